Context: an optimization exercise on an open-source flow, tuned for small area, a short achievable clock period and few clock cycles. The choices shown serve that exercise and are no tape-out recipe.
At most, simulation tests tie the RTL to the original design; equivalence was not proved.
Order is by start time. A run may have started before the one above it ended, and the first run may already hold edits.
Not every run is shown, and edits may drop behaviour that the tests do not exercise.
Function not checked in runs 5, 6 and 8: the RTL went through the layout flow alone.
Power and IR drop assume default switching activity.

`design/flow/run.sh`:
```
#!/bin/bash
# synth_recipe.tcl (not shown) runs the flow's synth.tcl, then flattens the netlist and writes it again
# the make line also repeats each setting of config.mk as NAME=value (left out here)
make -C /OpenROAD-flow-scripts/flow DESIGN_CONFIG=/design/flow/config.mk WORK_HOME=/design/flow/orfs CLKGATE_MAP_FILE= SYNTH_SCRIPT=/design/flow/synth_recipe.tcl finish
```
`design/flow/config.mk`:
```
export PLATFORM = sky130hd
export DESIGN_NAME = multicycle
export DESIGN_NICKNAME = multicycle
export VERILOG_FILES = /design/flow/design.v
export SDC_FILE = /design/flow/constraint.sdc
export NUM_CORES = 4
export LEC_CHECK = 0
export CAP_MARGIN = 20
export CORE_MARGIN = 2
export CORE_UTILIZATION = 40
export PLACE_DENSITY = 0.6
export SLEW_MARGIN = 20
```
`design/flow/constraint.sdc`:
```
create_clock -name core_clock -period 20.0 [get_ports {clk}]
set_input_delay 4.0000 -clock core_clock [delete_from_list [all_inputs] [get_ports {clk}]]
set_output_delay 4.0000 -clock core_clock [all_outputs]
set_load 0.01 [all_outputs]
```
`design/flow/design.v`:
```
`timescale 1ns/1ps
module alu
#(	parameter[3:0] 	LAND = 4'b0000,
			LOR  = 4'b0001,
			ADD  = 4'b0010,
			SUB  = 4'b0110,
			LESS = 4'b0111,
			LSHR = 4'b1000,
			LSHL = 4'b1001,
			ASHR = 4'b1010,
			LXOR = 4'b1101
)
(
input [31:0] op1,
input [31:0] op2,
input [3:0] alu_op,
output reg zero,
output reg [31:0] result
);
always @(op1, op2, alu_op)
begin
case(alu_op)
LAND:result = op1 & op2;
LOR: result = op1 | op2;
ADD: result = op1 + op2;
SUB: result = op1 - op2;
LESS: result = $signed(op1) < $signed(op2);
LSHR: result = op1 >> op2[4:0];
LSHL: result = op1 << op2[4:0];
ASHR: result = $unsigned($signed(op1) >>> op2[4:0]);
LXOR: result = op1 ^ op2;
default: result=0;
endcase
zero = ~|result ;
end
endmodule
`timescale 1ns/1ps
module regfile(
input clk,
input [4:0] readReg1, readReg2, writeReg,
input [31:0] writeData,
input  write,
output reg [31:0] readData1, readData2
);
integer i;
reg [31:0] Registers [0:31];
always @(posedge clk)
begin
	if (write) 
	begin
		Registers[writeReg] <= writeData;
	end
end
always @(negedge clk)
begin
	readData1 <= Registers[readReg1];
	readData2 <= Registers[readReg2];
end
endmodule
`timescale 1ns/1ps
module datapath
#(	parameter [31:0] INITIAL_PC = 32'h00400000
)
(
input clk, rst,
input [31:0] instr, dReadData,
input PCSrc, ALUSrc, RegWrite, MemToReg,
input [3:0] ALUCtrl,
input loadPC,
output reg [31:0] PC,
output zero,
output [31:0] dAddress, dWriteData, WriteBackData
);
wire [31:0] readData1, readData2, writeData, result, branchOffset;
reg [31:0] op2, dataMemMuxOut, immGenOut;
always @(posedge clk)
begin
if (rst) PC <= INITIAL_PC;
else if(loadPC)
	begin:PC_mux
		case(PCSrc)
		1'b0: PC <= PC + 32'h00000004;
		1'b1: PC <= PC + branchOffset;
		default: PC<=32'bx;  
		endcase
	end
end
regfile regfile1 (.readData1(readData1), .readData2(readData2), .clk(clk),
		  .readReg1(instr[19:15]), .readReg2(instr[24:20]), .writeReg(instr[11:7]),
		  .writeData(dataMemMuxOut), .write(RegWrite));
always @( * )
begin : opcode_case
	case(instr[6:0])
	7'b0010011: immGenOut = { {20{instr[31]}}, instr[31:20]};  
	7'b0000011: immGenOut = { {20{instr[31]}}, instr[31:20]};  
	7'b0100011: immGenOut = { {20{instr[31]}}, instr[31:25], instr[11:7]};  
	7'b1100011: immGenOut = { {20{instr[31]}}, instr[31], instr[7], instr[30:25], instr[11:8]};  
	default: immGenOut = 32'bx;  
	endcase
end
assign branchOffset = immGenOut << 1;
always @( * ) 
begin:ALU_mux
	case(ALUSrc)
		1'b0: op2 = readData2;
		1'b1: op2 = immGenOut;
		default: op2 = 32'bx;
	endcase
end
alu alu1 (.result(result), .zero(zero), .op1(readData1), .op2(op2), .alu_op(ALUCtrl));
assign dAddress = result;
always @( * ) 
begin:DataMemory_mux
	case(MemToReg)
		1'b0: dataMemMuxOut = result;
		1'b1: dataMemMuxOut = dReadData;
		default: dataMemMuxOut = 32'bx;
	endcase
end
assign WriteBackData = dataMemMuxOut;
assign dWriteData = readData2;
endmodule
`timescale 1ns/1ps
module multicycle
#(	parameter [31:0] INITIAL_PC = 32'h00400000
)
(
input clk, rst, 
input [31:0] instr, dReadData,
output reg MemRead, MemWrite,
output [31:0] PC, dAddress, dWriteData
);
localparam[3:0]	LAND = 4'b0000,
		LOR  = 4'b0001,
		ADD  = 4'b0010,
		SUB  = 4'b0110,
		LESS = 4'b0111,
		LSHR = 4'b1000,
		LSHL = 4'b1001,
		ASHR = 4'b1010,
		LXOR = 4'b1101;
wire zero;
reg ALUSrc, RegWrite, MemToReg, PCSrc, loadPC;
reg [3:0] ALUCtrl;
datapath #(INITIAL_PC) datapath1(.PC(PC), .zero(zero), .dAddress(dAddress), .dWriteData(dWriteData), .WriteBackData(),
			       .clk(clk), .rst(rst), .instr(instr), .dReadData(dReadData), .PCSrc(PCSrc),
			       .ALUSrc(ALUSrc), .RegWrite(RegWrite), .MemToReg(MemToReg), .ALUCtrl(ALUCtrl), .loadPC(loadPC));
reg [2:0] state, next_state;
parameter [2:0] IF  = 3'b001,
		ID  = 3'b010,
		EX  = 3'b011,
		MEM = 3'b100,
		WB  = 3'b101;
always @ ( posedge clk )
begin:STATE_MEMORY
	if(rst) 
		state <= IF;
	else 
		state <= next_state;
end
always @ ( state )
begin:NEXT_STATE_LOGIC
	case(state)
	IF: next_state = ID; 
	ID: next_state = EX;
	EX: next_state = MEM;
	MEM: next_state = WB;
	WB: next_state = IF;
	default: next_state=3'bxxx; 
	endcase
end
always @( instr )
begin : ALUCtrl_block
	casex( { instr[31:25] , instr[14:12] , instr[6:0] } )
	17'bxxxxxxx_xxx_0000011: ALUCtrl = ADD; 	 
	17'bxxxxxxx_xxx_0100011: ALUCtrl = ADD; 	 
	17'bxxxxxxx_xxx_1100011: ALUCtrl = SUB; 	 
	17'bxxxxxxx_000_0010011: ALUCtrl = ADD; 	 
	17'bxxxxxxx_010_0010011: ALUCtrl = LESS;	 
	17'bxxxxxxx_100_0010011: ALUCtrl = LXOR; 	 
	17'bxxxxxxx_110_0010011: ALUCtrl = LOR;		 
	17'bxxxxxxx_111_0010011: ALUCtrl = LAND;	 
	17'bxxxxxxx_001_0010011: ALUCtrl = LSHL;	 
	17'b0000000_101_0010011: ALUCtrl = LSHR;	 
	17'b0100000_101_0010011: ALUCtrl = ASHR; 	 
	17'b0000000_000_0110011: ALUCtrl = ADD; 	 
	17'b0100000_000_0110011: ALUCtrl = SUB; 	 
	17'bxxxxxxx_001_0110011: ALUCtrl = LSHL; 	 
	17'bxxxxxxx_010_0110011: ALUCtrl = LESS;	 
	17'bxxxxxxx_100_0110011: ALUCtrl = LXOR;	 
	17'b0000000_101_0110011: ALUCtrl = LSHR;	 
	17'b0100000_101_0110011: ALUCtrl = ASHR; 	 
	17'bxxxxxxx_110_0110011: ALUCtrl = LOR; 	 
	17'bxxxxxxx_111_0110011: ALUCtrl = LAND;	 
	default: ALUCtrl = 4'bx;
	endcase
end
always @( instr )
begin : ALUSrc_block
	case(instr[6:0])  
	7'b0000011: ALUSrc = 1'b1; 	 
	7'b0100011: ALUSrc = 1'b1; 	 
	7'b0010011: ALUSrc = 1'b1; 	 
	default: ALUSrc = 1'b0;
	endcase
end
always @( * )
begin
	if ( state == MEM ) begin
		case(instr[6:0])  
		7'b0000011: begin MemRead = 1'b1; MemWrite = 1'b0; end  
		7'b0100011: begin MemRead = 1'b0; MemWrite = 1'b1; end  
		default:
			begin
				MemRead = 1'b0;  
				MemWrite = 1'b0;  
			end
		endcase
	end else begin
		MemRead = 1'b0;  
		MemWrite = 1'b0;  
	end
end
always @( instr, state )
begin : RegWrite_block
	if( state == WB )begin
		if( instr[6:0] == 7'b1100011 || instr[6:0] == 7'b0100011 ) RegWrite = 1'b0;
		else RegWrite = 1'b1;
		end
	else RegWrite = 1'b0;
end
always @( instr )
begin : MemToReg_block
	if( instr[6:0] == 7'b0000011 ) MemToReg = 1'b1;  
	else MemToReg = 1'b0;
end
always @( state )
begin : loadPC_block
	if( state == WB ) loadPC = 1'b1;  
	else loadPC = 1'b0;
end
always @( instr, zero )
begin : PCSrc_block
	if( (instr[6:0] == 7'b1100011)   && zero) PCSrc = 1'b1;
	else PCSrc = 1'b0;
end
endmodule
```
==> reports/metrics.cfg, run 1 <==
[floorplanning]
rows=145
core_area_sq_um=156000
die_area_sq_um=160000
start_util_pct=40.2
die_h_microns=400
die_w_microns=400
ioPinCount=164

[worst_setup_path]
crit_required_ns=16.00
cpMaxStageDelayCell=clkdlybuf4s50_1
arrival_ns=15.76
r2r_setup_slack_ns=2.73
endpoint_kind=primary output
critPathKind=reg -> out
slowest_delay_ns=0.63
crit_path_start_kind=flop
critPathMaxFanout=6
cpMostUsedCell=a21oi_1
path_cells=o21ai_1, nand2_2, ha_1, a21oi_1, o2111ai_1, a41oi_1, o211ai_1, buf_4, a21o_1, a211oi_1, o21bai_1, a21oi_1, o21bai_1, a21oi_1, nor2_1, nor2_1, xor2_1, o2111ai_2, clkdlybuf4s50_1

[logic_synthesis]
synth_fa_ha_area_share_pct=2.49
yosysSeqAreaShare_pct=52.0
synth.largest_area_cell=edfxtp_1
synth_ff_type=edfxtp_1
yosys.area.top_type_share_pct=48.9
synth-simple-area-share_pct=6.89
synth_compound_area_share_pct=9.78
synth_common_cells=edfxtp_1 (1024), mux4_2 (642), nor2_1 (256), a21oi_1 (205), nand2_1 (204)
synth-edff-count=1024
synth_most_common_cell=edfxtp_1
async_reset_ff_share_pct=0
ys_warn_count=4
ys_seq_elements=1122
synthCells=4327
synth_area_leaders=edfxtp_1 (49%), mux4_2 (23%), dfxtp_1 (3.1%)
synth_area_per_cell_sq_um=14.5
syn_area_sq_um=62900
synth.distinct_cells=103
synth_top_family_by_area=multiplexers
synthXorXnorAreaFrac_pct=0.627
synth_mux_area_share_pct=25.3

[cells_and_area]
syn2layout_area_growth_pct=13.9
fin_cells=6642
finalInstanceArea_sq_um=71600
multi_input_area_sq_um=28800
drive_above_1_share_pct=25.7
nFillCells=13600
ff_latch_area_sq_um=32700
layout.nets=4669

[placement]
pre_cts_slack_ns=0.306
place_inst=6357
portBuffers=162
gp_congestion=1.03
dp_hpwl_mm=151
placed_cell_area_sq_um=67300

[route]
drc=0
viasPerCell=6.70
drt-total-wl_mm=236
vias=44500
drt-initial-drc-count=5956
ant_nets=0
wl_per_cell_microns=35.5
dr.pass1.iters=6

[sta]
rsz0062_at_grt=no
finalSetupViolCount=0
slew_headroom_pct=28.4
fin_worst_skew_ns=0.0639
drv_slew=0
hold_violations=0
worstMarginPinSlew_ns=1.07
fin_setup_tns_ns=0
setup_ws_ns=0.240

[global_routing]
grt_pass1_wl_mm=332
grt_overflow_total=0
grt_pass1_vias=43300
grt_start_max_net_pins=89
antenna_found_initial=21
track_usage_pct=29.0

[hold_path]
hold_class=reg -> reg

[clock_network]
clockBufferDepth=3
hold_buffers=0
cts_buffers=114
cts_root_buf=clkbuf_16
path_clk_slew_ns=0.06
clkSinkCount=1122
htreeDepth=3
cts_tree=built
worstSkewPairLatency_ns=0.76

[status]
status=timing/DRC/antenna clean

[power]
leakage_nw=23.5
ir_drop_mv=0.0716
power_density_nw_per_um2=96.2
power_mw=6.88

[job]
maxCapViolCount=0

==> placed cells by master, fill, tap and decap left out, types with 16 or more instances in the layout <==
cell             count
inv_1              184
ha_1               122
nand3_1            112
o211ai_1            58
clkinv_1            19
a21oi_1            196
nor2_1             220
nand2_1            203
mux4_2             642
and3_1              19
o22ai_1             16
nor4_1              19
nor2b_1             19
nor3_1              91
xnor2_1             33
bufinv_16           17
edfxtp_1          1024
a21o_1              47
o31ai_1             29
nor2_4              33
dfxtp_1             98
a211oi_1            68
a31oi_1             50
mux2_2              95
clkdlybuf4s50_1    151
a2111oi_0           17
buf_4              134
clkbuf_1            19
and2_1              17
mux2i_1             31
o21ai_0            175
clkbuf_16          119
clkinv_2            20
nand4_1             22
nand2b_1            23
or3_1               31
==> critical path, delay by kind of cell, from the launching register on <==
kind | cells | cell delay, ns
buffers and inverters | 2 | 0.86
adder cells (fa/ha/maj) | 1 | 0.33
flip-flops | 1 | 0.31
AO/OA/AOI/OAI | 12 | 3.06
XOR/XNOR | 1 | 0.10
AND/OR/NAND/NOR | 3 | 0.34
==> per-layer routing <==
layer  GRT usage (%)  vias up  share of wire, %
li1                -    18100                 -
met1            38.9    23200                39
met2            47.1     2606                48
met3            3.87      490               8.4
met4            13.5       12               5.2
met5               0        -             0.037
==> cell families after synthesis <==
logic type	Yosys count
AO/OA/AOI/OAI	914
XOR/XNOR	45
adder cells (fa/ha/maj)	124
buffers and inverters	456
flip-flops	1122
multiplexers	771
other	1
AND/OR/NAND/NOR	894
==> where the power goes <==
part	leakage [nW]	switching, mW	internal, mW
clock network	2.28	0.981	1.33
logic	11.2	1.14	0.516
registers	10.0	0.0392	2.87
total	23.5	2.16	4.72
==> final timing paths <==
path	from	to	depth (start not counted)
worst max-delay path	datapath1.regfile1.readData2[1]	dAddress[31]	19
worst min-delay path	state[1]	state[2]	2
worst max register to register	datapath1.regfile1.readData2[0]	datapath1.PC[27]	18
worst min register to register	state[1]	state[2]	2
==> per-stage QoR <==
stage	util [%]	hold slack (ns)
final	45.8	0.542
after global routing	45.8	0.576
after CTS	45.8	0.539
after detailed placement	43.1	0.532
after global placement	43.1	0.497
after floorplan	-	0.487
==> layout make-up <==
type	instances	share of cell area, %
flip-flops and latches	1122	45.7
multi-input cells	2749	40.2
clock buffers	138	4.26
repair buffers	303	3.91
well taps	2058	3.60
clock inverters	142	1.67
inverters	125	0.656
diodes	5	0.0175
==> registers in the layout (all words and copies together) (netlist names) <==
register and flops:
datapath1.regfile1.readData2 32, datapath1.PC 31, datapath1.regfile1.Registers 1024, datapath1.regfile1.readData1 32
state 3
==> what timing repair did <==
action | 4_1_cts | 5_1_grt
setup buffers | 1 | 0
endpoints found under the hold margin | 0 | 0
pin swaps | 1 | 0
resized for setup | 2 | 3
setup endpoints to repair | 3 | 3
Testbench counts, summed over its fixed seeds: cycles 67,622.
==> run 2: changes to the inputs <==
==> design/flow/design.v (replaced) <==
`timescale 1ns/1ps
module alu (
input  [31:0] a,
input  [31:0] b,
input         sub,       
input         sel_add,   
input         sel_slt,
input         sel_xor,
input         sel_or,
input         sel_and,
input         sel_sh,    
input         sh_left,
input         sh_arith,
output [31:0] result,
output        eq         
);
wire [31:0] bx  = sub ? ~b : b;
wire [31:0] sum = a + bx + {31'b0, sub};
wire        lt  = (a[31] ^ b[31]) ? a[31] : sum[31];
wire [31:0] x   = a ^ b;
reg  [31:0] ain, sr, shout;
integer i;
always @(*) begin
	for (i = 0; i < 32; i = i + 1) ain[i] = sh_left ? a[31-i] : a[i];
	sr = $unsigned($signed({sh_arith & a[31], ain}) >>> b[4:0]);
	for (i = 0; i < 32; i = i + 1) shout[i] = sh_left ? sr[31-i] : sr[i];
end
assign result = ({32{sel_add}} & sum)
              | ({32{sel_slt}} & {31'b0, lt})
              | ({32{sel_xor}} & x)
              | ({32{sel_or}}  & (a | b))
              | ({32{sel_and}} & (a & b))
              | ({32{sel_sh}}  & shout);
assign eq = ~|x;
endmodule
`timescale 1ns/1ps
module regfile(
input clk,
input [4:0] readReg1, readReg2, writeReg,
input [31:0] writeData,
input  write,
output [31:0] readData1, readData2
);
reg [31:0] Registers [0:31];
always @(posedge clk)
	if (write) Registers[writeReg] <= writeData;
assign readData1 = Registers[readReg1];
assign readData2 = Registers[readReg2];
endmodule
`timescale 1ns/1ps
module datapath
#(	parameter [31:0] INITIAL_PC = 32'h00400000
)
(
input clk, rst,
input [31:0] instr, dReadData,
output reg [31:0] PC,
output reg MemRead, MemWrite,
output reg [31:0] dAddress, dWriteData
);
reg        iv;           
reg [31:0] ir;
reg        dv;           
reg [31:0] ea, eb;
reg [13:0] eimm;
reg [4:0]  erd;
reg        ewe, eld, est, ebr, euimm;
reg        esub, esel_add, esel_slt, esel_xor, esel_or, esel_and, esel_sh, esh_left, esh_arith;
reg        efa, efb;
reg [4:0]  m1rd, m2rd;
reg        m1we, m1ld, m2we, m2ld;
reg [31:0] m2res;
wire [6:0] op  = ir[6:0];
wire [2:0] f3  = ir[14:12];
wire [4:0] rs1 = ir[19:15];
wire [4:0] rs2 = ir[24:20];
wire [4:0] rd  = ir[11:7];
wire isR  = (op == 7'b0110011);
wire isI  = (op == 7'b0010011);
wire isLW = (op == 7'b0000011);
wire isSW = (op == 7'b0100011);
wire isBR = (op == 7'b1100011);
wire isA  = isR | isI;
wire d_we  = isA | isLW;
wire d_rs2 = isR | isSW | isBR;
wire [12:0] immb = {ir[31], ir[7], ir[30:25], ir[11:8], 1'b0};
wire [13:0] d_imm = isBR ? ({immb[12], immb} - 14'd12)
                  : isSW ? {{2{ir[31]}}, ir[31:25], ir[11:7]}
                  :        {{2{ir[31]}}, ir[31:20]};
wire [31:0] wdata = m2ld ? dReadData : m2res;
wire [31:0] rd1, rd2;
regfile regfile1 (.clk(clk), .readReg1(rs1), .readReg2(rs2), .writeReg(m2rd),
		  .writeData(wdata), .write(m2we), .readData1(rd1), .readData2(rd2));
wire [31:0] d_a = (m1we && m1rd == rs1) ? dAddress : (m2we && m2rd == rs1) ? wdata : rd1;
wire [31:0] d_b = (m1we && m1rd == rs2) ? dAddress : (m2we && m2rd == rs2) ? wdata : rd2;
wire hz = dv & ((eld  & (erd  == rs1 || (d_rs2 && erd  == rs2)))
              | (m1ld & (m1rd == rs1 || (d_rs2 && m1rd == rs2))));
wire [31:0] a   = efa ? dAddress : ea;
wire [31:0] b   = efb ? dAddress : eb;
wire [31:0] op2 = euimm ? {{18{eimm[13]}}, eimm} : b;
wire [31:0] result;
wire        eq;
alu alu1 (.a(a), .b(op2), .sub(esub), .sel_add(esel_add), .sel_slt(esel_slt),
	  .sel_xor(esel_xor), .sel_or(esel_or), .sel_and(esel_and), .sel_sh(esel_sh),
	  .sh_left(esh_left), .sh_arith(esh_arith), .result(result), .eq(eq));
wire taken    = ebr & eq;
wire redirect = taken | hz;
wire d_go     = dv & ~redirect;
wire [31:0] pc_off = taken ? {{18{eimm[13]}}, eimm} : hz ? 32'hfffffff8 : 32'd4;
always @(posedge clk) begin
	if (rst) PC <= INITIAL_PC;
	else     PC <= PC + pc_off;
	iv <= ~rst & ~redirect;
	dv <= ~rst & iv & ~redirect;
	ir <= instr;
	ewe  <= ~rst & d_go & d_we;
	eld  <= ~rst & d_go & isLW;
	est  <= ~rst & d_go & isSW;
	ebr  <= ~rst & d_go & isBR;
	euimm <= isI | isLW | isSW;
	esub     <= isR & ((f3 == 3'b000 & ir[30]) | f3 == 3'b010) | isI & f3 == 3'b010;
	esel_add <= isA & f3 == 3'b000 | isLW | isSW;
	esel_slt <= isA & f3 == 3'b010;
	esel_xor <= isA & f3 == 3'b100;
	esel_or  <= isA & f3 == 3'b110;
	esel_and <= isA & f3 == 3'b111;
	esel_sh  <= isA & f3[1:0] == 2'b01;
	esh_left <= ~f3[2];
	esh_arith <= ir[30];
	eimm <= d_imm;
	erd  <= rd;
	efa  <= ewe && erd == rs1;
	efb  <= ewe && erd == rs2;
	ea   <= d_a;
	eb   <= d_b;
	dAddress   <= result;
	dWriteData <= b;
	MemRead    <= ~rst & eld;
	MemWrite   <= ~rst & est;
	m1we <= ~rst & ewe;
	m1ld <= ~rst & eld;
	m1rd <= erd;
	m2we  <= ~rst & m1we;
	m2ld  <= m1ld;
	m2rd  <= m1rd;
	m2res <= dAddress;
end
endmodule
`timescale 1ns/1ps
module multicycle
#(	parameter [31:0] INITIAL_PC = 32'h00400000
)
(
input clk, rst,
input [31:0] instr, dReadData,
output MemRead, MemWrite,
output [31:0] PC, dAddress, dWriteData
);
datapath #(INITIAL_PC) datapath1 (.clk(clk), .rst(rst), .instr(instr), .dReadData(dReadData),
	.PC(PC), .MemRead(MemRead), .MemWrite(MemWrite), .dAddress(dAddress), .dWriteData(dWriteData));
endmodule
==> run 2 against run 1 <==
Largest cell class unchanged. Count of clock-buffer cells in the layout increased by 45. Power shrank 5.6%. Via count down 11%. Synthesized cell count is 8.2% lower. Combinational power shrank 54%. Final cell count fell by 3.9%. Sequential power grew 2%. Worst setup slack gained 13 ns. Non-clock buffer count is 45 lower. Critical path depth rose by 2.
==> reports/metrics.cfg, run 2 <==
[logic_synthesis]
yosysSeqAreaShare_pct=56.4
synth_most_common_cell=edfxtp_1
ys_seq_elements=1300
synth-edff-count=1024
synth_area_per_cell_sq_um=16.2
syn_area_sq_um=64300
synth_area_leaders=edfxtp_1 (48%), mux4_2 (24%), dfxtp_1 (8.6%)
yosys.area.top_type_share_pct=47.8
async_reset_ff_share_pct=0
ys_warn_count=3
synth.largest_area_cell=edfxtp_1
synth.distinct_cells=81
synth_common_cells=edfxtp_1 (1024), mux4_2 (672), dfxtp_1 (276), nand2_1 (192), clkbuf_1 (172)
synthCells=3974
synth_ff_type=edfxtp_1

[cells_and_area]
final_common_cell=edfxtp_1
layout.nets=4294
ff_latch_area_sq_um=36300
utilization_pct=45.9
multi_input_area_sq_um=26800
syn2layout_area_growth_pct=14.4
fin_cells=6381
drive_above_1_share_pct=27.0
layout_common_cells=edfxtp_1 (1024), mux4_2 (672), dfxtp_1 (259), nand2_1 (191)
nFillCells=13800
n_antenna_cell=0
top_register=datapath1.regfile1.Registers
largest_register_ffs=1024
finalInstanceArea_sq_um=73600

[floorplanning]
rows=147
start_util_pct=40.1
die_h_microns=405
die_w_microns=405
ioPinCount=164
core_area_sq_um=160000
die_area_sq_um=164000

[placement]
gp_congestion=0.954
portBuffers=163
pre_cts_slack_ns=13.48
dp_hpwl_mm=123
place_inst=6106
placed_cell_area_sq_um=68600

[clock_network]
hold_buffers=0
clkSinkCount=1300
clockBufferDepth=3
cts_root_buf=clkbuf_16
cts_tree=built
path_clk_slew_ns=0.06
cts_resized=0
worstSkewPairLatency_ns=0.79
post_cts_buffers=0
cts_buffers=146
htreeDepth=4

[worst_setup_path]
ff2ff_path_depth=21
endpoint_kind=flop
r2r_setup_slack_ns=13.45
crit_path_start_kind=flop
worstReg2RegEnd=datapath1.PC[28]
crit_required_ns=20.66
endpoint=datapath1.PC[28]
r2r_start=datapath1.efb
arrival_ns=7.21
critPathKind=reg -> reg
critPathMaxFanout=32
critPathLaunch=datapath1.efb

[sta]
setup_ws_ns=13.45
rsz0062_at_grt=no
min_period_ns=6.55
fmax_ghz=0.153
slew_headroom_pct=27.5
fin_setup_tns_ns=0
fin_crit_sh_pct=32.7
hold_violations=0
finalSetupViolCount=0
worstMarginPinSlew_ns=1.09
drv_slew=0
fin_worst_skew_ns=0.0338

[power]
leakage_nw=25.3
ir_drop_mv=0.0918
power_density_nw_per_um2=88.3

[route]
wl_per_cell_microns=32.4
drt-initial-drc-count=4789
drt-total-wl_mm=207
viasPerCell=6.22
drc=0
ant_nets=0
vias=39700
dr.pass1.iters=6

[job]
maxCapViolCount=0

[global_routing]
track_usage_pct=25.1
antenna_found_initial=4
grt_pass1_vias=39500
grt_overflow_total=0
grt_pass1_wl_mm=293
grt_start_max_net_pins=106

[hold_path]
worstHoldStart=datapath1.ir[8]
hold_class=reg -> reg

[status]
status=timing/DRC/antenna clean

[run 2: cell count changes after synthesis, sizes merged, moves of 38 or more]
cell / previous run / this run
nor3: 92 / 21
a31oi: 53 / 9
xnor2: 33 / 71
nand3: 114 / 37
o211ai: 59 / 20
dfxtp: 98 / 276
a21oi: 206 / 167
mux2i: 31 / 170
o21ai: 193 / 151
xor2: 12 / 51
nor2: 259 / 153
[run 2: where the power goes]
group | total [mW] | internal [mW] | switching (mW)
logic | 0.760 | 0.332 | 0.428
clock network | 2.75 | 1.60 | 1.15
registers | 2.98 | 2.92 | 0.0580
[run 2: routing by layer]
metal / global-route usage, % / wire length (microns)
met3: 4.26 / 17300
met5: 0 / 13
met1: 34.1 / 82100
met4: 9.61 / 8090
met2: 40.4 / 99000
[run 2: worst max-delay path: stages (launching register included)]
cell and delay [ns]:
dfxtp_2 0.31, buf_4 0.47, mux2_2 0.41, mux2i_1 0.29
ha_1 0.31, nor4_1 0.75, nand4_1 0.25, nor4_2 0.32
buf_4 0.25, a211oi_1 0.08, buf_4 0.20, a21o_1 0.44
ha_1 0.51, a21o_1 0.20, a21o_1 0.17, a21oi_1 0.18
nand4_1 0.13, o211ai_1 0.30, a311oi_1 0.21, o41ai_1 0.36
xor2_1 0.17, nor2_1 0.05
[run 2: through the flow]
stage	power, mW	hold slack (ns)
floorplan	3.52	0.327
global placement	3.79	0.380
detailed placement	3.78	0.364
CTS	6.53	0.379
global route	6.68	0.396
finish	6.49	0.385
[run 2: cell type report]
type                            instances  share of cell area (%)
Sequential cell                      1300                    49.4
Multi-Input combinational cell       2276                    36.4
Clock buffer                          183                    5.24
Tap cell                             2160                    3.67
Timing Repair Buffer                  258                    3.33
Clock inverter                         86                    1.40
Inverter                              118                   0.605
[run 2: worst min path at each step]
stage,cells past startpoint,endpoint
floorplan,0,datapath1.erd[1]
global placement,0,datapath1.erd[1]
detailed placement,0,datapath1.erd[1]
CTS,0,datapath1.erd[1]
global route,0,datapath1.erd[1]
finish,0,datapath1.erd[1]
[run 2: kinds of logic after synthesis]
kind of cell	Yosys count	share of synthesized area, %
compound gates	566	5.64
xor+xnor	122	1.66
fa+ha+maj	128	2.51
buf+inv	398	2.42
flops	1300	56.4
mux	912	27.4
simple gates	548	3.94
Testbench counts for the RTL of run 2, summed over its fixed seeds: cycles 15,346.
==> run 3: changes to the inputs <==
--- a/design/flow/design.v
+++ b/design/flow/design.v
@@ -14,3 +14,3 @@
 output [31:0] result,
-output        eq         
+output        eq_unused
 );
@@ -33,3 +33,3 @@
               | ({32{sel_sh}}  & shout);
-assign eq = ~|x;
+assign eq_unused = ~|x;
 endmodule
@@ -41,3 +41,3 @@
 input  write,
-output [31:0] readData1, readData2
+output reg [31:0] readData1, readData2
 );
@@ -46,4 +46,14 @@
 	if (write) Registers[writeReg] <= writeData;
-assign readData1 = Registers[readReg1];
-assign readData2 = Registers[readReg2];
+reg [31:0] sel1, sel2;
+integer r;
+always @(*) begin
+	readData1 = 32'b0;
+	readData2 = 32'b0;
+	for (r = 0; r < 32; r = r + 1) begin
+		sel1[r] = (readReg1 == r);
+		sel2[r] = (readReg2 == r);
+		readData1 = readData1 | ({32{sel1[r]}} & Registers[r]);
+		readData2 = readData2 | ({32{sel2[r]}} & Registers[r]);
+	end
+end
 endmodule
@@ -65,2 +75,3 @@
 reg [13:0] eimm;
+reg [31:0] etgt;         
 reg [4:0]  erd;
@@ -68,3 +79,3 @@
 reg        esub, esel_add, esel_slt, esel_xor, esel_or, esel_and, esel_sh, esh_left, esh_arith;
-reg        efa, efb;
+reg [31:0] m1res;       
 reg [4:0]  m1rd, m2rd;
@@ -86,4 +97,3 @@
 wire [12:0] immb = {ir[31], ir[7], ir[30:25], ir[11:8], 1'b0};
-wire [13:0] d_imm = isBR ? ({immb[12], immb} - 14'd12)
-                  : isSW ? {{2{ir[31]}}, ir[31:25], ir[11:7]}
+wire [13:0] d_imm = isSW ? {{2{ir[31]}}, ir[31:25], ir[11:7]}
                   :        {{2{ir[31]}}, ir[31:20]};
@@ -93,21 +103,25 @@
 		  .writeData(wdata), .write(m2we), .readData1(rd1), .readData2(rd2));
-wire [31:0] d_a = (m1we && m1rd == rs1) ? dAddress : (m2we && m2rd == rs1) ? wdata : rd1;
-wire [31:0] d_b = (m1we && m1rd == rs2) ? dAddress : (m2we && m2rd == rs2) ? wdata : rd2;
+wire [31:0] d_a = (m1we && m1rd == rs1) ? m1res : (m2we && m2rd == rs1) ? wdata : rd1;
+wire [31:0] d_b = (m1we && m1rd == rs2) ? m1res : (m2we && m2rd == rs2) ? wdata : rd2;
 wire hz = dv & ((eld  & (erd  == rs1 || (d_rs2 && erd  == rs2)))
               | (m1ld & (m1rd == rs1 || (d_rs2 && m1rd == rs2))));
-wire [31:0] a   = efa ? dAddress : ea;
-wire [31:0] b   = efb ? dAddress : eb;
+wire [31:0] a   = ea;
+wire [31:0] b   = eb;
 wire [31:0] op2 = euimm ? {{18{eimm[13]}}, eimm} : b;
 wire [31:0] result;
-wire        eq;
 alu alu1 (.a(a), .b(op2), .sub(esub), .sel_add(esel_add), .sel_slt(esel_slt),
 	  .sel_xor(esel_xor), .sel_or(esel_or), .sel_and(esel_and), .sel_sh(esel_sh),
-	  .sh_left(esh_left), .sh_arith(esh_arith), .result(result), .eq(eq));
-wire taken    = ebr & eq;
-wire redirect = taken | hz;
+	  .sh_left(esh_left), .sh_arith(esh_arith), .result(result), .eq_unused());
+wire jmp      = dv & isBR & (rs1 == rs2);
+wire [13:0] jmp_off = {immb[12], immb} - 14'd8;
+wire taken    = ebr & (a == b);
+wire redirect = taken | hz | jmp;
 wire d_go     = dv & ~redirect;
-wire [31:0] pc_off = taken ? {{18{eimm[13]}}, eimm} : hz ? 32'hfffffff8 : 32'd4;
+wire [31:0] d_tgt   = PC + {{18{jmp_off[13]}}, jmp_off};
+wire [31:0] pc_seq  = hz ? PC - 32'd8 : jmp ? d_tgt : PC + 32'd4;
+wire fwa = ewe && erd == rs1;
+wire fwb = ewe && erd == rs2;
 always @(posedge clk) begin
 	if (rst) PC <= INITIAL_PC;
-	else     PC <= PC + pc_off;
+	else     PC <= taken ? etgt : pc_seq;
 	iv <= ~rst & ~redirect;
@@ -130,8 +144,8 @@
 	eimm <= d_imm;
+	etgt <= d_tgt;
 	erd  <= rd;
-	efa  <= ewe && erd == rs1;
-	efb  <= ewe && erd == rs2;
-	ea   <= d_a;
-	eb   <= d_b;
+	ea   <= fwa ? result : d_a;
+	eb   <= fwb ? result : d_b;
 	dAddress   <= result;
+	m1res      <= result;
 	dWriteData <= b;
@@ -145,3 +159,3 @@
 	m2rd  <= m1rd;
-	m2res <= dAddress;
+	m2res <= m1res;
 end
==> run 3 against run 2 <==
Clock skew up 0.0026 ns. Die area is 1.9% lower. Sequential cell count grew 27. Sequential power rose by 3%. First-iteration DRC count increased by 120%. Combinational power up 8.7%. Sequential share of layout area rose by 1.5 points. Non-clock buffer count is 62 higher. Count of clock-buffer cells in the layout decreased by 1. Hold slack lost 0.015 ns. Register-to-register slack improved by 1.6 ns. Largest power group unchanged.
==> reports/metrics.cfg, run 3 <==
[status]
status=timing/DRC/antenna clean

[global_routing]
grt_start_max_net_pins=51
grt_overflow_total=0
track_usage_pct=36.8
antenna_found_initial=23
grt_pass1_vias=51300
grt_pass1_wl_mm=415

[worst_setup_path]
endpoint_kind=primary output
r2r_setup_slack_ns=15.04
crit_path_start_kind=flop
path_cells=clkdlybuf4s50_1
endpoint=PC[16]
slowest_delay_ns=0.63
cpMaxStageDelayCell=dfxtp_1
r2r_start=datapath1.ir[10]
ff2ff_path_depth=15
critPathLaunch=datapath1.PC[16]
worstReg2RegEnd=datapath1.PC[30]
crit_buf_inv=1
arrival_ns=2.05
crit_cells=1
critPathMaxFanout=11
crit_required_ns=16.00
cp_top_family=flip-flops
critPathKind=reg -> out

[logic_synthesis]
yosys.area.top_type_share_pct=48.7
synth_most_common_cell=a22oi_1
synth.distinct_cells=98
synth-simple-area-share_pct=9.98
synth_mux_area_share_pct=4.71
synth_fa_ha_area_share_pct=2.60
synth_compound_area_share_pct=18.8
synth-edff-count=1024
synth.largest_area_cell=edfxtp_1
synth_area_per_cell_sq_um=11.8
synthXorXnorAreaFrac_pct=2.42
ys_warn_count=3
synth_area_leaders=edfxtp_1 (49%), a22oi_1 (12%), dfxtp_1 (9.6%)
syn_area_sq_um=63100
ys_seq_elements=1327
synth_ff_type=edfxtp_1
synth_common_cells=a22oi_1 (1037), edfxtp_1 (1024), nand2_1 (463), dfxtp_1 (303), clkbuf_1 (297)
synthCells=5359
async_reset_ff_share_pct=0
yosysSeqAreaShare_pct=58.3
synth_top_family_by_area=compound AO/OA/AOI/OAI gates

[floorplanning]
die_w_microns=401
rows=145
ioPinCount=164
die_area_sq_um=161000
start_util_pct=40.3
core_area_sq_um=156000
die_h_microns=401

[sta]
min_period_ns=6.05
fin_setup_tns_ns=0
fin_worst_skew_ns=0.0364
hold_violations=0
fmax_ghz=0.165
worstMarginPinSlew_ns=1.30
finalSetupViolCount=0
slew_headroom_pct=12.9
fin_crit_sh_pct=30.3
rsz0062_at_grt=no
drv_slew=0

[cells_and_area]
ff_latch_area_sq_um=36800
final_common_cell=a22oi_1
top_register=datapath1.regfile1.Registers
nFillCells=14000
layout_common_cells=a22oi_1 (1037), edfxtp_1 (1024), nand2_1 (461), dfxtp_1 (299), a21oi_1 (194)
finalInstanceArea_sq_um=72400
largest_register_ffs=1024
multi_input_area_sq_um=25100
syn2layout_area_growth_pct=14.7
layout.nets=5671
drive_above_1_share_pct=10.6

[clock_network]
htreeDepth=4
cts_tree=built
cts_root_buf=clkbuf_16
hold_buffers=0
clockBufferDepth=3
post_cts_buffers=0
worstSkewPairLatency_ns=0.81
cts_buffers=137
clkSinkCount=1327
path_clk_slew_ns=0.05
cts_resized=0

[power]
leakage_nw=25.6
power_density_nw_per_um2=89.8
ir_drop_mv=0.0835

[route]
ant_nets=0
drc=0
drt-total-wl_mm=307
viasPerCell=7.19
vias=55000
drt-initial-drc-count=10500
dr.pass1.iters=9
wl_per_cell_microns=40.1

[placement]
dp_hpwl_mm=175
gp_congestion=0.978
placed_cell_area_sq_um=67900
portBuffers=163

[hold_path]
worstHoldStart=datapath1.PC[0]
hold_class=reg -> reg

[job]
maxCapViolCount=0

[run 3: changes by cell type after synthesis, sizes merged, moves of 47 or more]
| cell | change |
|---|---|
| a22oi | +1031 |
| mux4 | -646 |
| nand2 | +271 |
| nand4 | +143 |
| clkbuf | +126 |
| nor2 | +119 |
| nor3 | +108 |
| buf | -63 |
| and3 | +53 |
| xnor2 | +47 |
[run 3: final cells by class]
| type | count | area share, % |
|---|---|---|
| repair buffers | 320 | 3.91 |
| clock buffers | 182 | 5.20 |
| multi-input cells | 3531 | 34.6 |
| diodes | 15 | 0.0519 |
| well taps | 2058 | 3.56 |
| inverters | 158 | 0.819 |
| clock inverters | 62 | 0.937 |
| flip-flops and latches | 1327 | 50.9 |
[run 3: worst min path at each step]
stage / endpoint / slack, ns / cells after the start
5_1_grt: datapath1.etgt[0] / 0.38 / 0
6_report: datapath1.etgt[0] / 0.37 / 0
2_1_floorplan: datapath1.erd[1] / 0.35 / 0
3_3_place_gp: datapath1.etgt[0] / 0.36 / 0
3_5_place_dp: datapath1.etgt[0] / 0.37 / 0
4_1_cts: datapath1.etgt[0] / 0.37 / 0
[run 3: stage by stage]
step           setup WS [ns]  hold slack, ns  util, %  cells  total power [mW]
2_1_floorplan          14.91           0.350        -   5359              3.59
3_3_place_gp           13.52           0.364     43.4   7393              3.92
3_5_place_dp           13.51           0.365     43.4   7393              3.92
4_1_cts                13.93           0.373     46.2   7637              6.45
5_1_grt                13.91           0.378     46.3   7639              6.64
6_report               13.95           0.370     46.3   7653              6.50
[run 3: kinds of logic (layout without fill, tap and decap cells)]
| group | Yosys count | in the layout |
|---|---|---|
| AND/OR/NAND/NOR | 1318 | 1318 |
| buffers and inverters | 501 | 722 |
| XOR/XNOR | 174 | 174 |
| adder cells (fa/ha/maj) | 130 | 130 |
| other | 0 | 15 |
| AO/OA/AOI/OAI | 1658 | 1658 |
| flip-flops | 1327 | 1327 |
| multiplexers | 251 | 251 |
[run 3: power breakdown]
| part | switching [mW] | internal (mW) | leakage [nW] | total (mW) |
|---|---|---|---|---|
| sequential | 0.0860 | 2.99 | 11.5 | 3.08 |
| combinational | 0.530 | 0.296 | 11.9 | 0.826 |
| clock | 1.14 | 1.45 | 2.17 | 2.60 |
| total | 1.76 | 4.74 | 25.6 | 6.50 |
[run 3: routing by layer]
metal,vias to the layer above,global-route usage [%],routed length [microns]
li1,21300,-,-
met1,26500,44.0,103000
met2,5514,52.9,126000
met3,1711,16.1,50300
met4,24,25.7,27600
met5,-,0.387,203
Testbench counts for the RTL of run 3, summed over its fixed seeds: cycles 14,924.
==> run 4: changes to the inputs <==
==> design/flow/flow/run.sh (new file) <==
#!/bin/bash
set -euo pipefail
work=$(pwd)
export POST_GLOBAL_PLACE_TCL=$work/flow/io_buffers.tcl
bash standard.sh synth > "$work/flow_synth.log" 2>&1
bash standard.sh finish > "$work/flow_layout.log" 2>&1
==> design/flow/flow/io_buffers.tcl (new file) <==
# Sourced after global placement (POST_GLOBAL_PLACE_TCL). Swap each port
# buffer for a plain buffer: buf_4 on inputs, buf_2 on outputs.
set nswap 0
foreach inst [[ord::get_db_block] getInsts] {
  if { [[$inst getMaster] getName] ne "sky130_fd_sc_hd__clkdlybuf4s50_1" } { continue }
  set to ""
  foreach it [$inst getITerms] {
    set net [$it getNet]
    if { $net eq "NULL" || [llength [$net getBTerms]] == 0 } { continue }
    if { [$it isInputSignal] } { set to sky130_fd_sc_hd__buf_4 } else { set to sky130_fd_sc_hd__buf_2 }
  }
  if { $to ne "" } {
    replace_cell [$inst getName] $to
    incr nswap
  }
}
puts "io_buffers: swapped $nswap port buffers"
==> design/flow/standard.sh (new file) <==
#!/bin/bash
# synth_recipe.tcl (not shown) runs the flow's synth.tcl, then flattens the netlist and writes it again
# the make line also repeats each setting of config.mk as NAME=value (left out here)
make -C /OpenROAD-flow-scripts/flow DESIGN_CONFIG=/design/flow/config.mk WORK_HOME=/design/flow/orfs CLKGATE_MAP_FILE= SYNTH_SCRIPT=/design/flow/synth_recipe.tcl "${@:-finish}"
removed: design/flow/run.sh
==> run 4 against run 3 <==
Power about the same. Critical path depth stayed put. Critical endpoint unchanged. Largest power group unchanged. Combinational power decreased by 2%. Synthesized cell count unchanged. Die area did not move. Sequential cell count did not move.
==> reports/metrics.cfg, run 4 <==
[hold_path]
hold_class=reg -> reg
min_to=datapath1.etgt[0]
whs_path_depth=0
worstHoldStart=datapath1.PC[0]

[sta]
fin_setup_tns_ns=0
finalSetupViolCount=0
fmax_ghz=0.178
hold_violations=0
drv_slew=0
worstMarginPinSlew_ns=1.30
fin_worst_skew_ns=0.0395
slew_headroom_pct=11.0
min_period_ns=5.63
rsz0062_at_grt=no
fin_crit_sh_pct=28.2
setup_ws_ns=14.37

[cells_and_area]
drive_above_1_share_pct=13.5
utilization_pct=45.9
finalInstanceArea_sq_um=71800
largest_register_ffs=1024
top_register=datapath1.regfile1.Registers
final_common_cell=a22oi_1
layout.nets=5672
layout_common_cells=a22oi_1 (1037), edfxtp_1 (1024), nand2_1 (461), dfxtp_1 (299), buf_4 (221)
syn2layout_area_growth_pct=13.8

[clock_network]
cts_root_buf=clkbuf_16
path_clk_slew_ns=0.05
clockBufferDepth=3
htreeDepth=4
worstSkewPairLatency_ns=0.82
post_cts_buffers=0
cts_tree=built
cts_resized=0
cts_buffers=137
clkSinkCount=1327
hold_buffers=0

[worst_setup_path]
cp_top_family=flip-flops
crit_buf_inv=1
ff2ff_path_depth=15
r2r_setup_slack_ns=15.08
cpMaxStageDelayCell=dfxtp_1
arrival_ns=1.63
crit_path_start_kind=flop
critPathKind=reg -> out
path_cells=buf_2
slowest_delay_ns=0.62
crit_required_ns=16.00
endpoint_kind=primary output
r2r_start=datapath1.ir[10]
worstReg2RegEnd=datapath1.PC[30]
critPathMaxFanout=11

[logic_synthesis]
synth_ff_type=edfxtp_1
synth_area_per_cell_sq_um=11.8
synth_common_cells=a22oi_1 (1037), edfxtp_1 (1024), nand2_1 (463), dfxtp_1 (303), clkbuf_1 (297)
synth_most_common_cell=a22oi_1
synth-edff-count=1024
synth.distinct_cells=98
synth.largest_area_cell=edfxtp_1
synth_area_leaders=edfxtp_1 (49%), a22oi_1 (12%), dfxtp_1 (9.6%)
ys_seq_elements=1327
synthCells=5359
async_reset_ff_share_pct=0
syn_area_sq_um=63100
yosysSeqAreaShare_pct=58.3
yosys.area.top_type_share_pct=48.7
ys_warn_count=3

[floorplanning]
die_w_microns=401
rows=145
die_h_microns=401
core_area_sq_um=156000
die_area_sq_um=161000
start_util_pct=40.3
ioPinCount=164

[status]
status=timing/DRC/antenna clean

[route]
vias=54900
viasPerCell=7.17
drt-total-wl_mm=307
dr.pass1.iters=9
drc=0
wl_per_cell_microns=40.1
ant_nets=0
drt-initial-drc-count=10100

[power]
power_density_nw_per_um2=90.6
power_mw=6.50
ir_drop_mv=0.0980
leakage_nw=25.8

[global_routing]
grt_pass1_vias=50900
antenna_found_initial=20
grt_start_max_net_pins=51
grt_pass1_wl_mm=415
track_usage_pct=36.8
grt_overflow_total=0

[placement]
pre_cts_slack_ns=13.87
portBuffers=163
placed_cell_area_sq_um=67200
dp_hpwl_mm=175

[job]
maxCapViolCount=0

==> run 4: cell counts after synthesis <==
Identical to the previous run, type by type.
==> run 4: how the worst max path moves through the flow <==
| stage | from | end | slack (ns) | depth (start not counted) |
|---|---|---|---|---|
| 2_1_floorplan | dReadData[2] | datapath1.ea[2] | 14.91 | 6 |
| 3_3_place_gp | dReadData[7] | datapath1.regfile1.Registers[27][7] | 13.52 | 3 |
| 3_5_place_dp | dReadData[7] | datapath1.regfile1.Registers[29][7] | 13.87 | 3 |
| 4_1_cts | datapath1.PC[16] | PC[16] | 14.35 | 1 |
| 5_1_grt | datapath1.PC[16] | PC[16] | 14.33 | 1 |
| 6_report | datapath1.PC[16] | PC[16] | 14.37 | 1 |
==> run 4: cell families (layout without fill, tap and decap cells) <==
logic type | count (synthesis) | in the layout | share of synthesized area (%)
muxes | 251 | 251 | 4.71
buffers and inverters | 501 | 729 | 3.15
AOI/OAI and AO/OA | 1658 | 1658 | 18.8
xor gates and xnor gates | 174 | 174 | 2.42
and+or+nand+nor | 1318 | 1318 | 9.98
other | 0 | 17 | 0
DFF | 1327 | 1327 | 58.3
adders and majority gates | 130 | 130 | 2.60
==> run 4: final cells by class <==
cell class / count / area (sq um)
clock buffer: 181 / 3840
antenna: 17 / 42.5
inverter: 158 / 593
clock inverter: 69 / 648
fill: 14100 / 84600
tap: 2058 / 2570
sequential: 1327 / 36800
multi-input combinational: 3531 / 25100
timing repair buffer: 321 / 2190
==> run 4: through the flow <==
| step | hold slack, ns | std cells |
|---|---|---|
| after detailed placement | 0.367 | 7393 |
| final | 0.370 | 7662 |
| after global placement | 0.364 | 7393 |
| after global routing | 0.377 | 7647 |
| after CTS | 0.375 | 7643 |
| after floorplan | 0.350 | 5359 |
==> run 4: power breakdown <==
part,internal (mW),switching (mW)
Clock,1.46,1.16
Combinational,0.280,0.529
Sequential,2.99,0.0858
Total,4.73,1.77
==> run 4: per-layer routing <==
layer  share of wire [%]  global-route usage (%)  wire length (microns)
met1                  34                    44.5                 104000
met3                  16                    15.6                  50000
met2                  41                    52.8                 125000
met4                 9.1                    25.6                  27900
met5                0.15                  0.0595                    454
==> run 5: changes to the inputs <==
--- a/design/flow/design.v
+++ b/design/flow/design.v
@@ -1,35 +1,23 @@
 `timescale 1ns/1ps
-module alu (
-input  [31:0] a,
-input  [31:0] b,
-input         sub,       
-input         sel_add,   
-input         sel_slt,
-input         sel_xor,
-input         sel_or,
-input         sel_and,
-input         sel_sh,    
-input         sh_left,
-input         sh_arith,
-output [31:0] result,
-output        eq_unused
-);
-wire [31:0] bx  = sub ? ~b : b;
-wire [31:0] sum = a + bx + {31'b0, sub};
-wire        lt  = (a[31] ^ b[31]) ? a[31] : sum[31];
-wire [31:0] x   = a ^ b;
-reg  [31:0] ain, sr, shout;
-integer i;
-always @(*) begin
-	for (i = 0; i < 32; i = i + 1) ain[i] = sh_left ? a[31-i] : a[i];
-	sr = $unsigned($signed({sh_arith & a[31], ain}) >>> b[4:0]);
-	for (i = 0; i < 32; i = i + 1) shout[i] = sh_left ? sr[31-i] : sr[i];
-end
-assign result = ({32{sel_add}} & sum)
-              | ({32{sel_slt}} & {31'b0, lt})
-              | ({32{sel_xor}} & x)
-              | ({32{sel_or}}  & (a | b))
-              | ({32{sel_and}} & (a & b))
-              | ({32{sel_sh}}  & shout);
-assign eq_unused = ~|x;
+module rf_read32 (
+input  [31:0] sel,
+input  [31:0] d,
+output        y
+);
+wire [10:0] n;
+genvar g;
+generate
+	for (g = 0; g < 10; g = g + 1) begin : grp
+		rf_aoi3 u (.s(sel[3*g+2:3*g]), .d(d[3*g+2:3*g]), .y(n[g]));
+	end
+endgenerate
+rf_aoi3 u10 (.s({1'b0, sel[31:30]}), .d({1'b0, d[31:30]}), .y(n[10]));
+assign y = ~&n;
+endmodule
+module rf_aoi3 (
+input  [2:0] s,
+input  [2:0] d,
+output       y
+);
+assign y = ~|(s & d);
 endmodule
@@ -41,3 +29,3 @@
 input  write,
-output reg [31:0] readData1, readData2
+output [31:0] readData1, readData2
 );
@@ -47,6 +35,5 @@
 reg [31:0] sel1, sel2;
-integer r;
+reg [31:0] col [0:31];		 
+integer r, b;
 always @(*) begin
-	readData1 = 32'b0;
-	readData2 = 32'b0;
 	for (r = 0; r < 32; r = r + 1) begin
@@ -54,6 +41,14 @@
 		sel2[r] = (readReg2 == r);
-		readData1 = readData1 | ({32{sel1[r]}} & Registers[r]);
-		readData2 = readData2 | ({32{sel2[r]}} & Registers[r]);
 	end
-end
+	for (b = 0; b < 32; b = b + 1)
+		for (r = 0; r < 32; r = r + 1)
+			col[b][r] = Registers[r][b];
+end
+genvar gb;
+generate
+	for (gb = 0; gb < 32; gb = gb + 1) begin : bit_
+		rf_read32 p1 (.sel(sel1), .d(col[gb]), .y(readData1[gb]));
+		rf_read32 p2 (.sel(sel2), .d(col[gb]), .y(readData2[gb]));
+	end
+endgenerate
 endmodule
@@ -75,3 +70,3 @@
 reg [13:0] eimm;
-reg [31:0] etgt;         
+reg        brp;          
 reg [4:0]  erd;
@@ -97,3 +92,4 @@
 wire [12:0] immb = {ir[31], ir[7], ir[30:25], ir[11:8], 1'b0};
-wire [13:0] d_imm = isSW ? {{2{ir[31]}}, ir[31:25], ir[11:7]}
+wire [13:0] d_imm = isBR ? ({immb[12], immb} - 14'd12)
+                  : isSW ? {{2{ir[31]}}, ir[31:25], ir[11:7]}
                   :        {{2{ir[31]}}, ir[31:20]};
@@ -111,5 +107,38 @@
 wire [31:0] result;
-alu alu1 (.a(a), .b(op2), .sub(esub), .sel_add(esel_add), .sel_slt(esel_slt),
-	  .sel_xor(esel_xor), .sel_or(esel_or), .sel_and(esel_and), .sel_sh(esel_sh),
-	  .sh_left(esh_left), .sh_arith(esh_arith), .result(result), .eq_unused());
+wire [31:0] bx  = esub ? ~op2 : op2;
+wire [31:0] sum = p0 ^ cy;
+wire        lt  = (a[31] ^ op2[31]) ? a[31] : sum[31];
+wire [31:0] x   = a ^ op2;
+wire [31:0] g0 = a & bx;
+wire [31:0] p0 = a ^ bx;
+reg  [31:0] g, p, cy;
+integer i, d;
+always @(*) begin
+	g = g0;
+	p = p0;
+	for (d = 1; d < 32; d = d * 2)
+		for (i = 2*d-1; i < 32; i = i + 2*d) begin
+			g[i] = g[i] | (p[i] & g[i-d]);
+			p[i] = p[i] & p[i-d];
+		end
+	for (d = 8; d >= 1; d = d / 2)
+		for (i = 3*d-1; i < 32; i = i + 2*d) begin
+			g[i] = g[i] | (p[i] & g[i-d]);
+			p[i] = p[i] & p[i-d];
+		end
+	cy[0] = esub;
+	for (i = 1; i < 32; i = i + 1) cy[i] = g[i-1] | (p[i-1] & esub);
+end
+reg  [31:0] ain, sr, shout;
+always @(*) begin
+	for (i = 0; i < 32; i = i + 1) ain[i] = esh_left ? a[31-i] : a[i];
+	sr = $unsigned($signed({esh_arith & a[31], ain}) >>> op2[4:0]);
+	for (i = 0; i < 32; i = i + 1) shout[i] = esh_left ? sr[31-i] : sr[i];
+end
+assign result = ({32{esel_add}} & sum)
+              | ({32{esel_slt}} & {31'b0, lt})
+              | ({32{esel_xor}} & x)
+              | ({32{esel_or}}  & (a | op2))
+              | ({32{esel_and}} & (a & op2))
+              | ({32{esel_sh}}  & shout);
 wire jmp      = dv & isBR & (rs1 == rs2);
@@ -117,6 +146,6 @@
 wire taken    = ebr & (a == b);
-wire redirect = taken | hz | jmp;
+wire redirect = taken | brp | hz | jmp;
 wire d_go     = dv & ~redirect;
-wire [31:0] d_tgt   = PC + {{18{jmp_off[13]}}, jmp_off};
-wire [31:0] pc_seq  = hz ? PC - 32'd8 : jmp ? d_tgt : PC + 32'd4;
+wire [13:0] pc_off = brp ? eimm : hz ? -14'd8 : jmp ? jmp_off : 14'd4;
+wire [31:0] pc_nx  = PC + {{18{pc_off[13]}}, pc_off};
 wire fwa = ewe && erd == rs1;
@@ -125,3 +154,4 @@
 	if (rst) PC <= INITIAL_PC;
-	else     PC <= taken ? etgt : pc_seq;
+	else if (!taken) PC <= pc_nx;
+	brp <= ~rst & taken;
 	iv <= ~rst & ~redirect;
@@ -143,4 +173,3 @@
 	esh_arith <= ir[30];
-	eimm <= d_imm;
-	etgt <= d_tgt;
+	if (!taken) eimm <= d_imm;
 	erd  <= rd;
--- a/design/flow/flow/run.sh
+++ b/design/flow/flow/run.sh
@@ -4,2 +4,3 @@
 export POST_GLOBAL_PLACE_TCL=$work/flow/io_buffers.tcl
+export SETUP_SLACK_MARGIN=14.6
 bash standard.sh synth > "$work/flow_synth.log" 2>&1
--- a/design/flow/config.mk
+++ b/design/flow/config.mk
@@ -12 +12,2 @@
 export SLEW_MARGIN = 20
+export SYNTH_HIERARCHICAL = 1
==> run 5 against run 4 <==
Die area shrank 8.2%. Sequential cell count shrank 28. Count of clock-buffer cells in the layout unchanged. Via count is 13% lower. Clock skew decreased by 0.0045 ns. Hold slack improved by 0.020 ns. Wire length fell by 18%. Still clean on timing, DRC and antenna.
==> reports/metrics.cfg, run 5 <==
[status]
status=timing/DRC/antenna clean

[worst_setup_path]
worstReg2RegEnd=datapath1.PC[28]
critPathLaunch=datapath1.dAddress[27]
critPathKind=reg -> out
crit_path_start_kind=flop
endpoint_kind=primary output
path_cells=buf_2
ff2ff_path_depth=18
arrival_ns=1.38
crit_buf_inv=1
r2r_setup_slack_ns=14.76
critPathMaxFanout=4
cpMaxStageDelayCell=dfxtp_1
cp_top_family=flip-flops
slowest_delay_ns=0.43
r2r_start=datapath1.ir[20]
crit_required_ns=16.00

[clock_network]
worstSkewPairLatency_ns=0.80
hold_buffers=0
cts_root_buf=clkbuf_16
clockBufferDepth=3
cts_tree=built
htreeDepth=4
path_clk_slew_ns=0.07
clkSinkCount=1299
cts_buffers=140

[route]
vias=47700
viasPerCell=7.19
drc=0
drt-total-wl_mm=253
dr.pass1.iters=30
ant_nets=0
drt-initial-drc-count=10000
wl_per_cell_microns=38.2

[global_routing]
grt_pass1_wl_mm=343
antenna_found_initial=10
grt_overflow_total=0
grt_pass1_vias=45300
grt_start_max_net_pins=65
track_usage_pct=33.2

[hold_path]
worstHoldStart=datapath1.dAddress[18]
hold_class=reg -> reg
min_to=datapath1.m2res[18]
whs_path_depth=0

[sta]
slew_headroom_pct=18.8
fin_setup_tns_ns=0
fmax_ghz=0.186
drv_slew=0
worstMarginPinSlew_ns=1.22
min_period_ns=5.38
fin_worst_skew_ns=0.0351
finalSetupViolCount=0
setup_ws_ns=14.62
rsz0062_at_grt=yes
fin_crit_sh_pct=26.9
hold_violations=0

[cells_and_area]
drive_above_1_share_pct=15.2
layout.nets=4807
finalInstanceArea_sq_um=67100
largest_register_ffs=1024
top_register=datapath1.regfile1.Registers
ff_latch_area_sq_um=36400
layout_common_cells=edfxtp_1 (1038), a222oi_1 (704), dfxtp_1 (226), buf_4 (205), nand2_1 (181)
multi_input_area_sq_um=21300
nFillCells=12700
syn2layout_area_growth_pct=15.9
final_common_cell=edfxtp_1

[placement]
dp_hpwl_mm=147
placed_cell_area_sq_um=62600
pre_cts_slack_ns=13.93
portBuffers=163

[logic_synthesis]
synth_ff_type=edfxtp_1
ys_warn_count=10
synth_area_leaders=edfxtp_1 (54%), a222oi_1 (12%), dfxtp_1 (9.0%)
synth.largest_area_cell=edfxtp_1
synthCells=4223
synth.distinct_cells=80
async_reset_ff_share_pct=0
synth_most_common_cell=edfxtp_1
synth-edff-count=1038
yosysSeqAreaShare_pct=62.9
yosys.area.top_type_share_pct=53.8
synth_area_per_cell_sq_um=13.7
synth_common_cells=edfxtp_1 (1038), a222oi_1 (704), dfxtp_1 (261), nor2_1 (218), nand2_1 (181)
syn_area_sq_um=57900
ys_seq_elements=1299

[floorplanning]
die_w_microns=384
die_area_sq_um=148000
rows=139
start_util_pct=40.3
die_h_microns=384
ioPinCount=164
core_area_sq_um=144000

[power]
leakage_nw=23.5
power_density_nw_per_um2=93.1
ir_drop_mv=0.0731

[job]
maxCapViolCount=0

-- run 5: per-module statistics from Yosys (local to each module, per instance), a selection --
module,copies in the design,flops+latches
rf_read32,64,0
regfile,1,1024
rf_aoi3,704,0
-- run 5: kinds of logic (layout without fill, tap and decap cells) --
group / count (synthesis) / in the layout / synth area share (%)
AOI/OAI and AO/OA: 1291 / 1291 / 18.8
xor gates and xnor gates: 159 / 159 / 2.41
adders and majority gates: 130 / 130 / 2.82
buffers and inverters: 259 / 690 / 1.72
DFF: 1299 / 1299 / 62.9
muxes: 159 / 159 / 3.49
other: 64 / 132 / 0.415
and+or+nand+nor: 862 / 862 / 7.49
-- run 5: area by class of cell --
class	count	area share, %
inverters	139	0.778
clock buffers	181	5.64
flip-flops and latches	1299	54.3
clock inverters	68	0.889
diodes	4	0.0149
multi-input cells	2729	31.8
well taps	1903	3.55
repair buffers	302	3.02
-- run 5: power breakdown --
part	leakage, nW	internal (mW)	switching [mW]
sequential	12.3	2.94	0.0906
combinational	9.03	0.259	0.441
clock	2.15	1.42	1.10
-- run 5: worst max path at each step --
| stage | end | slack, ns | depth (start not counted) |
|---|---|---|---|
| after floorplan | datapath1.eb[28] | 14.98 | 5 |
| after global placement | datapath1.regfile1.Registers[18][1] | 13.64 | 3 |
| after detailed placement | datapath1.regfile1.Registers[19][1] | 13.93 | 3 |
| after CTS | dAddress[5] | 14.60 | 1 |
| after global routing | datapath1.PC[28] | 14.52 | 18 |
| final | dAddress[27] | 14.62 | 1 |
-- run 5: layer usage --
metal	GRT usage, %	routed length, microns
met3	11.6	37400
met4	22.7	21200
met5	1.14	305
met1	38.6	83500
met2	51.4	110000
-- run 5: metrics by stage --
stage,hold slack (ns),std cells,power [mW],util [%]
floorplan,0.348,4287,3.47,-
global placement,0.387,6371,3.76,44.1
detailed placement,0.382,6371,3.75,43.6
CTS,0.389,6620,6.23,46.7
global route,0.395,6621,6.41,46.7
finish,0.390,6625,6.25,46.7
-- run 5: what timing repair did --
| action | 4_1_cts | 5_1_grt |
|---|---|---|
| setup buffers | 0 | 1 |
| hold endpoints to repair | 0 | 0 |
| resized for setup | 34 | 7 |
| pin swaps | 0 | 0 |
| setup endpoints to repair | 39 | 43 |
==> run 6: changes to the inputs <==
--- a/design/flow/design.v
+++ b/design/flow/design.v
@@ -66,2 +66,3 @@
 reg        iv;           
+reg [12:0] fa;           
 reg [31:0] ir;
@@ -145,7 +146,11 @@
 wire [13:0] jmp_off = {immb[12], immb} - 14'd8;
+wire        ijmp;
+wire [31:0] pc_next;
 wire taken    = ebr & (a == b);
-wire redirect = taken | brp | hz | jmp;
-wire d_go     = dv & ~redirect;
+wire redirect = taken | brp | hz | jmp | ijmp;
+wire d_go     = dv & ~(taken | brp | hz | jmp);
 wire [13:0] pc_off = brp ? eimm : hz ? -14'd8 : jmp ? jmp_off : 14'd4;
 wire [31:0] pc_nx  = PC + {{18{pc_off[13]}}, pc_off};
+fetch_jmp fj (.instr(instr), .fa(fa), .pc_hi(PC[31:13]), .pc_mid(PC[12:2]),
+	.live(iv & ~brp & ~hz & ~jmp), .pc_nx(pc_nx), .ijmp(ijmp), .pc_next(pc_next));
 wire fwa = ewe && erd == rs1;
@@ -154,3 +159,4 @@
 	if (rst) PC <= INITIAL_PC;
-	else if (!taken) PC <= pc_nx;
+	else if (!taken) PC <= pc_next;
+	fa <= PC[12:0];
 	brp <= ~rst & taken;
@@ -191,2 +197,18 @@
 endmodule
+module fetch_jmp (
+input  [31:0] instr,
+input  [12:0] fa,	 
+input  [31:13] pc_hi,
+input  [12:2] pc_mid,
+input         live,	 
+input  [31:0] pc_nx,
+output        ijmp,
+output [31:0] pc_next
+);
+wire [12:0] iimm = {instr[31], instr[7], instr[30:25], instr[11:8], 1'b0};
+wire [12:0] ilo  = fa + iimm;
+assign ijmp = live & (instr[6:0] == 7'b1100011) & (instr[19:15] == instr[24:20])
+            & (fa[12] == instr[31]) & (|pc_mid);
+assign pc_next = ijmp ? {pc_hi, ilo} : pc_nx;
+endmodule
 `timescale 1ns/1ps
==> run 6 against run 5 <==
Final area increased by 3.0%. Register-to-register slack improved by 0.07 ns. Wire length decreased by 10%. Largest cell class unchanged. Largest power group unchanged.
==> reports/metrics.cfg, run 6 <==
[sta]
slew_headroom_pct=21.3
fin_crit_sh_pct=26.8
worstMarginPinSlew_ns=1.17
rsz0062_at_grt=yes
setup_ws_ns=14.64
fin_worst_skew_ns=0.0263
finalSetupViolCount=0
fin_setup_tns_ns=0
min_period_ns=5.36
fmax_ghz=0.186
drv_slew=0
hold_violations=0

[global_routing]
grt_start_max_net_pins=65
grt_overflow_total=0
grt_pass1_vias=45000
track_usage_pct=28.8
grt_pass1_wl_mm=319
antenna_found_initial=9

[logic_synthesis]
synth-edff-count=1038
synth.largest_area_cell=edfxtp_1
synth.distinct_cells=87
synth_most_common_cell=edfxtp_1
synth_area_leaders=edfxtp_1 (52%), a222oi_1 (12%), dfxtp_1 (9.2%)
synth_area_per_cell_sq_um=13.6
async_reset_ff_share_pct=0
ys_warn_count=10
synth_ff_type=edfxtp_1
syn_area_sq_um=59800
yosys.area.top_type_share_pct=52.2
synth_common_cells=edfxtp_1 (1038), a222oi_1 (704), dfxtp_1 (274), nor2_1 (265), nand2_1 (169)
ys_seq_elements=1312
synthCells=4394
yosysSeqAreaShare_pct=61.3

[floorplanning]
ioPinCount=164
rows=141
die_area_sq_um=152000
start_util_pct=40.4
core_area_sq_um=148000
die_w_microns=391
die_h_microns=391

[worst_setup_path]
arrival_ns=1.36
crit_required_ns=16.00
crit_buf_inv=1
path_cells=buf_2
crit_path_start_kind=flop
critPathMaxFanout=4
cp_top_family=flip-flops
slowest_delay_ns=0.41
cpMaxStageDelayCell=dfxtp_2
critPathKind=reg -> out
endpoint_kind=primary output

[clock_network]
path_clk_slew_ns=0.06
clkSinkCount=1312
clockBufferDepth=3
htreeDepth=4
worstSkewPairLatency_ns=0.79
hold_buffers=0
cts_root_buf=clkbuf_16
cts_buffers=140
post_cts_buffers=0
cts_tree=built

[cells_and_area]
drive_above_1_share_pct=16.0
layout_common_cells=edfxtp_1 (1038), a222oi_1 (704), dfxtp_1 (216), buf_4 (197), nand2_1 (169)
layout.nets=4959
largest_register_ffs=1024
finalInstanceArea_sq_um=69100
nFillCells=13000
utilization_pct=46.7
final_common_cell=edfxtp_1
top_register=datapath1.regfile1.Registers
syn2layout_area_growth_pct=15.7

[route]
vias=46600
ant_nets=0
wl_per_cell_microns=33.4
drt-initial-drc-count=8588
viasPerCell=6.86
dr.pass1.iters=13
drc=0
drt-total-wl_mm=227

[hold_path]
hold_class=reg -> reg

[placement]
portBuffers=163
dp_hpwl_mm=140
pre_cts_slack_ns=13.89
placed_cell_area_sq_um=64500

[status]
status=timing/DRC/antenna clean

[power]
power_density_nw_per_um2=91.8
ir_drop_mv=0.0736
leakage_nw=24.5

[job]
maxCapViolCount=0

[run 6: changes by cell type in the layout (fill, tap and decap cells not counted), sizes merged, moves of 12 or more]
cell,previous run,this run
a21oi,169,145
dfxtp,261,274
inv,151,124
mux2,21,52
mux2i,107,149
nand2,181,169
nor2,218,265
nor3,30,45
o22ai,19,6
[run 6: modules after synthesis (local to each module, per instance), a selection]
module | area [sq um] | flops+latches
regfile | 31400 | 1024
rf_read32 | 27.5 | 0
rf_aoi3 | 10.0 | 0
fetch_jmp | 1050 | 0
[run 6: report_power, final]
group / switching, mW / leakage [nW] / internal [mW] / total, mW
clock network: 1.12 / 2.16 / 1.42 / 2.55
registers: 0.0862 / 12.4 / 2.96 / 3.05
logic: 0.474 / 9.93 / 0.277 / 0.751
[run 6: final cells by class]
cell class,count,area [sq um],area share [%]
Tap cell,1930,2410,3.49
Antenna cell,6,15.0,0.0217
Timing Repair Buffer,292,1960,2.84
Clock buffer,176,3710,5.37
Clock inverter,70,743,1.08
Inverter,115,434,0.628
Sequential cell,1312,36800,53.2
Multi-Input combinational cell,2890,23100,33.4
[run 6: per-layer routing]
metal	up-vias	part of all wire [%]	GRT usage (%)	wire length [microns]
li1	19500	-	-	-
met1	23000	37	36.5	83200
met2	3457	45	45.3	103000
met3	645	13	8.03	29600
met4	4	4.9	13.9	11000
met5	-	0.038	0.447	85
[run 6: metrics by stage]
step / std cells / hold slack (ns) / total power [mW]
after detailed placement: 6539 / 0.389 / 3.83
after global placement: 6539 / 0.385 / 3.84
after CTS: 6785 / 0.393 / 6.35
after global routing: 6786 / 0.403 / 6.52
final: 6791 / 0.392 / 6.34
after floorplan: 4458 / 0.329 / 3.53
[run 6: timing repair]
action | in CTS | in global routing
pin swaps | 0 | 1
resized for setup | 77 | 16
setup endpoints to repair | 46 | 9
[run 6: path summary, 6_finish.rpt]
check | startpoint | endpoint | slack (ns) | cells past startpoint
worst min-delay path | datapath1.m1ld | datapath1.m2ld | 0.39 | 0
worst max register to register | datapath1.ir[3] | datapath1.PC[30] | 14.83 | 20
worst min register to register | datapath1.m1ld | datapath1.m2ld | 0.39 | 0
worst max-delay path | datapath1.dAddress[17] | dAddress[17] | 14.64 | 1
[run 6: worst register-to-register path, stage by stage, from the launching register on]
cell      delay [ns]
dfxtp_1         0.29
nor2_1          0.10
nand3_1         0.23
a211o_1         0.39
nor4_1          0.32
o21ai_0         0.19
a21boi_0        0.20
buf_4           0.24
o31ai_1         0.15
fa_1            0.49
a21oi_1         0.17
nor2b_1         0.09
o41a_1          0.44
a211o_1         0.39
a22oi_1         0.28
a211o_1         0.19
o211a_1         0.22
o311ai_0        0.19
mux2_4          0.31
mux2i_1         0.13
nor2_1          0.05
[run 6: cell families (layout without fill, tap and decap cells)]
| group | after synthesis | after routing | synth area share, % |
|---|---|---|---|
| adders and majority gates | 142 | 142 | 3.00 |
| AOI/OAI and AO/OA | 1279 | 1279 | 18.2 |
| xor gates and xnor gates | 176 | 176 | 2.58 |
| buffers and inverters | 256 | 653 | 1.71 |
| and+or+nand+nor | 928 | 928 | 7.77 |
| other | 64 | 134 | 0.402 |
| muxes | 237 | 237 | 5.00 |
| DFF | 1312 | 1312 | 61.3 |
==> run 7: changes to the inputs <==
--- a/design/flow/design.v
+++ b/design/flow/design.v
@@ -1,23 +1,65 @@
 `timescale 1ns/1ps
-module rf_read32 (
-input  [31:0] sel,
-input  [31:0] d,
-output        y
-);
-wire [10:0] n;
-genvar g;
-generate
-	for (g = 0; g < 10; g = g + 1) begin : grp
-		rf_aoi3 u (.s(sel[3*g+2:3*g]), .d(d[3*g+2:3*g]), .y(n[g]));
-	end
-endgenerate
-rf_aoi3 u10 (.s({1'b0, sel[31:30]}), .d({1'b0, d[31:30]}), .y(n[10]));
-assign y = ~&n;
-endmodule
-module rf_aoi3 (
-input  [2:0] s,
-input  [2:0] d,
-output       y
-);
-assign y = ~|(s & d);
+module alu (
+input  [31:0] a,
+input  [31:0] b,
+input         sub,       
+input         sel_add,   
+input         sel_slt,
+input         sel_xor,
+input         sel_or,
+input         sel_and,
+input         sel_sh,    
+input         sh_left,
+input         sh_arith,
+output [31:0] result,
+output        eq_unused
+);
+wire [31:0] bx  = sub ? ~b : b;
+wire [31:0] sum;
+add32 add (.a(a), .b(bx), .cin(sub), .s(sum));
+wire        lt  = (a[31] ^ b[31]) ? a[31] : sum[31];
+wire [31:0] x   = a ^ b;
+reg  [31:0] ain, sr, shout;
+integer i;
+always @(*) begin
+	for (i = 0; i < 32; i = i + 1) ain[i] = sh_left ? a[31-i] : a[i];
+	sr = $unsigned($signed({sh_arith & a[31], ain}) >>> b[4:0]);
+	for (i = 0; i < 32; i = i + 1) shout[i] = sh_left ? sr[31-i] : sr[i];
+end
+assign result = ({32{sel_add}} & sum)
+              | ({32{sel_slt}} & {31'b0, lt})
+              | ({32{sel_xor}} & x)
+              | ({32{sel_or}}  & (a | b))
+              | ({32{sel_and}} & (a & b))
+              | ({32{sel_sh}}  & shout);
+assign eq_unused = ~|x;
+endmodule
+module add32 (
+input  [31:0] a,
+input  [31:0] b,
+input         cin,
+output [31:0] s
+);
+wire [31:0] g0 = a & b;
+wire [31:0] p0 = a ^ b;
+reg  [31:0] g, p;
+reg  [31:0] c;		 
+integer i, d;
+always @(*) begin
+	g = g0;
+	p = p0;
+	for (d = 1; d < 32; d = d * 2)
+		for (i = 2*d-1; i < 32; i = i + 2*d) begin
+			g[i] = g[i] | (p[i] & g[i-d]);
+			p[i] = p[i] & p[i-d];
+		end
+	for (d = 8; d >= 1; d = d / 2)
+		for (i = 3*d-1; i < 32; i = i + 2*d) begin
+			g[i] = g[i] | (p[i] & g[i-d]);
+			p[i] = p[i] & p[i-d];
+		end
+	c[0] = cin;
+	for (i = 1; i < 32; i = i + 1) c[i] = g[i-1] | (p[i-1] & cin);
+end
+assign s = p0 ^ c;
 endmodule
@@ -29,3 +71,3 @@
 input  write,
-output [31:0] readData1, readData2
+output reg [31:0] readData1, readData2
 );
@@ -35,5 +77,6 @@
 reg [31:0] sel1, sel2;
-reg [31:0] col [0:31];		 
-integer r, b;
+integer r;
 always @(*) begin
+	readData1 = 32'b0;
+	readData2 = 32'b0;
 	for (r = 0; r < 32; r = r + 1) begin
@@ -41,14 +84,6 @@
 		sel2[r] = (readReg2 == r);
+		readData1 = readData1 | ({32{sel1[r]}} & Registers[r]);
+		readData2 = readData2 | ({32{sel2[r]}} & Registers[r]);
 	end
-	for (b = 0; b < 32; b = b + 1)
-		for (r = 0; r < 32; r = r + 1)
-			col[b][r] = Registers[r][b];
-end
-genvar gb;
-generate
-	for (gb = 0; gb < 32; gb = gb + 1) begin : bit_
-		rf_read32 p1 (.sel(sel1), .d(col[gb]), .y(readData1[gb]));
-		rf_read32 p2 (.sel(sel2), .d(col[gb]), .y(readData2[gb]));
-	end
-endgenerate
+end
 endmodule
@@ -66,3 +101,2 @@
 reg        iv;           
-reg [12:0] fa;           
 reg [31:0] ir;
@@ -108,49 +142,12 @@
 wire [31:0] result;
-wire [31:0] bx  = esub ? ~op2 : op2;
-wire [31:0] sum = p0 ^ cy;
-wire        lt  = (a[31] ^ op2[31]) ? a[31] : sum[31];
-wire [31:0] x   = a ^ op2;
-wire [31:0] g0 = a & bx;
-wire [31:0] p0 = a ^ bx;
-reg  [31:0] g, p, cy;
-integer i, d;
-always @(*) begin
-	g = g0;
-	p = p0;
-	for (d = 1; d < 32; d = d * 2)
-		for (i = 2*d-1; i < 32; i = i + 2*d) begin
-			g[i] = g[i] | (p[i] & g[i-d]);
-			p[i] = p[i] & p[i-d];
-		end
-	for (d = 8; d >= 1; d = d / 2)
-		for (i = 3*d-1; i < 32; i = i + 2*d) begin
-			g[i] = g[i] | (p[i] & g[i-d]);
-			p[i] = p[i] & p[i-d];
-		end
-	cy[0] = esub;
-	for (i = 1; i < 32; i = i + 1) cy[i] = g[i-1] | (p[i-1] & esub);
-end
-reg  [31:0] ain, sr, shout;
-always @(*) begin
-	for (i = 0; i < 32; i = i + 1) ain[i] = esh_left ? a[31-i] : a[i];
-	sr = $unsigned($signed({esh_arith & a[31], ain}) >>> op2[4:0]);
-	for (i = 0; i < 32; i = i + 1) shout[i] = esh_left ? sr[31-i] : sr[i];
-end
-assign result = ({32{esel_add}} & sum)
-              | ({32{esel_slt}} & {31'b0, lt})
-              | ({32{esel_xor}} & x)
-              | ({32{esel_or}}  & (a | op2))
-              | ({32{esel_and}} & (a & op2))
-              | ({32{esel_sh}}  & shout);
+alu alu1 (.a(a), .b(op2), .sub(esub), .sel_add(esel_add), .sel_slt(esel_slt),
+	  .sel_xor(esel_xor), .sel_or(esel_or), .sel_and(esel_and), .sel_sh(esel_sh),
+	  .sh_left(esh_left), .sh_arith(esh_arith), .result(result), .eq_unused());
 wire jmp      = dv & isBR & (rs1 == rs2);
 wire [13:0] jmp_off = {immb[12], immb} - 14'd8;
-wire        ijmp;
-wire [31:0] pc_next;
 wire taken    = ebr & (a == b);
-wire redirect = taken | brp | hz | jmp | ijmp;
-wire d_go     = dv & ~(taken | brp | hz | jmp);
+wire redirect = taken | brp | hz | jmp;
+wire d_go     = dv & ~redirect;
 wire [13:0] pc_off = brp ? eimm : hz ? -14'd8 : jmp ? jmp_off : 14'd4;
 wire [31:0] pc_nx  = PC + {{18{pc_off[13]}}, pc_off};
-fetch_jmp fj (.instr(instr), .fa(fa), .pc_hi(PC[31:13]), .pc_mid(PC[12:2]),
-	.live(iv & ~brp & ~hz & ~jmp), .pc_nx(pc_nx), .ijmp(ijmp), .pc_next(pc_next));
 wire fwa = ewe && erd == rs1;
@@ -159,4 +156,3 @@
 	if (rst) PC <= INITIAL_PC;
-	else if (!taken) PC <= pc_next;
-	fa <= PC[12:0];
+	else if (!taken) PC <= pc_nx;
 	brp <= ~rst & taken;
@@ -197,18 +193,2 @@
 endmodule
-module fetch_jmp (
-input  [31:0] instr,
-input  [12:0] fa,	 
-input  [31:13] pc_hi,
-input  [12:2] pc_mid,
-input         live,	 
-input  [31:0] pc_nx,
-output        ijmp,
-output [31:0] pc_next
-);
-wire [12:0] iimm = {instr[31], instr[7], instr[30:25], instr[11:8], 1'b0};
-wire [12:0] ilo  = fa + iimm;
-assign ijmp = live & (instr[6:0] == 7'b1100011) & (instr[19:15] == instr[24:20])
-            & (fa[12] == instr[31]) & (|pc_mid);
-assign pc_next = ijmp ? {pc_hi, ilo} : pc_nx;
-endmodule
 `timescale 1ns/1ps
--- a/design/flow/config.mk
+++ b/design/flow/config.mk
@@ -12,2 +12 @@
 export SLEW_MARGIN = 20
-export SYNTH_HIERARCHICAL = 1
==> run 7 against run 6 <==
Still clean on timing, DRC and antenna. First-iteration DRC count rose by 29%. Sequential share of layout area fell by 0.36 points. Power rose by 0.98%. Final cell count rose by 6.3%. Clock power rose by 5%. Worst setup slack got worse by 0.017 ns. Sequential cell count fell by 13. Die area rose by 0.54%. Wire length rose by 29%. Critical path depth did not move. Critical path type unchanged. Highest routed layer unchanged.
==> reports/metrics.cfg, run 7 <==
[worst_setup_path]
endpoint_kind=primary output
cpMaxStageDelayCell=dfxtp_2
critPathKind=reg -> out
crit_required_ns=16.00
path_cells=buf_2
crit_path_start_kind=flop
cp_top_family=flip-flops
slowest_delay_ns=0.43
arrival_ns=1.38
critPathMaxFanout=4
crit_buf_inv=1

[route]
drt-total-wl_mm=291
dr.pass1.iters=10
wl_per_cell_microns=40.4
vias=52200
drt-initial-drc-count=11100
viasPerCell=7.23
drc=0
ant_nets=0

[clock_network]
htreeDepth=4
cts_tree=built
clkSinkCount=1299
worstSkewPairLatency_ns=0.81
path_clk_slew_ns=0.06
cts_root_buf=clkbuf_16
clockBufferDepth=3
cts_buffers=134

[job]
maxCapViolCount=0

[status]
status=timing/DRC/antenna clean

[placement]
portBuffers=163
pre_cts_slack_ns=14.04
dp_hpwl_mm=158

[sta]
fin_crit_sh_pct=26.9
fin_worst_skew_ns=0.0356
slew_headroom_pct=14.8
fmax_ghz=0.186
finalSetupViolCount=0
setup_ws_ns=14.62
min_period_ns=5.38
rsz0062_at_grt=yes
hold_ws_ns=0.373
hold_violations=0
drv_slew=0
worstMarginPinSlew_ns=1.28
fin_setup_tns_ns=0

[logic_synthesis]
synth.largest_area_cell=edfxtp_1
synth_ff_type=edfxtp_1
async_reset_ff_share_pct=0
syn_area_sq_um=60100
synthCells=4966
yosys.area.top_type_share_pct=51.9
synth_area_leaders=edfxtp_1 (52%), a22oi_1 (13%), dfxtp_1 (8.7%)
ys_warn_count=4
synth_area_per_cell_sq_um=12.1
ys_seq_elements=1299
synth_most_common_cell=edfxtp_1
synth_common_cells=edfxtp_1 (1038), a22oi_1 (1033), nand2_1 (333), clkbuf_1 (303), nor2_1 (263)
yosysSeqAreaShare_pct=60.6
synth-edff-count=1038
synth.distinct_cells=72

[power]
ir_drop_mv=0.0974
power_mw=6.41
power_density_nw_per_um2=92.9
leakage_nw=24.0

[global_routing]
track_usage_pct=37.0
grt_pass1_vias=48200
grt_pass1_wl_mm=391
grt_overflow_total=0
antenna_found_initial=14
grt_start_max_net_pins=63

[cells_and_area]
layout.nets=5275
top_register=datapath1.regfile1.Registers
final_common_cell=edfxtp_1
syn2layout_area_growth_pct=14.8
drive_above_1_share_pct=14.3
largest_register_ffs=1024
layout_common_cells=edfxtp_1 (1038), a22oi_1 (1033), nand2_1 (329), dfxtp_1 (224), buf_4 (203)

[floorplanning]
ioPinCount=164
die_w_microns=392
start_util_pct=40.2
die_h_microns=392
die_area_sq_um=153000
core_area_sq_um=149000
rows=142

[hold_path]
hold_class=reg -> reg

## run 7: cell count changes in the layout (fill, tap and decap cells not counted), moves of 30 or more
cell      before   now
a22oi_1       17  1033
nand3_1       98    66
nand2_1      169   329
or3_1         78     7
nor2_2        31     1
o21ai_0       86   117
a21oi_1      142   185
nand4_1      139   179
conb_1       128     0
nor3_1        43   110
a211oi_1      75    30
a222oi_1     704     0
inv_1        111   162
## run 7: per-stage QoR
stage | instance area, sq um | instances | util (%)
floorplan | 60100 | 4966 | -
global placement | 64800 | 6952 | 43.3
detailed placement | 64100 | 6953 | 42.9
CTS | 68900 | 7204 | 46.1
global route | 68900 | 7208 | 46.1
finish | 69000 | 7219 | 46.1
## run 7: cells by family after synthesis
kind of cell	synth area share (%)
fa+ha+maj	2.72
simple gates	8.83
flops	60.6
mux	3.58
xor+xnor	2.45
buf+inv	3.15
compound gates	18.7
## run 7: final cells by class
type                            instances  area (sq um)
Timing Repair Buffer                  302          2060
Inverter                              169           642
Clock buffer                          171          3790
Fill cell                           13500         80500
Antenna cell                           12          30.0
Timing Repair inverter                  1          5.00
Clock inverter                         77           865
Multi-Input combinational cell       3172         22600
Sequential cell                      1299         36400
Tap cell                             2016          2520
## run 7: worst paths after layout
| path | slack [ns] | from | to | cells after the start |
|---|---|---|---|---|
| min | 0.37 | datapath1.MemRead | datapath1.m2ld | 0 |
| max reg2reg | 14.83 | datapath1.euimm | datapath1.ea[0] | 15 |
| min reg2reg | 0.37 | datapath1.MemRead | datapath1.m2ld | 0 |
| max | 14.62 | datapath1.dAddress[29] | dAddress[29] | 1 |
## run 7: layer usage
layer,share of wire (%),global-route usage [%],routed length (microns)
met5,0.17,1.72,503
met2,40,52.7,117000
met3,18,17.1,51200
met4,9.9,26.9,28700
met1,32,43.5,93800
## run 7: repair_timing
item | in CTS | in global routing
hold buffers | 0 | 0
setup endpoints to repair | 29 | 14
gates resized for setup | 31 | 15
cloned | 0 | 1
setup buffers | 3 | 1
pin swaps | 0 | 0
## run 7: where the power goes
part	total [mW]	switching (mW)	internal, mW
sequential	3.03	0.0965	2.93
combinational	0.702	0.446	0.256
clock	2.67	1.13	1.55
Testbench counts for the RTL of run 7, summed over its fixed seeds: cycles 14,956.
==> run 8: changes to the inputs <==
--- a/design/flow/design.v
+++ b/design/flow/design.v
@@ -1,65 +1,23 @@
 `timescale 1ns/1ps
-module alu (
-input  [31:0] a,
-input  [31:0] b,
-input         sub,       
-input         sel_add,   
-input         sel_slt,
-input         sel_xor,
-input         sel_or,
-input         sel_and,
-input         sel_sh,    
-input         sh_left,
-input         sh_arith,
-output [31:0] result,
-output        eq_unused
-);
-wire [31:0] bx  = sub ? ~b : b;
-wire [31:0] sum;
-add32 add (.a(a), .b(bx), .cin(sub), .s(sum));
-wire        lt  = (a[31] ^ b[31]) ? a[31] : sum[31];
-wire [31:0] x   = a ^ b;
-reg  [31:0] ain, sr, shout;
-integer i;
-always @(*) begin
-	for (i = 0; i < 32; i = i + 1) ain[i] = sh_left ? a[31-i] : a[i];
-	sr = $unsigned($signed({sh_arith & a[31], ain}) >>> b[4:0]);
-	for (i = 0; i < 32; i = i + 1) shout[i] = sh_left ? sr[31-i] : sr[i];
-end
-assign result = ({32{sel_add}} & sum)
-              | ({32{sel_slt}} & {31'b0, lt})
-              | ({32{sel_xor}} & x)
-              | ({32{sel_or}}  & (a | b))
-              | ({32{sel_and}} & (a & b))
-              | ({32{sel_sh}}  & shout);
-assign eq_unused = ~|x;
-endmodule
-module add32 (
-input  [31:0] a,
-input  [31:0] b,
-input         cin,
-output [31:0] s
-);
-wire [31:0] g0 = a & b;
-wire [31:0] p0 = a ^ b;
-reg  [31:0] g, p;
-reg  [31:0] c;		 
-integer i, d;
-always @(*) begin
-	g = g0;
-	p = p0;
-	for (d = 1; d < 32; d = d * 2)
-		for (i = 2*d-1; i < 32; i = i + 2*d) begin
-			g[i] = g[i] | (p[i] & g[i-d]);
-			p[i] = p[i] & p[i-d];
-		end
-	for (d = 8; d >= 1; d = d / 2)
-		for (i = 3*d-1; i < 32; i = i + 2*d) begin
-			g[i] = g[i] | (p[i] & g[i-d]);
-			p[i] = p[i] & p[i-d];
-		end
-	c[0] = cin;
-	for (i = 1; i < 32; i = i + 1) c[i] = g[i-1] | (p[i-1] & cin);
-end
-assign s = p0 ^ c;
+module rf_read32 (
+input  [31:0] sel,
+input  [31:0] d,
+output        y
+);
+wire [10:0] n;
+genvar g;
+generate
+	for (g = 0; g < 10; g = g + 1) begin : grp
+		rf_aoi3 u (.s(sel[3*g+2:3*g]), .d(d[3*g+2:3*g]), .y(n[g]));
+	end
+endgenerate
+rf_aoi3 u10 (.s({1'b0, sel[31:30]}), .d({1'b0, d[31:30]}), .y(n[10]));
+assign y = ~&n;
+endmodule
+module rf_aoi3 (
+input  [2:0] s,
+input  [2:0] d,
+output       y
+);
+assign y = ~|(s & d);
 endmodule
@@ -71,3 +29,3 @@
 input  write,
-output reg [31:0] readData1, readData2
+output [31:0] readData1, readData2
 );
@@ -77,6 +35,5 @@
 reg [31:0] sel1, sel2;
-integer r;
+reg [31:0] col [0:31];		 
+integer r, b;
 always @(*) begin
-	readData1 = 32'b0;
-	readData2 = 32'b0;
 	for (r = 0; r < 32; r = r + 1) begin
@@ -84,6 +41,14 @@
 		sel2[r] = (readReg2 == r);
-		readData1 = readData1 | ({32{sel1[r]}} & Registers[r]);
-		readData2 = readData2 | ({32{sel2[r]}} & Registers[r]);
-	end
-end
+	end
+	for (b = 0; b < 32; b = b + 1)
+		for (r = 0; r < 32; r = r + 1)
+			col[b][r] = Registers[r][b];
+end
+genvar gb;
+generate
+	for (gb = 0; gb < 32; gb = gb + 1) begin : bit_
+		rf_read32 p1 (.sel(sel1), .d(col[gb]), .y(readData1[gb]));
+		rf_read32 p2 (.sel(sel2), .d(col[gb]), .y(readData2[gb]));
+	end
+endgenerate
 endmodule
@@ -101,2 +66,3 @@
 reg        iv;           
+reg [12:0] fa;           
 reg [31:0] ir;
@@ -142,12 +108,49 @@
 wire [31:0] result;
-alu alu1 (.a(a), .b(op2), .sub(esub), .sel_add(esel_add), .sel_slt(esel_slt),
-	  .sel_xor(esel_xor), .sel_or(esel_or), .sel_and(esel_and), .sel_sh(esel_sh),
-	  .sh_left(esh_left), .sh_arith(esh_arith), .result(result), .eq_unused());
+wire [31:0] bx  = esub ? ~op2 : op2;
+wire [31:0] sum = p0 ^ cy;
+wire        lt  = (a[31] ^ op2[31]) ? a[31] : sum[31];
+wire [31:0] x   = a ^ op2;
+wire [31:0] g0 = a & bx;
+wire [31:0] p0 = a ^ bx;
+reg  [31:0] g, p, cy;
+integer i, d;
+always @(*) begin
+	g = g0;
+	p = p0;
+	for (d = 1; d < 32; d = d * 2)
+		for (i = 2*d-1; i < 32; i = i + 2*d) begin
+			g[i] = g[i] | (p[i] & g[i-d]);
+			p[i] = p[i] & p[i-d];
+		end
+	for (d = 8; d >= 1; d = d / 2)
+		for (i = 3*d-1; i < 32; i = i + 2*d) begin
+			g[i] = g[i] | (p[i] & g[i-d]);
+			p[i] = p[i] & p[i-d];
+		end
+	cy[0] = esub;
+	for (i = 1; i < 32; i = i + 1) cy[i] = g[i-1] | (p[i-1] & esub);
+end
+reg  [31:0] ain, sr, shout;
+always @(*) begin
+	for (i = 0; i < 32; i = i + 1) ain[i] = esh_left ? a[31-i] : a[i];
+	sr = $unsigned($signed({esh_arith & a[31], ain}) >>> op2[4:0]);
+	for (i = 0; i < 32; i = i + 1) shout[i] = esh_left ? sr[31-i] : sr[i];
+end
+assign result = ({32{esel_add}} & sum)
+              | ({32{esel_slt}} & {31'b0, lt})
+              | ({32{esel_xor}} & x)
+              | ({32{esel_or}}  & (a | op2))
+              | ({32{esel_and}} & (a & op2))
+              | ({32{esel_sh}}  & shout);
 wire jmp      = dv & isBR & (rs1 == rs2);
 wire [13:0] jmp_off = {immb[12], immb} - 14'd8;
+wire        ijmp;
+wire [12:0] pc_next;
 wire taken    = ebr & (a == b);
-wire redirect = taken | brp | hz | jmp;
-wire d_go     = dv & ~redirect;
+wire redirect = taken | brp | hz | jmp | ijmp;
+wire d_go     = dv & ~(taken | brp | hz | jmp);
 wire [13:0] pc_off = brp ? eimm : hz ? -14'd8 : jmp ? jmp_off : 14'd4;
 wire [31:0] pc_nx  = PC + {{18{pc_off[13]}}, pc_off};
+fetch_jmp fj (.instr(instr), .fa(fa), .pc_mid(PC[12:2]),
+	.live(iv & ~brp & ~hz & ~jmp), .pc_nx(pc_nx[12:0]), .ijmp(ijmp), .pc_next(pc_next));
 wire fwa = ewe && erd == rs1;
@@ -156,3 +159,7 @@
 	if (rst) PC <= INITIAL_PC;
-	else if (!taken) PC <= pc_nx;
+	else if (!taken) begin
+		PC[12:0] <= pc_next;
+		if (!ijmp) PC[31:13] <= pc_nx[31:13];	 
+	end
+	fa <= PC[12:0];
 	brp <= ~rst & taken;
@@ -193,2 +200,17 @@
 endmodule
+module fetch_jmp (
+input  [31:0] instr,
+input  [12:0] fa,	 
+input  [12:2] pc_mid,
+input         live,	 
+input  [12:0] pc_nx,
+output        ijmp,
+output [12:0] pc_next
+);
+wire [12:0] iimm = {instr[31], instr[7], instr[30:25], instr[11:8], 1'b0};
+wire [12:0] ilo  = fa + iimm;
+assign ijmp = live & (instr[6:0] == 7'b1100011) & (instr[19:15] == instr[24:20])
+            & (fa[12] == instr[31]) & (|pc_mid);
+assign pc_next = ijmp ? ilo : pc_nx;
+endmodule
 `timescale 1ns/1ps
--- a/design/flow/config.mk
+++ b/design/flow/config.mk
@@ -10,3 +10,6 @@
 export CORE_UTILIZATION = 40
+export CTS_CLUSTER_DIAMETER = 100
+export CTS_CLUSTER_SIZE = 30
 export PLACE_DENSITY = 0.6
 export SLEW_MARGIN = 20
+export SYNTH_HIERARCHICAL = 1
==> run 8 against run 7 <==
Power shrank 19%. Largest cell class unchanged. Core utilization shrank 1.6 points. Critical endpoint is now dAddress[12]. Clock skew grew 0.059 ns. Via count shrank 13%. Non-clock buffer count shrank 11.
==> reports/metrics.cfg, run 8 <==
[sta]
hold_ws_ns=0.390
fin_setup_tns_ns=0
min_period_ns=5.35
hold_violations=0
fin_worst_skew_ns=0.0951
fin_crit_sh_pct=26.8
slew_headroom_pct=24.6
drv_slew=0
worstMarginPinSlew_ns=1.13
fmax_ghz=0.187
finalSetupViolCount=0
rsz0062_at_grt=yes

[logic_synthesis]
synth_top_family_by_area=compound AO/OA/AOI/OAI gates
synthXorXnorAreaFrac_pct=2.66
synth-simple-area-share_pct=7.72
synth.distinct_cells=86
synthCells=4384
synth-edff-count=1038
yosysSeqAreaShare_pct=61.8
synth_compound_area_share_pct=18.5
synth_ff_type=edfxtp_1
synth_most_common_cell=edfxtp_1
synth_mux_area_share_pct=4.11
synth_fa_ha_area_share_pct=3.02
async_reset_ff_share_pct=0
synth.largest_area_cell=edfxtp_1
syn_area_sq_um=59300
synth_area_leaders=edfxtp_1 (53%), a222oi_1 (12%), dfxtp_1 (9.2%)
ys_warn_count=10
synth_area_per_cell_sq_um=13.5
synth_common_cells=edfxtp_1 (1038), a222oi_1 (704), dfxtp_1 (274), nor2_1 (269), a21oi_1 (193)
ys_seq_elements=1312
yosys.area.top_type_share_pct=52.6

[global_routing]
met2_usage_pct=44.6
busiest_layer=met2
grt_pass1_vias=43400
grt_start_max_net_pins=65
track_usage_pct=28.4
grt_overflow_total=0
grt_pass1_wl_mm=313
antenna_found_initial=10
met3_usage_pct=7.27
grt_use_met1_pct=37.3

[floorplanning]
start_util_pct=40.2
die_w_microns=389
core_area_sq_um=147000
die_area_sq_um=151000
ioPinCount=164
rows=141
die_h_microns=389

[route]
drc=0
drt-initial-drc-count=8890
wl_per_cell_microns=33.8
viasPerCell=6.91
vias=45700
ant_nets=0
dr.pass1.iters=14
drt-total-wl_mm=224

[cells_and_area]
top_register=datapath1.regfile1.Registers
largest_register_ffs=1024
layout_common_cells=edfxtp_1 (1038), a222oi_1 (704), dfxtp_1 (226), a21oi_1 (190), buf_4 (190)
nFillCells=13200
finalInstanceArea_sq_um=65700
syn2layout_area_growth_pct=10.8
final_common_cell=edfxtp_1
drive_above_1_share_pct=13.2
layout.nets=4866

[power]
power_mw=5.16
power_density_nw_per_um2=78.6
ir_drop_mv=0.0767
leakage_nw=22.7

[worst_setup_path]
cpMaxStageDelayCell=dfxtp_2
critPathMaxFanout=4
slowest_delay_ns=0.44
arrival_ns=1.35
cp_top_family=flip-flops
crit_buf_inv=1
endpoint_kind=primary output
crit_required_ns=16.00
path_cells=buf_2
critPathKind=reg -> out
crit_path_start_kind=flop

[hold_path]
hold_class=reg -> reg

[clock_network]
clkSinkCount=1312
worstSkewPairLatency_ns=0.79
cts_tree=built
cts_root_buf=clkbuf_16
htreeDepth=2
clockBufferDepth=3
cts_buffers=52
hold_buffers=0
path_clk_slew_ns=0.12

[placement]
portBuffers=163
dp_hpwl_mm=136
placed_cell_area_sq_um=64000

[job]
maxCapViolCount=0

[status]
status=timing/DRC/antenna clean

[run 8: changes by cell type after synthesis, sizes merged, moves of 38 or more]
cell / previous run / this run
a22oi: 1033 / 14
a222oi: 0 / 704
clkbuf: 303 / 106
nand2: 333 / 170
nor3: 110 / 39
or3: 7 / 75
conb: 0 / 64
a211oi: 30 / 85
inv: 166 / 128
nand4: 179 / 141
[run 8: worst paths after layout]
kind | start | to | slack [ns] | depth (start not counted)
hold / removal | datapath1.PC[8] | datapath1.fa[8] | 0.39 | 0
setup / recovery | datapath1.dAddress[12] | dAddress[12] | 14.65 | 1
hold reg to reg | datapath1.PC[8] | datapath1.fa[8] | 0.39 | 0
setup reg to reg | datapath1.euimm | datapath1.eb[0] | 14.89 | 15
[run 8: kinds of logic after synthesis]
| kind of cell | after synthesis |
|---|---|
| mux | 190 |
| other cells | 64 |
| flops | 1312 |
| buf+inv | 264 |
| xor+xnor | 180 |
| fa+ha+maj | 142 |
| compound gates | 1314 |
| simple gates | 918 |
[run 8: through the flow]
step | util (%) | setup slack [ns] | std cells
after floorplan | - | 14.45 | 4448
after global placement | 43.8 | 13.01 | 6533
after detailed placement | 43.4 | 13.50 | 6533
after CTS | 44.5 | 14.60 | 6609
after global routing | 44.5 | 14.55 | 6610
final | 44.5 | 14.65 | 6614
[run 8: cell type report]
type | instances | area (sq um) | area share (%)
Inverter | 129 | 484 | 0.737
Clock inverter | 12 | 244 | 0.371
Timing Repair Buffer | 291 | 1950 | 2.97
Multi-Input combinational cell | 2872 | 22500 | 34.3
Clock buffer | 64 | 1350 | 2.05
Antenna cell | 4 | 10.0 | 0.0152
Tap cell | 1930 | 2410 | 3.68
Sequential cell | 1312 | 36700 | 55.9
[run 8: power by group]
group	total, mW	leakage (nW)	switching (mW)	internal (mW)
clock	1.39	0.762	0.871	0.519
sequential	3.04	12.4	0.0859	2.96
combinational	0.731	9.54	0.459	0.272
total	5.16	22.7	1.42	3.75
[run 8: per-module statistics from Yosys, one instance, submodules excluded, excerpt]
module | times used | cells
fetch_jmp | 1 | 113
regfile | 1 | 1165
rf_aoi3 | 704 | 1
rf_read32 | 64 | 5
[run 8: timing repair]
item | 4_1_cts | 5_1_grt
setup endpoints to repair | 57 | 20
gates resized for setup | 36 | 25
setup buffers | 0 | 1
pin swaps | 0 | 1
[run 8: metal layers]
layer / vias to the layer above / share of wire, %
li1: 19100 / -
met3: 588 / 12
met1: 22700 / 38
met4: 10 / 4.7
met5: - / 0.053
met2: 3327 / 45
==> run 9: changes to the inputs <==
--- a/design/flow/design.v
+++ b/design/flow/design.v
@@ -13,3 +13,3 @@
 endgenerate
-rf_aoi3 u10 (.s({1'b0, sel[31:30]}), .d({1'b0, d[31:30]}), .y(n[10]));
+rf_aoi2 u10 (.s(sel[31:30]), .d(d[31:30]), .y(n[10]));
 assign y = ~&n;
@@ -19,2 +19,9 @@
 input  [2:0] d,
+output       y
+);
+assign y = ~|(s & d);
+endmodule
+module rf_aoi2 (
+input  [1:0] s,
+input  [1:0] d,
 output       y
@@ -154,3 +161,3 @@
 fetch_jmp fj (.instr(instr), .fa(fa), .pc_mid(PC[12:2]),
-	.live(iv & ~brp & ~hz & ~jmp), .pc_nx(pc_nx[12:0]), .ijmp(ijmp), .pc_next(pc_next));
+	.live(iv & ~brp & ~hz & ~(dv & isBR)), .pc_nx(pc_nx[12:0]), .ijmp(ijmp), .pc_next(pc_next));
 wire fwa = ewe && erd == rs1;
==> run 9 against run 8 <==
Worst setup slack lost 0.010 ns. Critical path type is now in -> reg. Largest power group unchanged. First-iteration DRC count grew 2.2%. Maximum frequency shrank 0.19%.
==> reports/metrics.cfg, run 9 <==
[sta]
fin_worst_skew_ns=0.0592
hold_violations=0
fmax_ghz=0.186
rsz0062_at_grt=yes
drv_slew=0
min_period_ns=5.36
fin_crit_sh_pct=26.8
fin_setup_tns_ns=0
slew_headroom_pct=27.4
finalSetupViolCount=0
worstMarginPinSlew_ns=1.09

[power]
ir_drop_mv=0.0793
power_density_nw_per_um2=79.1
leakage_nw=23.2

[clock_network]
clkSinkCount=1312
worstSkewPairLatency_ns=0.73
cts_root_buf=clkbuf_16
cts_buffers=52
clockBufferDepth=3
cts_tree=built
path_clk_slew_ns=0.11
htreeDepth=2

[logic_synthesis]
synth_compound_area_share_pct=18.8
synthXorXnorAreaFrac_pct=2.48
synth_area_per_cell_sq_um=13.7
synth-simple-area-share_pct=7.93
synth_top_family_by_area=compound AO/OA/AOI/OAI gates
synth-edff-count=1038
synth_fa_ha_area_share_pct=3.00
synthCells=4372
yosysSeqAreaShare_pct=61.3
synth.largest_area_cell=edfxtp_1
synth_mux_area_share_pct=4.48
synth_area_leaders=edfxtp_1 (52%), a222oi_1 (11%), dfxtp_1 (9.2%)
syn_area_sq_um=59800
async_reset_ff_share_pct=0
synth_ff_type=edfxtp_1
synth_common_cells=edfxtp_1 (1038), a222oi_1 (640), dfxtp_1 (274), nor2_1 (231), nand2_1 (194)
ys_seq_elements=1312
synth_most_common_cell=edfxtp_1
synth.distinct_cells=94
yosys.area.top_type_share_pct=52.2
ys_warn_count=10

[route]
maxUsedRoutingLayer=met5
ant_nets=0
drt-total-wl_mm=225
dr.pass1.iters=11
wl_per_cell_microns=34.5
drc=0
vias=45600
drt-initial-drc-count=9085
met1Wirelength_mm=84.7
wl_met3_mm=27.0
viasPerCell=6.99
wl_met2_mm=103

[hold_path]
min_to=datapath1.m2ld
hold_class=reg -> reg
whs_path_depth=0
worstHoldStart=datapath1.MemRead

[worst_setup_path]
worstReg2RegEnd=datapath1.PC[31]
crit_buf_inv=1
arrival_ns=5.98
endpoint_kind=flop
slowest_delay_ns=0.40
ff2ff_path_depth=15
cpMaxStageDelayCell=nor4_4
cpMostUsedCell=mux2_4
crit_required_ns=20.62
critPathMaxFanout=16
r2r_start=datapath1.ir[5]
crit_path_start_kind=primary input
path_cells=buf_4, xor2_1, nor2_1, nand3_1, nor4_4, nand2b_4, or4_1, mux2_4, nand3_2, mux2_4
cp_top_family=simple AND/OR/NAND/NOR gates
r2r_setup_slack_ns=14.80
critPathKind=in -> reg

[global_routing]
antenna_found_initial=12
grt_pass1_vias=43500
grt_overflow_total=0
grt_pass1_wl_mm=316
track_usage_pct=28.5
grt_start_max_net_pins=65

[cells_and_area]
fin_cells=6525
drive_above_1_share_pct=14.7
top_register=datapath1.regfile1.Registers
layout.nets=4776
syn2layout_area_growth_pct=10.2
finalInstanceArea_sq_um=65900
layout_common_cells=edfxtp_1 (1038), a222oi_1 (640), dfxtp_1 (233), nand2_1 (194), buf_4 (191)
utilization_pct=44.5
nFillCells=13200
final_common_cell=edfxtp_1
largest_register_ffs=1024

[placement]
place_inst=6441
portBuffers=163
placed_cell_area_sq_um=64200
dp_hpwl_mm=141

[floorplanning]
die_area_sq_um=153000
die_h_microns=391
rows=141
die_w_microns=391
ioPinCount=164
start_util_pct=40.4
core_area_sq_um=148000

[job]
maxCapViolCount=0

[status]
status=timing/DRC/antenna clean

[run 9: changes by cell type in the layout (fill, tap and decap cells not counted), sizes merged, moves of 13 or more]
cell,before,now
nand2,170,194
a31oi,5,21
nand3,96,109
xor2,74,92
a211oi,85,102
conb,128,0
a21oi,193,176
a22oi,14,80
mux2i,131,150
nor2,269,232
o21ai,122,91
xnor2,106,77
a222oi,704,640
[run 9: Yosys stat by module, one instance, submodules excluded, a selection]
module,flops+latches,times used
fetch_jmp,0,1
regfile,1024,1
rf_aoi2,0,64
rf_aoi3,0,640
rf_read32,0,64
[run 9: worst max-delay path by stage]
stage | endpoint | from | cells after the start
floorplan | datapath1.PC[31] | instr[1] | 8
global placement | datapath1.PC[31] | instr[24] | 10
detailed placement | datapath1.PC[31] | instr[24] | 10
CTS | datapath1.PC[31] | instr[24] | 10
global route | datapath1.PC[31] | datapath1.ir[5] | 17
finish | datapath1.PC[31] | instr[24] | 10
[run 9: metal layers]
metal | vias to the layer above | GRT usage, %
li1 | 19100 | -
met1 | 22800 | 37.2
met2 | 3217 | 45.6
met3 | 561 | 6.60
met4 | 4 | 11.5
met5 | - | 0
[run 9: logic make-up (layout without fill, tap and decap cells)]
logic type      Yosys count  in the layout
fa+ha+maj               142            142
xor+xnor                169            169
buf+inv                 286            503
simple gates            937            938
mux                     213            213
compound gates         1313           1313
other cells               0              5
flops                  1312           1312
[run 9: final cells by class]
cell class,instances,area (sq um),area share [%]
Tap cell,1930,2410,3.67
Timing Repair Buffer,293,1980,3.00
Clock inverter,12,176,0.268
Clock buffer,64,1350,2.04
Inverter,134,510,0.775
Multi-Input combinational cell,2775,22700,34.5
Sequential cell,1312,36700,55.7
Antenna cell,5,12.5,0.0190
[run 9: worst register-to-register path: stages (launching register included)]
cell      delay, ns
dfxtp_1        0.59
nor2b_1        0.26
nand3_1        0.28
or4_1          0.70
o21bai_1       0.25
o31ai_2        0.14
inv_2          0.33
ha_1           0.29
nand2_1        0.11
or3_1          0.35
o21ai_1        0.39
a21oi_1        0.20
o31ai_1        0.48
mux2_4         0.35
nand3_2        0.07
mux2_4         0.30
[run 9: per-stage QoR]
stage	setup slack (ns)	hold WS (ns)	power, mW
2_1_floorplan	14.41	0.347	3.59
3_3_place_gp	13.39	0.383	3.91
3_5_place_dp	13.70	0.383	3.90
4_1_cts	14.51	0.394	5.21
5_1_grt	14.42	0.393	5.36
6_report	14.64	0.391	5.21
[run 9: what timing repair did]
item                       4_1_cts  5_1_grt
cloned                           1        0
hold buffers                     0        0
setup endpoints to repair       36       40
gates resized for setup         35       12
pin swaps                        0        1
setup buffers                    0        1
[run 9: power breakdown]
part | total [mW] | internal, mW | switching, mW
sequential | 3.06 | 2.96 | 0.103
clock | 1.35 | 0.499 | 0.851
combinational | 0.798 | 0.296 | 0.503
total | 5.21 | 3.76 | 1.46
Testbench counts for the RTL of run 9, summed over its fixed seeds: cycles 14,546.
==> run 10: changes to the inputs <==
==> design/flow/flow/run.sh (replaced) <==
#!/bin/bash
set -euo pipefail
work=$(pwd)
export POST_GLOBAL_PLACE_TCL=$work/flow/io_buffers.tcl
export SETUP_SLACK_MARGIN=14.75
bash standard.sh synth > "$work/flow_synth.log" 2>&1
bash standard.sh finish > "$work/flow_layout.log" 2>&1
==> run 10 against run 9 <==
Still clean on timing, DRC and antenna. Via count up 0.77%. Core utilization up 0.55 points. Final cell count up 0.92%. Clock power about the same. Synthesized area unchanged. Global-route usage up 0.22 points. Sequential power about the same. First-iteration DRC count down 6.4%. Hold slack better by 0.018 ns.
==> reports/metrics.cfg, run 10 <==
[cells_and_area]
multi_input_area_sq_um=22700
final_common_cell=edfxtp_1
layout.nets=4834
finalInstanceArea_sq_um=66700
top_register=datapath1.regfile1.Registers
largest_register_ffs=1024
syn2layout_area_growth_pct=11.6
nFillCells=13200
ff_latch_area_sq_um=36800
drive_above_1_share_pct=16.6
layout_common_cells=edfxtp_1 (1038), a222oi_1 (640), buf_4 (255), dfxtp_1 (199), nand2_1 (194)

[sta]
fin_worst_skew_ns=0.0451
fmax_ghz=0.186
hold_ws_ns=0.409
min_period_ns=5.38
drv_slew=0
slew_headroom_pct=21.2
fin_crit_sh_pct=26.9
fin_setup_tns_ns=0
hold_violations=0
rsz0062_at_grt=yes
finalSetupViolCount=0
setup_ws_ns=14.62
worstMarginPinSlew_ns=1.18

[route]
drc=0
viasPerCell=6.98
drt-initial-drc-count=8506
wl_per_cell_microns=34.6
vias=46000
dr.pass1.iters=14
drt-total-wl_mm=228
ant_nets=0

[logic_synthesis]
syn_area_sq_um=59800
synth_common_cells=edfxtp_1 (1038), a222oi_1 (640), dfxtp_1 (274), nor2_1 (231), nand2_1 (194)
synth.largest_area_cell=edfxtp_1
ys_warn_count=10
ys_seq_elements=1312
synth_most_common_cell=edfxtp_1
synth_area_per_cell_sq_um=13.7
yosysSeqAreaShare_pct=61.3
synthCells=4372
synth_area_leaders=edfxtp_1 (52%), a222oi_1 (11%), dfxtp_1 (9.2%)
synth-edff-count=1038
async_reset_ff_share_pct=0
yosys.area.top_type_share_pct=52.2
synth.distinct_cells=94
synth_ff_type=edfxtp_1

[worst_setup_path]
arrival_ns=5.99
cp_top_family=simple AND/OR/NAND/NOR gates
crit_path_start_kind=primary input
cpMostUsedCell=mux2_4
path_cells=buf_4, xnor2_1, nand2_1, nor4_4, nand2b_4, or4_1, mux2_4, nand3_2, mux2_4
slowest_delay_ns=0.45
critPathMaxFanout=16
crit_required_ns=20.61
critPathKind=in -> reg
endpoint_kind=flop
crit_buf_inv=1
cpMaxStageDelayCell=nor4_4

[power]
leakage_nw=23.6
power_density_nw_per_um2=78.5
p_sw_share_pct=28.0
share_comb_of_total_power_pct=15.5
clkPwrFrac_pct=26.3
ir_drop_mv=0.0721
p_int_mw=3.77
p_seq_share_pct=58.2
p_sw_mw=1.47

[global_routing]
grt_pass1_vias=43800
grt_pass1_wl_mm=318
grt_overflow_total=0
track_usage_pct=28.7
grt_start_max_net_pins=65
antenna_found_initial=9

[floorplanning]
die_area_sq_um=153000
ioPinCount=164
start_util_pct=40.4
rows=141
die_w_microns=391
core_area_sq_um=148000
die_h_microns=391

[clock_network]
clockBufferDepth=3
htreeDepth=2
worstSkewPairLatency_ns=0.75
clkSinkCount=1312
cts_root_buf=clkbuf_16
cts_tree=built
cts_buffers=52
path_clk_slew_ns=0.12
hold_buffers=0

[status]
status=timing/DRC/antenna clean

[job]
maxCapViolCount=0

[placement]
dp_hpwl_mm=140
placed_cell_area_sq_um=64200
portBuffers=163
pre_cts_slack_ns=13.71

[hold_path]
hold_class=reg -> reg

[run 10: cell counts after synthesis]
Identical to the previous run, type by type.
[run 10: final timing paths]
path                                       start                        to  slack [ns]  depth (start not counted)
worst max-delay path                   instr[31]          datapath1.PC[31]       14.62                          9
worst min-delay path            datapath1.eb[25]  datapath1.dWriteData[25]        0.41                          0
worst max register to register  datapath1.ir[18]          datapath1.PC[31]       14.98                         15
worst min register to register  datapath1.eb[25]  datapath1.dWriteData[25]        0.41                          0
[run 10: area by class of cell]
class / count / share of cell area (%)
multi-input combinational: 2775 / 34.0
inverter: 134 / 0.777
antenna: 6 / 0.0225
timing repair buffer: 351 / 3.94
tap: 1930 / 3.62
clock inverter: 16 / 0.342
sequential: 1312 / 55.3
clock buffer: 61 / 2.00
[run 10: modules after synthesis, one instance, submodules excluded, excerpt]
module,flops+latches,cells
fetch_jmp,0,113
regfile,1024,1165
rf_aoi2,0,1
rf_aoi3,0,1
rf_read32,0,4
[run 10: logic make-up (layout without fill, tap and decap cells)]
group | Yosys count | count (layout) | synth area share [%]
xor+xnor | 169 | 169 | 2.48
buf+inv | 286 | 562 | 1.99
other cells | 0 | 6 | 0
fa+ha+maj | 142 | 142 | 3.00
flops | 1312 | 1312 | 61.3
mux | 213 | 213 | 4.48
compound gates | 1313 | 1313 | 18.8
simple gates | 937 | 938 | 7.93
[run 10: power groups by stage]
stage	sequential, mW	clock, mW	combinational, mW
CTS	3.05	1.39	0.787
floorplan	3.06	0	0.523
detailed placement	3.11	0	0.779
global route	3.05	1.47	0.856
global placement	3.11	0	0.785
finish	3.05	1.38	0.809
[run 10: stage by stage]
step	std cells	utilization [%]	total power [mW]
after floorplan	4372	-	3.59
after detailed placement	6441	43.4	3.89
final	6585	45.0	5.23
after global placement	6441	43.8	3.90
after global routing	6579	45.0	5.38
after CTS	6567	44.9	5.22
[run 10: what timing repair did]
action,in CTS,in global routing
buffers inserted,48,10
cloned,1,0
pin swaps,0,1
endpoints found under the setup margin,82,89
resized for setup,151,17
[run 10: metal layers]
metal	global-route usage (%)	up-vias	wire, microns
met1	36.7	23000	84000
met2	46.1	3194	105000
met4	12.1	4	10900
met5	0	-	23
met3	7.38	575	27800
li1	-	19200	-
==> run 11: changes to the inputs <==
--- a/design/flow/design.v
+++ b/design/flow/design.v
@@ -166,6 +166,3 @@
 	if (rst) PC <= INITIAL_PC;
-	else if (!taken) begin
-		PC[12:0] <= pc_next;
-		if (!ijmp) PC[31:13] <= pc_nx[31:13];	 
-	end
+	else if (!taken) PC <= {pc_nx[31:13], pc_next};	 
 	fa <= PC[12:0];
@@ -219,3 +216,3 @@
 assign ijmp = live & (instr[6:0] == 7'b1100011) & (instr[19:15] == instr[24:20])
-            & (fa[12] == instr[31]) & (|pc_mid);
+            & (fa[12] == instr[31]) & (|pc_mid) & ~(&pc_mid);
 assign pc_next = ijmp ? ilo : pc_nx;
==> design/flow/flow/run.sh (replaced) <==
#!/bin/bash
set -euo pipefail
work=$(pwd)
export POST_GLOBAL_PLACE_TCL=$work/flow/io_buffers.tcl
export SETUP_SLACK_MARGIN=14.6
bash standard.sh synth > "$work/flow_synth.log" 2>&1
bash standard.sh finish > "$work/flow_layout.log" 2>&1
==> run 11 against run 10 <==
Count of clock-buffer cells in the layout is 4 higher. Synthesized cell count is 1.2% lower. Sequential power hardly changed. Hold slack worse by 0.053 ns. Highest routed layer unchanged. Sequential share of layout area is 0.32 points higher. Worst setup slack better by 0.014 ns. Maximum frequency is 0.26% higher. Largest power group unchanged. Combinational power is 3.7% higher. Non-clock buffer count is 53 lower. Still clean on timing, DRC and antenna. Via count is 0.38% lower. Core utilization is 0.38 points lower.
==> reports/metrics.cfg, run 11 <==
[status]
status=timing/DRC/antenna clean

[clock_network]
hold_buffers=0
htreeDepth=2
cts_root_buf=clkbuf_16
cts_tree=built
path_clk_slew_ns=0.12
worstSkewPairLatency_ns=0.75
cts_buffers=53
clockBufferDepth=3
post_cts_buffers=0
clkSinkCount=1312

[sta]
rsz0062_at_grt=yes
fin_worst_skew_ns=0.0521
finalSetupViolCount=0
drv_slew=0
min_period_ns=5.37
slew_headroom_pct=25.6
fin_crit_sh_pct=26.8
hold_violations=0
fin_setup_tns_ns=0
worstMarginPinSlew_ns=1.12
fmax_ghz=0.186

[logic_synthesis]
synth.largest_area_cell=edfxtp_1
synth_common_cells=edfxtp_1 (1038), a222oi_1 (640), dfxtp_1 (274), nor2_1 (238), a21oi_1 (168)
ys_seq_elements=1312
syn_area_sq_um=59700
synth_most_common_cell=edfxtp_1
ys_warn_count=10
yosys.area.top_type_share_pct=52.2
yosysSeqAreaShare_pct=61.4
synth_area_leaders=edfxtp_1 (52%), a222oi_1 (11%), dfxtp_1 (9.2%)
synth_ff_type=edfxtp_1
synth.distinct_cells=97
synth_area_per_cell_sq_um=13.8
synth-edff-count=1038
synthCells=4319
async_reset_ff_share_pct=0

[cells_and_area]
layout.nets=4741
nFillCells=13300
syn2layout_area_growth_pct=10.7
drive_above_1_share_pct=16.1
layout_common_cells=edfxtp_1 (1038), a222oi_1 (640), dfxtp_1 (232), buf_4 (201), a21oi_1 (166)
utilization_pct=44.7
fin_cells=6490
largest_register_ffs=1024
final_common_cell=edfxtp_1
top_register=datapath1.regfile1.Registers

[power]
clkPwrFrac_pct=26.3
ir_drop_mv=0.0888
leakage_nw=23.5
p_int_mw=3.78
p_sw_share_pct=28.3
p_sw_mw=1.50
power_density_nw_per_um2=79.9
share_comb_of_total_power_pct=15.9
power_mw=5.28
p_seq_share_pct=57.8

[route]
vias=45800
drt-total-wl_mm=232
wl_per_cell_microns=35.7
viasPerCell=7.06
drc=0
dr.pass1.iters=14
ant_nets=0
drt-initial-drc-count=8646

[worst_setup_path]
crit_buf_inv=1
critPathMaxFanout=6
cp_top_family=flip-flops
cpMaxStageDelayCell=dfxtp_1
endpoint_kind=primary output
arrival_ns=1.37
crit_path_start_kind=flop
crit_required_ns=16.00
slowest_delay_ns=0.47
critPathKind=reg -> out
path_cells=buf_2

[global_routing]
grt_pass1_vias=44000
antenna_found_initial=9
grt_pass1_wl_mm=322
grt_overflow_total=0
grt_start_max_net_pins=65
track_usage_pct=29.3

[floorplanning]
start_util_pct=40.4
die_area_sq_um=152000
rows=141
die_w_microns=390
ioPinCount=164
die_h_microns=390
core_area_sq_um=148000

[placement]
place_inst=6408
dp_hpwl_mm=141
portBuffers=163

[job]
maxCapViolCount=0

[hold_path]
hold_class=reg -> reg

-- run 11: final cells by class --
cell class	instances	area, sq um	area share [%]
inverter	151	572	0.866
clock inverter	13	203	0.307
sequential	1312	36700	55.6
timing repair buffer	298	1990	3.02
tap	1930	2410	3.66
antenna	4	10.0	0.0152
clock buffer	65	1370	2.08
multi-input combinational	2717	22800	34.5
-- run 11: routing by layer --
| metal | part of all wire, % | up-vias | global-route usage (%) |
|---|---|---|---|
| li1 | - | 18900 | - |
| met1 | 36 | 22600 | 37.5 |
| met2 | 44 | 3549 | 45.8 |
| met3 | 13 | 739 | 7.38 |
| met4 | 6.3 | 2 | 15.6 |
| met5 | 0.0052 | - | 0 |
-- run 11: path summary, 6_finish.rpt --
| check | end | from | cells past startpoint | slack (ns) |
|---|---|---|---|---|
| setup / recovery | PC[5] | datapath1.PC[5] | 1 | 14.63 |
| hold / removal | datapath1.m2ld | datapath1.m1ld | 0 | 0.36 |
| setup reg to reg | datapath1.PC[28] | datapath1.ir[15] | 18 | 14.85 |
| hold reg to reg | datapath1.m2ld | datapath1.m1ld | 0 | 0.36 |
-- run 11: cell families (layout without fill, tap and decap cells) --
family                     after synthesis  in the layout  synth area share [%]
xor gates and xnor gates               182            182                  2.67
adders and majority gates              142            142                  3.00
DFF                                   1312           1312                  61.4
buffers and inverters                  290            527                  1.91
AOI/OAI and AO/OA                     1287           1287                  18.5
other                                    0              4                     0
and+or+nand+nor                        869            869                  7.39
muxes                                  237            237                  5.09
-- run 11: per-stage QoR --
step                      hold slack, ns  area [sq um]  setup WS (ns)
final                              0.356         66000          14.63
after global placement             0.356         65000          13.70
after floorplan                    0.329         59800          14.44
after global routing               0.355         66000          14.53
after CTS                          0.359         66000          14.61
after detailed placement           0.358         64400          14.07
-- run 11: power by group through the flow --
stage | clock (mW) | combinational [mW] | sequential [mW]
2_1_floorplan | 0 | 0.528 | 3.07
4_1_cts | 1.41 | 0.814 | 3.05
3_3_place_gp | 0 | 0.821 | 3.11
5_1_grt | 1.48 | 0.886 | 3.06
3_5_place_dp | 0 | 0.809 | 3.11
6_report | 1.39 | 0.839 | 3.05
-- run 11: per-module statistics from Yosys (local to each module, per instance), excerpt --
module     flip-flops and latches  cells inside  area [sq um]
regfile                      1024          1165         31400
fetch_jmp                       0           102           826
rf_read32                       0             4          23.8
rf_aoi2                         0             1          12.5
rf_aoi3                         0             1          10.0
-- run 11: timing repair --
item / 4_1_cts / 5_1_grt
setup endpoints to repair: 37 / 19
pin swaps: 0 / 0
cloned: 0 / 0
gates resized for setup: 34 / 14
Testbench counts for the RTL of run 11, summed over its fixed seeds: cycles 14,546.
==> run 12: changes to the inputs <==
--- a/design/flow/config.mk
+++ b/design/flow/config.mk
@@ -9,6 +9,6 @@
 export CORE_MARGIN = 2
-export CORE_UTILIZATION = 40
+export CORE_UTILIZATION = 45
 export CTS_CLUSTER_DIAMETER = 100
 export CTS_CLUSTER_SIZE = 30
-export PLACE_DENSITY = 0.6
+export PLACE_DENSITY = 0.65
 export SLEW_MARGIN = 20
==> run 12 against run 11 <==
Global-route usage up 4.0 points. Sequential cell count unchanged. Core utilization up 5.4 points. Non-clock buffer count up 8. Clock power about the same. Wire length up 0.73%. Critical path type is now in -> reg. Count of clock-buffer cells in the layout down 1.
==> reports/metrics.cfg, run 12 <==
[job]
maxCapViolCount=0

[cells_and_area]
layout_common_cells=edfxtp_1 (1038), a222oi_1 (640), dfxtp_1 (240), buf_4 (203), a21oi_1 (165)
fin_cells=6326
largest_register_ffs=1024
layout.nets=4748
syn2layout_area_growth_pct=10.3
nFillCells=11200
final_common_cell=edfxtp_1
drive_above_1_share_pct=16.2
top_register=datapath1.regfile1.Registers

[worst_setup_path]
crit_path_start_kind=primary input
endpoint_kind=flop
critPathKind=in -> reg
slowest_delay_ns=0.89
cpMaxStageDelayCell=clkinvlp_4
arrival_ns=5.75
crit_buf_inv=2
path_cells=buf_4, mux2i_1, clkinvlp_4
critPathMaxFanout=32
crit_required_ns=20.24
cp_top_family=buffers and inverters
ff2ff_path_depth=14
crit_cells=3

[power]
power_mw=5.27
p_sw_share_pct=28.2
leakage_nw=23.5
p_int_mw=3.79
power_density_nw_per_um2=80.1
ir_drop_mv=0.0694
share_comb_of_total_power_pct=15.7
p_seq_share_pct=58.0
p_sw_mw=1.48
clkPwrFrac_pct=26.2

[logic_synthesis]
synth-edff-count=1038
synth_area_leaders=edfxtp_1 (52%), a222oi_1 (11%), dfxtp_1 (9.2%)
synth.distinct_cells=97
ys_warn_count=10
yosysSeqAreaShare_pct=61.4
synth_common_cells=edfxtp_1 (1038), a222oi_1 (640), dfxtp_1 (274), nor2_1 (238), a21oi_1 (168)
async_reset_ff_share_pct=0
synth_area_per_cell_sq_um=13.8
yosys.area.top_type_share_pct=52.2
syn_area_sq_um=59700
synth_ff_type=edfxtp_1
synthCells=4319
ys_seq_elements=1312
synth.largest_area_cell=edfxtp_1
synth_most_common_cell=edfxtp_1

[global_routing]
grt_overflow_total=0
antenna_found_initial=20
grt_start_max_net_pins=65
track_usage_pct=33.3
grt_pass1_vias=44100
grt_pass1_wl_mm=326

[route]
drc=0
wl_per_cell_microns=36.9
vias=46500
drt-total-wl_mm=234
ant_nets=0
drt-initial-drc-count=10200
dr.pass1.iters=13
viasPerCell=7.36

[floorplanning]
start_util_pct=45.4
die_area_sq_um=136000
rows=133
core_area_sq_um=131000
ioPinCount=164
die_h_microns=368
die_w_microns=368

[clock_network]
clockBufferDepth=3
path_clk_slew_ns=0.12
clkSinkCount=1312
worstSkewPairLatency_ns=0.73
cts_tree=built
cts_buffers=52
cts_root_buf=clkbuf_16
htreeDepth=2

[sta]
fin_worst_skew_ns=0.0359
finalSetupViolCount=0
fin_setup_tns_ns=0
worstMarginPinSlew_ns=1.14
setup_ws_ns=14.50
hold_violations=0
rsz0062_at_grt=yes
drv_slew=0
fin_crit_sh_pct=27.5
slew_headroom_pct=23.9
fmax_ghz=0.182
hold_ws_ns=0.363
min_period_ns=5.50

[status]
status=timing/DRC/antenna clean

[placement]
portBuffers=163
pre_cts_slack_ns=13.94
place_inst=6237
dp_hpwl_mm=148

[hold_path]
whs_path_depth=0
hold_class=reg -> reg

==> run 12: layout make-up <==
type | instances | area (sq um) | area share [%]
sequential | 1312 | 36700 | 55.8
multi-input combinational | 2717 | 22700 | 34.4
tap | 1755 | 2200 | 3.34
timing repair buffer | 306 | 2110 | 3.20
clock buffer | 64 | 1360 | 2.06
inverter | 151 | 579 | 0.880
clock inverter | 13 | 211 | 0.321
antenna | 8 | 20.0 | 0.0304
==> run 12: through the flow <==
stage | utilization (%) | area, sq um
global route | 50.1 | 65800
finish | 50.1 | 65800
floorplan | - | 59800
global placement | 49.2 | 64700
detailed placement | 48.7 | 64000
CTS | 49.9 | 65700
==> run 12: Yosys stat by module (local to each module, per instance), excerpt <==
module,flip-flops and latches,cells inside
regfile,1024,1165
fetch_jmp,0,102
rf_read32,0,4
rf_aoi2,0,1
rf_aoi3,0,1
==> run 12: per-layer routing <==
metal / global-route usage, % / wire [microns]
met5: 0.142 / 126
met4: 19.3 / 16500
met3: 10.2 / 33000
met2: 50.7 / 102000
met1: 42.0 / 81700
==> run 12: final timing paths <==
check	start	endpoint	slack, ns
setup / recovery	dReadData[10]	datapath1.regfile1.Registers[7][10]	14.50
hold / removal	datapath1.eb[22]	datapath1.dWriteData[22]	0.36
setup reg to reg	datapath1.euimm	datapath1.ea[0]	14.74
hold reg to reg	datapath1.eb[22]	datapath1.dWriteData[22]	0.36
==> run 12: logic make-up (layout without fill, tap and decap cells) <==
group                    count (synthesis)  in the layout  synth area share, %
multiplexers                           237            237                 5.09
flip-flops                            1312           1312                 61.4
AND/OR/NAND/NOR                        869            869                 7.39
XOR/XNOR                               182            182                 2.67
adder cells (fa/ha/maj)                142            142                 3.00
other                                    0              8                    0
buffers and inverters                  290            534                 1.91
AO/OA/AOI/OAI                         1287           1287                 18.5
==> run 12: repair_timing <==
item                       4_1_cts  5_1_grt
resized for setup               33       13
cloned                           0        0
setup buffers                    0        0
setup endpoints to repair       39       48
hold buffers                     0        0
==> run 12: power groups by stage <==
stage                     Clock (mW)  Combinational [mW]  Sequential [mW]
after floorplan                    0               0.528             3.07
after global placement             0               0.805             3.12
after detailed placement           0               0.797             3.12
after CTS                       1.39               0.802             3.06
after global routing            1.47               0.876             3.06
final                           1.38               0.830             3.06
==> run 13: changes to the inputs <==
--- a/design/flow/config.mk
+++ b/design/flow/config.mk
@@ -9,6 +9,6 @@
 export CORE_MARGIN = 2
-export CORE_UTILIZATION = 45
-export CTS_CLUSTER_DIAMETER = 100
+export CORE_UTILIZATION = 40
+export CTS_CLUSTER_DIAMETER = 60
 export CTS_CLUSTER_SIZE = 30
-export PLACE_DENSITY = 0.65
+export PLACE_DENSITY = 0.6
 export SLEW_MARGIN = 20
==> run 13 against run 12 <==
Power is 18% higher. Critical path type is now reg -> out. Sequential share of layout area shrank 2.0 points. Clock skew grew 0.0081 ns. Global-route usage is 3.6 points lower. Sequential cell count unchanged. Largest power group unchanged. Final cell count up 4.5%. Wire length rose by 0.31%. Synthesized area is the same. Worst setup slack improved by 0.14 ns. Sequential power barely moved. Count of clock-buffer cells in the layout rose by 51. Critical endpoint is now dAddress[10]. Critical path depth fell by 2.
==> reports/metrics.cfg, run 13 <==
[logic_synthesis]
synth_area_per_cell_sq_um=13.8
ys_seq_elements=1312
synth_most_common_cell=edfxtp_1
synthCells=4319
yosysSeqAreaShare_pct=61.4
synth_ff_type=edfxtp_1
synth_common_cells=edfxtp_1 (1038), a222oi_1 (640), dfxtp_1 (274), nor2_1 (238), a21oi_1 (168)
synth-edff-count=1038
yosys.area.top_type_share_pct=52.2
synth.distinct_cells=97
ys_warn_count=10
syn_area_sq_um=59700
synth.largest_area_cell=edfxtp_1
synth_area_leaders=edfxtp_1 (52%), a222oi_1 (11%), dfxtp_1 (9.2%)
async_reset_ff_share_pct=0

[floorplanning]
start_util_pct=40.4
ioPinCount=164
die_area_sq_um=152000
core_area_sq_um=148000
die_h_microns=390
die_w_microns=390
rows=141

[sta]
drv_slew=0
worstMarginPinSlew_ns=1.06
min_period_ns=5.36
fin_setup_tns_ns=0
fmax_ghz=0.187
finalSetupViolCount=0
fin_crit_sh_pct=26.8
hold_violations=0
rsz0062_at_grt=yes
slew_headroom_pct=27.5
fin_worst_skew_ns=0.0440

[placement]
dp_hpwl_mm=141
portBuffers=163

[cells_and_area]
final_common_cell=edfxtp_1
layout_common_cells=edfxtp_1 (1038), a222oi_1 (640), dfxtp_1 (231), buf_4 (203), a21oi_1 (166)
ff_latch_area_sq_um=36700
top_register=datapath1.regfile1.Registers
drive_above_1_share_pct=18.3
syn2layout_area_growth_pct=14.5
largest_register_ffs=1024
multi_input_area_sq_um=22800
utilization_pct=46.2
layout.nets=4794
nFillCells=13100

[worst_setup_path]
critPathKind=reg -> out
endpoint_kind=primary output
arrival_ns=1.36
cpMaxStageDelayCell=dfxtp_1
crit_buf_inv=1
critPathMaxFanout=4
path_cells=buf_4
cp_top_family=flip-flops
slowest_delay_ns=0.43
crit_required_ns=16.00
crit_path_start_kind=flop

[clock_network]
cts_tree=built
worstSkewPairLatency_ns=0.76
clockBufferDepth=3
clkSinkCount=1312
path_clk_slew_ns=0.09
htreeDepth=3
cts_root_buf=clkbuf_16
cts_buffers=106

[global_routing]
met3_usage_pct=7.42
grt_use_met1_pct=37.7
grt_start_max_net_pins=65
grt_pass1_vias=44700
met2_usage_pct=46.3
grt_pass1_wl_mm=325
busiest_layer=met2
grt_overflow_total=0
antenna_found_initial=10
track_usage_pct=29.7

[route]
dr.pass1.iters=17
drt-initial-drc-count=8689
vias=46400
wl_per_cell_microns=35.5
drt-total-wl_mm=234
drc=0
ant_nets=0
viasPerCell=7.01

[hold_path]
hold_class=reg -> reg

[power]
share_comb_of_total_power_pct=13.5
p_sw_mw=1.78
p_int_mw=4.42
p_seq_share_pct=49.2
power_density_nw_per_um2=90.8
clkPwrFrac_pct=37.2
p_sw_share_pct=28.7
leakage_nw=24.6
ir_drop_mv=0.0655

[job]
maxCapViolCount=0

[status]
status=timing/DRC/antenna clean

## run 13: cell counts after synthesis
Identical to the previous run, type by type.
## run 13: worst paths after layout
check	startpoint	end	slack (ns)	cells past startpoint
setup / recovery	datapath1.dAddress[10]	dAddress[10]	14.64	1
hold / removal	datapath1.m1ld	datapath1.m2ld	0.36	0
setup reg to reg	datapath1.ir[22]	datapath1.PC[28]	14.87	16
hold reg to reg	datapath1.m1ld	datapath1.m2ld	0.36	0
## run 13: cell type report
type	instances	area share, %
clock inverters	86	1.65
clock buffers	115	3.99
repair buffers	298	2.93
multi-input cells	2717	33.3
well taps	1930	3.53
flip-flops and latches	1312	53.7
diodes	3	0.0110
inverters	151	0.837
## run 13: through the flow
stage | hold WS (ns) | cell area, sq um | total power, mW | worst slack (ns) | std cells
2_1_floorplan | 0.329 | 59800 | 3.59 | 14.44 | 4319
3_3_place_gp | 0.356 | 65000 | 3.93 | 13.70 | 6408
3_5_place_dp | 0.358 | 64400 | 3.92 | 14.07 | 6408
4_1_cts | 0.352 | 68300 | 6.19 | 14.61 | 6609
5_1_grt | 0.357 | 68300 | 6.37 | 14.55 | 6610
6_report | 0.364 | 68300 | 6.20 | 14.64 | 6612
## run 13: Yosys stat by module (local to each module, per instance), excerpt
module,cells,flip-flops and latches
regfile,1165,1024
fetch_jmp,102,0
rf_aoi3,1,0
rf_read32,4,0
rf_aoi2,1,0
## run 13: logic make-up after synthesis
group / synth area share (%)
DFF: 61.4
AOI/OAI and AO/OA: 18.5
and+or+nand+nor: 7.39
buffers and inverters: 1.91
muxes: 5.09
xor gates and xnor gates: 2.67
adders and majority gates: 3.00
## run 13: per-layer routing
layer	routed length [microns]	part of all wire (%)
met5	41	0.017
met2	105000	45
met1	84900	36
met3	30100	13
met4	14600	6.2
## run 13: timing repair
item                                    in CTS  in global routing
hold buffers                                 0                  0
buffers inserted                             0                  0
resized for setup                           40                 12
pin swaps                                    0                  0
endpoints found under the setup margin      43                 19
## run 13: power by group through the flow
stage	registers [mW]	logic [mW]	clock network, mW
5_1_grt	3.05	0.886	2.43
3_5_place_dp	3.11	0.809	0
6_report	3.05	0.839	2.31
3_3_place_gp	3.11	0.821	0
2_1_floorplan	3.07	0.528	0
4_1_cts	3.05	0.814	2.33

## re-timing with driven ports
Ports are ideal in the flow. The routed layouts listed here were re-timed in OpenROAD.
Step 1 (the two cells are an assumption about what drives the block):
set clk [get_ports {clk}]
set_driving_cell -lib_cell sky130_fd_sc_hd__clkbuf_16 $clk
set_driving_cell -lib_cell sky130_fd_sc_hd__buf_2 [delete_from_list [all_inputs] $clk]
Step 2 adds t to the input delays and takes it off the output delays; t is the mean of the earliest and latest rising clock arrival at the registers after step 1. Input paths then give back, and output paths get back, about the clock's delay inside the block.
a / b / c = ideal ports / drivers / drivers and shift; a / b = the first two.
| run | t (ns) | setup WS [ns] | worst hold slack (ns) |
|---|---|---|---|
| run 2 | 0.873 | 13.451 / 13.451 / 13.451 | 0.385 / 0.385 / 0.385 |
| run 3 | 0.881 | 13.946 / 13.865 / 13.272 | 0.370 / 0.370 / 0.370 |
| run 4 | 0.883 | 14.367 / 14.285 / 13.574 | 0.370 / 0.370 / 0.370 |
| run 5 | 0.863 | 14.625 / 14.540 / 13.852 | 0.390 / 0.390 / 0.390 |
| run 6 | 0.860 | 14.637 / 14.557 / 13.903 | 0.392 / 0.392 / 0.392 |
| run 7 | 0.869 | 14.619 / 14.540 / 13.845 | 0.373 / 0.373 / 0.373 |
| run 8 | 0.813 | 14.647 / 14.566 / 14.034 | 0.390 / 0.390 / 0.390 |
| run 9 | 0.785 | 14.637 / 14.575 / 13.904 | 0.391 / 0.391 / 0.391 |
| run 10 | 0.805 | 14.617 / 14.634 / 13.870 | 0.409 / 0.409 / 0.409 |
| run 11 | 0.801 | 14.631 / 14.552 / 14.026 | 0.356 / 0.356 / 0.356 |
| run 12 | 0.795 | 14.496 / 14.520 / 13.755 | 0.363 / 0.363 / 0.363 |
| run 13 | 0.834 | 14.640 / 14.548 / 14.039 | 0.364 / 0.364 / 0.364 |
After both steps setup and hold are still met in every run listed. The setup slack of run 4, which loses most, moves by -0.082 ns with the drivers and by -0.793 ns with both steps.
